Background: an optimization exercise with open tools, aiming at small area. Do not read the settings as production practice. In this exercise RTL edits were held to simulation tests only and were not proved equivalent to the original. Runs are listed by start time; runs that overlapped did not see each other's results, and the first one shown may already differ from the original design. Not every run is shown, and edits may drop behaviour that the tests do not exercise. Power is estimated from default activity; no workload was simulated.

### design.v
module fz80wide(clk, reset, pc_out, insn_in, adr_out, data_in, data_out,
	mw_l, mw_u, iord, iowr, intreq, intack, nmireq, nmiack, busreq, busack);
input clk, reset, intreq, nmireq, busreq;
input [31:0] insn_in;
input [15:0] data_in;
output [15:0] pc_out, adr_out, data_out;
output mw_l, mw_u, iord, iowr, intack, nmiack, busack;
reg [15:0] pc, sp;
reg [7:0] rb[0:1], rc[0:1], rd[0:1], re[0:1], rh[0:1], rl[0:1];
reg [7:0] ra[0:1], rf[0:1];
reg [7:0] ixl, ixh, iyl, iyh, ri, rr;
reg [1:0] intmode;
reg iff1, iff2, intack, nmiack;
reg sel_bcdehl, sel_af;
wire [7:0] b = rb[sel_bcdehl];
wire [7:0] c = rc[sel_bcdehl];
wire [7:0] d = rd[sel_bcdehl];
wire [7:0] e = re[sel_bcdehl];
wire [7:0] h = rh[sel_bcdehl];
wire [7:0] l = rl[sel_bcdehl];
wire [7:0] a = ra[sel_af];
wire [7:0] f = rf[sel_af];
wire [15:0] ix = { ixh, ixl };
wire [15:0] iy = { iyh, iyl };
function [7:0] sel4x8;
	input [1:0] sel;
	input [31:0] a;
	begin
		case (sel)
			2'b00: sel4x8 = a[7:0];
			2'b01: sel4x8 = a[15:8];
			2'b10: sel4x8 = a[23:16];
			2'b11: sel4x8 = a[31:24];
		endcase
	end
endfunction
function [7:0] sel8x8;
	input [2:0] sel;
	input [63:0] a;
	begin
		case (sel)
			3'b000: sel8x8 = a[7:0];
			3'b001: sel8x8 = a[15:8];
			3'b010: sel8x8 = a[23:16];
			3'b011: sel8x8 = a[31:24];
			3'b100: sel8x8 = a[39:32];
			3'b101: sel8x8 = a[47:40];
			3'b110: sel8x8 = a[55:48];
			3'b111: sel8x8 = a[63:56];
		endcase
	end
endfunction
function [15:0] sel4x16;
	input [1:0] sel;
	input [63:0] a;
	begin
		case (sel)
			2'b00: sel4x16 = a[15:0];
			2'b01: sel4x16 = a[31:16];
			2'b10: sel4x16 = a[47:32];
			2'b11: sel4x16 = a[63:48];
		endcase
	end
endfunction
wire accept = ~(dbl_state & ~state) & ~exec_ret;
reg busack, busack1;
always @(posedge clk) begin
	if (reset | ~busreq) busack <= 1'b0;
	else if (busreq & accept) busack <= 1'b1;
	if (reset) busack1 <= 1'b0;
	else busack1 <= busack;
end
wire clken = ~busack;
reg [31:0] insn_in_l;
reg [15:0] data_in_l;
always @(posedge clk)
	if (~busack1) begin
		insn_in_l <= insn_in;
		data_in_l <= data_in;
	end
wire [31:0] insn_t = busack1 ? insn_in_l : insn_in;
wire [15:0] data = busack1 ? data_in_l : data_in;
wire force_nop;
wire [7:0] p0 = sel4x8(pc[1:0], insn_t);
wire [7:0] s = sel4x8(pc[1:0], { insn_t[7:0], insn_t[31:8] });
wire multi_pre = &p0[7:6] & p0[4:0] == 5'b11101 & &s[7:6] & s[4:0] == 5'b11101;
wire [7:0] pt = p0 & {8{ ~force_nop & ~multi_pre & ~nmiack }};
wire halt = pt == 8'h76;
wire [7:0] p = pt | {8{ intmode == 2'b10 & intack }};
wire [31:0] insn = {
	sel4x8(pc[1:0], { insn_t[23:0], insn_t[31:24] }),
	sel4x8(pc[1:0], { insn_t[15:0], insn_t[31:16] }),
	s,
	p
};
wire preIndex = &p[7:6] & p[4:0] == 5'b11101;
wire preIndexCB = preIndex & s == 8'hcb;
wire preCB = p == 8'hcb | preIndexCB;  
wire preED = p == 8'hed;
wire nopre = ~(preCB | preED | preIndex);
wire preNI = nopre | preIndex & s != 8'hcb;
wire indexSw = p[5];
wire [7:0] o = preIndexCB ? insn[31:24] : preIndex | preCB | preED ? s : p;
localparam LDSSNN = 0;  
localparam LDAIR = 1;
localparam LDIA = 2;
localparam LDRA = 3;
localparam PUSHPOP = 4;
localparam EXDEHL = 5;
localparam EXSPHL = 6;
localparam ARITH8CP = 7;  
localparam INCDEC8 = 8;
localparam ADD16 = 9;
localparam ADCSBC16 = 10; 
localparam DAA = 11;
localparam DJNZ = 12;
localparam BLOCK = 13;
localparam LDX = 14;
localparam CPX = 15;
localparam IOX = 16;
localparam SRALL = 17;
localparam RLDRRD = 18;
localparam BIT = 19;  
localparam CPL = 20;
localparam CCF = 21;
localparam SCF = 22;
localparam RETIN = 23;
localparam EIDI = 24;
localparam IM = 25;
localparam I1MAX = 25;
localparam LDRR = 26;  
localparam LDRN = 27;  
localparam LDRM = 28;  
localparam LDMR = 29;  
localparam LDMN = 30;  
localparam LDHL_NN = 31;  
localparam LDSS_NN = 32;  
localparam LDA_BC_A = 33;  
localparam LDA_DE_A = 34;  
localparam LDA_BCDENN = 35;  
localparam LD_BCDENNA = 36;  
localparam LDHL_NN_HL = 37;  
localparam LD_NNHL = 38;  
localparam LD_NNSS = 39;  
localparam LDSPHL = 40;  
localparam PUSH = 41;
localparam POP = 42;
localparam ADDADC8 = 43;  
localparam ARITH8 = 44;  
localparam NEG = 45;
localparam INCDEC16 = 46;
localparam LAL8 = 47;  
localparam AND = 48;
localparam XOR = 49;
localparam OR = 50;
localparam LOGIC = 51;  
localparam RA = 52;  
localparam SRCB = 53;  
localparam SETRES = 54;
localparam EXCBIT = 55;  
localparam INAN = 56;
localparam INRC = 57;
localparam OUTNA = 58;
localparam OUTCR = 59;
localparam IOCR = 60;  
localparam JP = 61;
localparam JR = 62;
localparam CALL = 63;
localparam RST = 64;
localparam RET = 65;
localparam JPHL = 66;
localparam IMAX = 66;
wire [IMAX:0] i;
assign i[LDRN] = ~|o[7:6] & o[2:0] == 3'b110 & preNI;
assign i[LDHL_NN] = o == 8'h2a & preNI;
assign i[LD_NNHL] = o == 8'h22 & preNI;
assign i[LD_NNSS] = o[7:6] == 2'b01 & o[3:0] == 4'b0011 & preED;
assign i[LDSS_NN] = o[7:6] == 2'b01 & o[3:0] == 4'b1011 & preED;
assign i[LDSPHL] = o == 8'hf9 & preNI;
assign i[PUSHPOP] = &o[7:6] & ~o[3] & o[1:0] == 2'b01 & preNI;
assign i[EXSPHL] = o == 8'he3 & preNI;
assign i[NEG] = preED & s == 8'h44;
assign i[ARITH8] = o[7:5] == 3'b100 & preNI |
	p[7:5] == 3'b110 & p[2:0] == 3'b110 |
	i[NEG];
assign i[ARITH8CP] = o[7:6] == 2'b10 & (~o[5] | &o[4:3]) & preNI |
	p[7:5] == 3'b110 & p[2:0] == 3'b110 |
	i[NEG] |
	p == 8'hfe;
assign i[ADD16] = ~|o[7:6] & o[3:0] == 4'b1001 & preNI;
assign i[ADCSBC16] = s[7:6] == 2'b01 & s[2:0] == 3'b010 & preED;
assign i[INCDEC8] = ~|o[7:6] & o[2:1] == 2'b10 & preNI;
assign i[INCDEC16] = ~|o[7:6] & o[2:0] == 3'b011 & preNI;
assign i[AND] = o[7:3] == 5'b10100 & preNI | p == 8'he6;
assign i[XOR] = o[7:3] == 5'b10101 & preNI | p == 8'hee;
assign i[OR] = o[7:3] == 5'b10110 & preNI | p == 8'hf6;
assign i[LOGIC] = o[7:5] == 3'b101 & ~&o[4:3] & preNI |
	&p[7:5] & ~&p[4:3] & p[2:0] == 3'b110;
assign i[CPL] = p == 8'h2f;
assign i[RLDRRD] = o[7:4] == 4'b0110 & &o[2:0] & preED;
assign i[DJNZ] = p == 8'h10;
assign i[INAN] = p == 8'hdb;
assign i[INRC] = s[7:6] == 2'b01 & ~|s[2:0] & preED;
assign i[OUTNA] = p == 8'hd3;
assign i[OUTCR] = s[7:6] == 2'b01 & s[2:0] == 3'b001 & preED;
assign i[CALL] = p == 8'hcd | &p[7:6] & p[2:0] == 3'b100;
assign i[RST] = &p[7:6] & &p[2:0];
assign i[RET] = p == 8'hc9 | &p[7:6] & ~|p[2:0];
assign i[RETIN] = s[7:4] == 4'b0100 & s[2:0] == 3'b101 & preED;
assign i[DAA] = p == 8'h27;
assign i[BLOCK] = s[7:5] == 3'b101 & ~s[2] & preED;
assign i[LDX] = i[BLOCK] & ~|s[1:0];
assign i[CPX] = i[BLOCK] & s[1:0] == 2'b01;
assign i[IOX] = i[BLOCK] & s[1];
assign i[LDIA] = s == 8'h47 & preED;
assign i[LDRA] = s == 8'h4f & preED;
assign i[RA] = ~|p[7:5] & &p[2:0];
assign i[SRCB] = ~|o[7:6] & preCB;
assign i[SETRES] = o[7] & preCB;
assign i[SRALL] = i[RA] | i[SRCB];
assign i[BIT] = o[7:6] == 2'b01 & preCB;
assign i[EXCBIT] = o[7:6] != 2'b01 & preCB;
assign i[SCF] = p == 8'h37;
assign i[CCF] = p == 8'h3f;
assign i[LDRR] = o[7:6] == 2'b01 & preNI;
assign i[LDSSNN] = ~|o[7:6] & o[3:0] == 4'b0001 & preNI;
assign i[EXDEHL] = p == 8'heb;
assign i[LDRM] = o[7:6] == 2'b01 & o[2:0] == 3'b110 & preNI;
assign i[PUSH] = i[PUSHPOP] & o[2];
assign i[POP] = i[PUSHPOP] & ~o[2];
assign i[LDAIR] = s[7:4] == 4'b0101 & &s[2:0] & preED;
assign i[LDA_BCDENN] = ~|p[7:6] & p[5:4] != 2'b10 & p[3:0] == 4'b1010;
assign i[LD_BCDENNA] = ~|p[7:6] & p[5:4] != 2'b10 & p[3:0] == 4'b0010;
assign i[ADDADC8] = o[7:4] == 4'b1000 & preNI |
	p[7:4] == 4'b1100 & p[2:0] == 3'b110;
assign i[LAL8] = ^o[7:6] & preNI;
assign i[LDMR] = o[7:3] == 5'b01110 & o[2:0] != 3'b110 & preNI;
assign i[LDMN] = o == 8'h36 & preNI;
assign i[LDA_BC_A] = ~|p[7:4] & p[2:0] == 3'b010;
assign i[LDA_DE_A] = p[7:4] == 4'b0001 & p[2:0] == 3'b010;
assign i[IOCR] = s[7:6] == 2'b01 & ~|s[2:1] & preED;
assign i[LDHL_NN_HL] = o[7:5] == 3'b001 & o[2:0] == 3'b010 & preNI;
assign i[JP] = p == 8'hc3 | &p[7:6] & ^p[2:1] & ~p[0];
assign i[JR] = p == 8'h18 | p[7:5] == 3'b001 & ~|p[2:0];
assign i[JPHL] = o == 8'he9 & preNI;
assign i[EIDI] = &p[7:4] & p[2:0] == 3'b011;
assign i[IM] = s[7:5] == 3'b010 & s[2:0] == 3'b110 & preED;
wire b_prim2 = ~^p[7:6] & p[2:0] == 3'b110 |
	~|p[7:6] & |p[5:4] & ~|p[2:0] |
	p[7:4] == 4'b1101 & p[2:0] == 3'b011;
wire b_prim3 = ~|p[7:6] & p[3:0] == 4'b0001 |
	p[7:5] == 3'b001 & p[2:0] == 3'b010 |
	&p[7:6] & ^p[2:1] & ~p[0] |
	p[7:4] == 4'b1100 & (p[3:1] == 3'b001 | p[3:1] == 3'b110) & p[0];
wire [1:0] b_prim = { b_prim2 | b_prim3, ~b_prim2 };
wire b_index3 = s[2:0] == 3'b110 & ~(~s[7] & s[5:3] == 3'b110) |
	s[7:3] == 5'b01110 & s[2:0] != 3'b110 |
	s[7:1] == 7'b0011010;
wire b_index4 = s == 8'h21 |
	s[7:4] == 4'b0010 & s[2:0] == 3'b010 |
	s == 8'h36;
wire [1:0] b_index = { ~b_index4, b_index3 };
wire [1:0] b_ed = { ~(s[7:6] == 2'b01 & s[2:0] == 3'b011), 1'b0 };
wire [1:0] t_bytes = preCB | preIndex ?
	preNI ? b_index : { ~preIndexCB, 1'b0 } :
	preED ? b_ed : b_prim;
wire [2:0] bytes = { ~|t_bytes[1:0], t_bytes };
wire dbl_state = i[EXSPHL] | i[RLDRRD] | i[LDX] | i[IOX] |
	i[INCDEC8] & o[5:3] == 3'b110 |
	(i[SRCB] | i[SETRES]) & o[2:0] == 3'b110;
reg state;
always @(posedge clk)
	if (reset) state <= 1'b0;
	else if (clken)
		if (state) state <= 1'b0;
		else if (dbl_state) state <= 1'b1;
wire exit8 = fwd_b == 8'h01;
wire exit16 = ~|fwd_b & fwd_c == 8'h01;
wire [3:0] cond = { fwd_f[7], fwd_f[2], fwd_f[0], fwd_f[6] };
wire cond_ok = cond[p[5:4]] ~^ p[3] | p[0];
wire cond_ok_jr = cond[{ 1'b0, p[4] }] ~^ p[3] | ~p[5];
wire exec_jp = i[JP] & cond_ok;
wire exec_jr = i[JR] & cond_ok_jr | i[DJNZ] & ~exit8;
wire exec_call = i[CALL] & cond_ok;
wire exec_ret = i[RET] & cond_ok | i[RETIN];
wire [15:0] nextpc_normal = pc + bytes;
reg exec_ret1;
always @(posedge clk)
	if (reset) exec_ret1 <= 0;
	else if (clken) exec_ret1 <= exec_ret;
wire [15:0] wd_hl;
wire [15:0] nextpc_imm = nmiack ?  16'h0066 :
	i[RST] ? { insn[5:3], 3'b000 } : insn[23:8];
wire [15:0] nextpc_s = exec_ret1 ? data : nextpc_imm;
wire [15:0] nextpc_rel = nextpc_normal + { {8{ insn[15] }}, insn[15:8] };
wire [15:0] nextpc = exec_jr ? nextpc_rel : i[JPHL] ? wd_hl :
	exec_jp | exec_call | i[RST] | exec_ret1 | nmiack ?
	nextpc_s : nextpc_normal;
wire alu_y_is0;
wire match = i1[CPX] & alu_y_is0;
reg match1;
always @(posedge clk)
	if (reset) match1 <= 1'b0;
	else if (clken) match1 <= match;
wire stay = halt & ~(intack | nmiack) |
	s[4] & ((i[LDX] | i[CPX] & ~match) & ~exit16 | i[IOX] & ~exit8);
reg active;
always @(posedge clk)
	if (reset) active <= 0;
	else if (clken) active <= 1;
assign pc_out = active & ~stay & ~(dbl_state & ~state) ? nextpc : pc;
always @(posedge clk)
	if (reset) pc <= 16'h0;
	else if (clken) pc <= pc_out;
assign force_nop = exec_ret1;
always @(posedge clk)
	if (reset) sel_af <= 0;
	else if (clken & p == 8'h08) sel_af <= ~sel_af;
always @(posedge clk)
	if (reset) sel_bcdehl <= 0;
	else if (clken & p == 8'hd9) sel_bcdehl <= ~sel_bcdehl;
wire sel_adr_bc = i[LDA_BC_A] | i[IOCR] | i[IOX] & ~s[2] & (s[0] ~^ state);
wire sel_adr_de = i[LDA_DE_A] | i[LDX] & state;
wire sel_adr_sp = i[EXSPHL] | i[PUSHPOP] |
	i[CALL] | i[RST] | i[RET] | i[RETIN] | nmiack;
wire [1:0] sel_adr = { sel_adr_bc | sel_adr_sp, sel_adr_de | sel_adr_sp };
wire sel_adr_imm = i[LDHL_NN_HL] | i[INAN] | i[OUTNA] | i[LDSS_NN] | i[LD_NNSS];
wire [7:0] fwd_b, fwd_c, fwd_d, fwd_e, fwd_h, fwd_l, fwd_f, fwd_a;
wire [7:0] fwd_ixh, fwd_ixl, fwd_iyh, fwd_iyl;
wire [15:0] fwd_ix = { fwd_ixh, fwd_ixl };
wire [15:0] fwd_iy = { fwd_iyh, fwd_iyl };
wire [15:0] fwd_sp;
wire [15:0] disp = { {8{ insn[23] }}, insn[23:16] };
wire [15:0] index_w_ofs = (indexSw ? fwd_iy : fwd_ix) + disp;
wire [15:0] hl_adr = preIndex ? index_w_ofs : { fwd_h, fwd_l };
wire [15:0] sp_adr = { fwd_sp[15:1] - (i[PUSH] | i[CALL] | i[RST] | nmiack), fwd_sp[0] };
wire [15:0] adr_r = sel4x16(sel_adr,
	{ sp_adr, fwd_b, fwd_c, fwd_d, fwd_e, hl_adr });
wire [15:0] imm16_s = nopre ? insn[23:8] : insn[31:16];
assign adr_out = sel_adr_imm ?
	{ i[INAN] | i[OUTNA] ? fwd_a : imm16_s[15:8], imm16_s[7:0] } : adr_r;
wire [2:0] sel_wd_r8 = (i[OUTCR] ? o[5:3] : o[2:0]) |
	{3{ ~(i[LDMR] | i[OUTCR]) }};
wire [7:0] wd_r8 = sel8x8(sel_wd_r8,
	{ fwd_a, 8'h00, fwd_l, fwd_h, fwd_e, fwd_d, fwd_c, fwd_b });
wire [7:0] wd_i = preIndex ? insn[31:24] : insn[15:8];
wire [7:0] wd8 = i[LDMN] ? wd_i : wd_r8;
assign wd_hl = preIndex ? indexSw ? fwd_iy : fwd_ix : { fwd_h, fwd_l };
wire [15:0] wd_spaf = i[PUSH] ? { fwd_a, fwd_f } : sp;
wire [15:0] wd_r16 = sel4x16(o[5:4],
	{ wd_spaf, wd_hl, fwd_d, fwd_e, fwd_b, fwd_c });
wire [15:0] wd16 = i[CALL] | i[RST] | nmiack ?
	(intack | nmiack) & ~halt ? pc : nextpc_normal : wd_r16;
wire mw_s0_u = ~state & (i[LD_NNHL] | i[LD_NNSS] | i[PUSH] | exec_call | i[RST] | nmiack);
wire mw_s0_l = ~state & (i[LDMR] | i[LDMN] | i[LD_BCDENNA]);
reg iord;
always @(posedge clk)
	if (reset) iord <= 1'b0;
	else if (clken) iord <= ~state & (i[INAN] | i[INRC] | i[IOX] & ~s[0]);
wire iowr_s0 = ~state & (i[OUTNA] | i[OUTCR]);
wire [15:0] wd_s0 = { wd16[15:8], mw_s0_u ? wd16[7:0] : wd8 };
reg [31:0] insn1;
reg [7:0] o1;
reg [I1MAX:0] i1;
reg preCB1, preIndex1, indexSw1, dbl_state1;
always @(posedge clk) if (clken) begin
	insn1 <= insn;
	i1 <= i[I1MAX:0];
	o1 <= o;
	preCB1 <= preCB;
	preIndex1 <= preIndex;
	indexSw1 <= indexSw;
	dbl_state1 <= dbl_state;
end
wire t_data = i[LDA_BCDENN] | i[LDHL_NN] | i[INAN] | i[INRC] | i[BLOCK];
wire [2:0] t_sel_alu_r = i[INCDEC8] | i[LAL8] | preCB ?
	i[INCDEC8] ? o[5:3] : o[2:0] :
	{ 2'b11, ~t_data };
reg [2:0] sel_alu_r;
always @(posedge clk)
	if (clken) sel_alu_r <= t_sel_alu_r & {3{ ~(i[DJNZ] | i[IOX]) }};
wire [15:0] hl_alu = preIndex1 ? indexSw1 ? iy : ix : { h, l };
wire [7:0] alu_r = sel8x8(sel_alu_r,
	{ a, data[7:0], hl_alu[7:0], hl_alu[15:8], e, d, c, b });
wire sel_by54 = i[LDSSNN] | i[LDSS_NN] | i[LD_NNSS] | i[PUSHPOP] |
	i[ADD16] | i[ADCSBC16] | i[INCDEC16];
reg [1:0] sel16;
always @(posedge clk)
	if (clken) sel16 <= { ~sel_by54 | o[5], sel_by54 & o[4] } & {2{ ~(i[LDX] | i[CPX]) }};
wire [15:0] spaf = i1[PUSHPOP] ? { a, f } : sp;
wire [15:0] alu16_b = sel4x16(sel16, { spaf, hl_alu, d, e, b, c });
wire imm34 = ~|s[7:6] & s[2:0] == 3'b110 & preIndex;
wire imm2 = ~^p[7:6] & p[2:0] == 3'b110;
wire imm4 = imm34 & s[5:3] == 3'b110;
reg [1:0] sel_i_sel;
always @(posedge clk)
	if (clken) sel_i_sel <= { imm34, imm4 | imm2 };
wire daa_l = f[4] | a[3:0] >= 4'b1010;
wire daa_u = f[0] | (a[7:4] >= 4'b1010 | a[7:4] == 4'b1001 & a[3:0] >= 4'b1010);
wire [7:0] daa_adj = { 1'b0, daa_u, daa_u, 2'b00, daa_l, daa_l, 1'b0 };
wire [7:0] sel_i = sel4x8(sel_i_sel, { insn1[31:8], daa_adj });
wire [7:0] alu_b = |sel_i_sel ? sel_i : alu_r;
reg t_isadd8, add_a_valid, add_a_ff, withCy8, cy8_1;
always @(posedge clk) if (clken) begin
	t_isadd8 <= i[INCDEC8] | i[DJNZ] | i[IOX] | i[ADDADC8];
	add_a_valid <= ~(i[CPL] | i[NEG] | i[INCDEC8] | i[DJNZ] | i[IOX]);
	add_a_ff <= i[INCDEC8] & o[0] | i[DJNZ] | i[IOX];
	withCy8 <= i[ARITH8] & o[3];
	cy8_1 <= i[NEG] | i[INCDEC8] & ~o[0];
end
wire isadd8 = t_isadd8 | i1[DAA] & ~f[1];
wire [7:0] add_a = a & {8{ add_a_valid }} | {8{ add_a_ff }};
wire [7:0] add_b = alu_b ~^ {8{ isadd8 }};
wire add_c = (withCy8 & f[0] ~^ isadd8) & ~i1[CPL] | cy8_1;
wire [8:0] add_y = add_a + add_b + add_c;
reg add16_a_valid, issub16, add16_a_ffff, cy16_1;
always @(posedge clk) if (clken) begin
	add16_a_valid <= i[ADD16] | i[ADCSBC16];
	issub16 <= i[ADCSBC16] & ~o[3];
	add16_a_ffff <= i[INCDEC16] & o[3] | i[LDX] | i[CPX];
	cy16_1 <= i[INCDEC16] & ~o[3];
end
wire [15:0] add16_a = hl_alu & {16{ add16_a_valid }} | {16{ add16_a_ffff }};
wire [15:0] add16_b = alu16_b ^ {16{ issub16 }};
wire add16_c = (i1[ADCSBC16] & f[0]) ^ issub16 | cy16_1;
wire [16:0] add16_y = add16_a + add16_b + add16_c;
wire l_and = i[AND] | ^o[7:6] & preCB;
wire l_or = i[OR] | &o[7:6] & preCB;
reg [1:0] sel_logic;
reg [7:0] logic_m;
always @(posedge clk) if (clken) begin
	sel_logic <= { i[XOR] | l_or , i[XOR] | l_and };
	logic_m <= 8'h01 << o[5:3] ^ {8{o[7:6] == 2'b10}};
end
wire [7:0] logic_a = preCB1 ? logic_m : a;
wire [7:0] logic_y = sel4x8(sel_logic,
	{ logic_a ^ alu_b, logic_a | alu_b, logic_a & alu_b, alu_b });
reg t_arith, t_left;
reg [1:0] sel_sftrot;
always @(posedge clk) if (clken) begin
	t_arith <= i[ARITH8CP] | i[INCDEC8] | i[DAA] | i[NEG] |
		i[CPL] | i[CPX] | i[DJNZ] | i[IOX];
	t_left <= i[SRALL] & ~o[3];
	sel_sftrot <= { preCB & o[5], o[4] };
end
wire [3:0] left0_a = { 2'b10, f[0], alu_r[7] };
wire [3:0] right7_a = { 1'b0, alu_r[7], f[0], alu_r[0] };
wire [7:0] alu_y = i1[SRALL] ?
	t_left ? { alu_r[6:0], left0_a[sel_sftrot] } :
		{ right7_a[sel_sftrot], alu_r[7:1] } :
	t_arith ? add_y[7:0] : logic_y;
assign alu_y_is0 = ~|alu_y;
reg sel_data16;
reg [15:0] imm16;
always @(posedge clk) if (clken) begin
	sel_data16 <= i[LDHL_NN] | i[LDSS_NN] | i[PUSHPOP] | i[EXSPHL];
	imm16 <= imm16_s;
end
wire [15:0] alu16_y = i1[LDSSNN] ? imm16 : sel_data16 ? data : add16_y[15:0];
wire alu16_y_is0 = ~|alu16_y;
wire [3:0] rldrrd_au = a[7:4];
wire [3:0] rldrrd_al = o1[3] ? data[7:4] : data[3:0];
wire [3:0] rldrrd_mu = o1[3] ? data[3:0] : a[3:0];
wire [3:0] rldrrd_ml = o1[3] ? a[3:0] : data[7:4];
wire [7:0] wd_a = i1[RLDRRD] ? { rldrrd_au, rldrrd_al } : alu_y;
reg sel_alu16, t_mw_s1_l;
always @(posedge clk) if (clken) begin
	sel_alu16 <= i[BLOCK] |
		i[LDHL_NN] | i[LD_NNHL] | i[LDSSNN] | i[LDSS_NN] | i[LDSPHL] |
		i[EXSPHL] | i[PUSHPOP] | i[ADD16] | i[ADCSBC16] | i[INCDEC16];
	t_mw_s1_l <= dbl_state & ~i[IOX];
end
wire mw_s1_l = state & t_mw_s1_l;
wire mw_s1_u = state & i1[EXSPHL];
wire iowr_s1 = state & i1[IOX] & o1[0];
wire [7:0] wd_s1_l = i1[RLDRRD] ? { rldrrd_mu, rldrrd_ml } :
	sel_alu16 ? alu16_y[7:0] : alu_y;
wire [15:0] wd_s1 = { alu16_y[15:8], wd_s1_l };
assign mw_u = ~busack & (mw_s0_u | mw_s1_u);
assign mw_l = ~busack & (mw_s0_l | mw_s1_l | mw_s0_u | mw_s1_u);
assign iowr = iowr_s0 | iowr_s1;
assign data_out = i1[LDX] & state ? data :
	i1[EXSPHL] & state ? hl_alu : mw_s1_l | mw_s1_u ? wd_s1 : wd_s0;
wire load8 = i[LDRR] | i[LDRN] | i[INCDEC8] | i[INRC] | i[EXCBIT];
wire [2:0] sel_load = preCB ? o[2:0] : o[5:3];
wire t_load16 = i[LDSSNN] | i[LDSS_NN] | i[INCDEC16];
wire load16 = t_load16 | i[POP];
wire loadaf = i[POP] & &o[5:4];
wire load_hl = i[LDHL_NN] | i[ADD16] | i[ADCSBC16] | i[EXSPHL] & ~state;
wire l_index = preIndex & ~(i[LDRM] & o[5:4] == 2'b10); 
wire match01 = match | match1;
reg load16_1, loadaf1, load16_hl1, l_index1, fsw_hl1, fsw_ix1, fsw_iy1, sp_sub1;
always @(posedge clk) if (clken) begin
	load16_1 <= load16;
	loadaf1 <= loadaf;
	load16_hl1 <= load16 | load_hl;
	l_index1 <= l_index;
	fsw_hl1 <= ~i[BLOCK] & ~l_index;
	fsw_ix1 <= l_index & ~indexSw;
	fsw_iy1 <= l_index &  indexSw;
	sp_sub1 <= o[2] & ~preED | nmiack;
end
wire [15:0] de_d = { d, e } + { {15{ o1[3] }}, 1'b1 };
wire [15:0] hl_d = { h, l } + { {15{ o1[3] }}, 1'b1 };
wire [15:0] sp_d = { sp[15:1] + { {14{ sp_sub1 }}, 1'b1 }, sp[0] };
wire ren = clken & (~dbl_state1 | state);
reg load_a1;
always @(posedge clk)
	if (clken) load_a1 <= i[LDA_BCDENN] | i[LDAIR] | i[ARITH8] | i[DAA] |
		i[LOGIC] | i[RA] | i[CPL] | i[INAN] |
		i[RLDRRD] & ~state |
		load8 & &sel_load |
		loadaf;
wire [7:0] r_or_i = o1[3] ? rr : ri;
assign fwd_a = load_a1 ?
	i1[LDAIR] ? r_or_i : load16_1 ? alu16_y[15:8] : wd_a : a;
always @(posedge clk)
	if (reset) begin
		ra[0] <= 8'hff;
		ra[1] <= 8'hff;
	end
	else if (ren & load_a1)
		ra[sel_af] <= fwd_a;
reg t_load_b1;
always @(posedge clk)
	if (clken) t_load_b1 <= i[DJNZ] | i[LDX] | i[CPX] & ~exit16 |
		load8 & sel_load == 3'b000 |
		load16 & o[5:4] == 2'b00;
wire load_b1 = t_load_b1 & ~match01;
assign fwd_b = load_b1 & ~i1[BLOCK] ? load16_1 ? alu16_y[15:8] : alu_y : b;
always @(posedge clk)
	if (reset) begin
		rb[0] <= 8'h00;
		rb[1] <= 8'h00;
	end
	else if (ren & load_b1)
		rb[sel_bcdehl] <= i1[BLOCK] ? alu16_y[15:8] : fwd_b;
reg t_load_c1;
always @(posedge clk)
	if (clken) t_load_c1 <= i[LDX] | i[CPX] & ~exit16 |
		load8 & sel_load == 3'b001 |
		load16 & o[5:4] == 2'b00;
wire load_c1 = t_load_c1 & ~match01;
assign fwd_c = load_c1 & ~i1[BLOCK] ? load16_1 ? alu16_y[7:0] : alu_y : c;
always @(posedge clk)
	if (reset) begin
		rc[0] <= 8'h00;
		rc[1] <= 8'h00;
	end
	else if (ren & load_c1)
		rc[sel_bcdehl] <= i1[BLOCK] ? alu16_y[7:0] : fwd_c;
reg load_d1;
always @(posedge clk)
	if (clken) load_d1 <= i[EXDEHL] | i[LDX] |
		load8 & sel_load == 3'b010 |
		load16 & o[5:4] == 2'b01;
assign fwd_d = load_d1 & ~i1[BLOCK] ?
	i1[EXDEHL] ? h : load16_1 ? alu16_y[15:8] : alu_y : d;
always @(posedge clk)
	if (reset) begin
		rd[0] <= 8'h00;
		rd[1] <= 8'h00;
	end
	else if (ren & load_d1)
		rd[sel_bcdehl] <= i1[BLOCK] ? de_d[15:8] : fwd_d;
reg load_e1;
always @(posedge clk)
	if (clken) load_e1 <= i[EXDEHL] | i[LDX] |
		load8 & sel_load == 3'b011 |
		load16 & o[5:4] == 2'b01;
assign fwd_e = load_e1 & ~i1[BLOCK] ?
	i1[EXDEHL] ? l : load16_1 ? alu16_y[7:0] : alu_y : e;
always @(posedge clk)
	if (reset) begin
		re[0] <= 8'h00;
		re[1] <= 8'h00;
	end
	else if (ren & load_e1)
		re[sel_bcdehl] <= i1[BLOCK] ? de_d[7:0] : fwd_e;
reg t_load_h1;
always @(posedge clk)
	if (clken) t_load_h1 <= i[EXDEHL] | i[LDX] | i[CPX] & ~exit16 |
		load_hl |
		load8 & sel_load == 3'b100 |
		load16 & o[5:4] == 2'b10;
wire [7:0] fwd_ht = i1[EXDEHL] ? d : load16_hl1 ? alu16_y[15:8] : alu_y;
assign fwd_h = t_load_h1 & ~match01 & fsw_hl1 ? fwd_ht : h;
assign fwd_ixh = t_load_h1 & fsw_ix1 ? fwd_ht : ixh;
assign fwd_iyh = t_load_h1 & fsw_iy1 ? fwd_ht : iyh;
always @(posedge clk)
	if (reset) begin
		rh[0] <= 8'h00;
		rh[1] <= 8'h00;
		ixh <= 8'h00;
		iyh <= 8'h00;
	end
	else if (ren)
		if (l_index1) begin
			if (t_load_h1)
				if (indexSw1) iyh <= fwd_iyh;
				else ixh <= fwd_ixh;
		end
		else if (t_load_h1 & ~match01)
			rh[sel_bcdehl] <= i1[BLOCK] ? hl_d[15:8] : fwd_h;
reg t_load_l1;
always @(posedge clk)
	if (clken) t_load_l1 <= i[EXDEHL] | i[LDX] | i[CPX] & ~exit16 |
		load_hl |
		load8 & sel_load == 3'b101 |
		load16 & o[5:4] == 2'b10;
wire [7:0] fwd_lt = i1[EXDEHL] ? e : load16_hl1 ? alu16_y[7:0] : alu_y;
assign fwd_l = t_load_l1 & ~match01 & fsw_hl1 ? fwd_lt : l;
assign fwd_ixl = t_load_l1 & fsw_ix1 ? fwd_lt : ixl;
assign fwd_iyl = t_load_l1 & fsw_iy1 ? fwd_lt : iyl;
always @(posedge clk)
	if (reset) begin
		rl[0] <= 8'h00;
		rl[1] <= 8'h00;
		ixl <= 8'h00;
		iyl <= 8'h00;
	end
	else if (ren)
		if (l_index1) begin
			if (t_load_l1)
				if (indexSw1) iyl <= fwd_iyl;
				else ixl <= fwd_ixl;
		end
		else if (t_load_l1 & ~match01)
			rl[sel_bcdehl] <= i1[BLOCK] ? hl_d[7:0] : fwd_l;
wire sp_addsub = exec_call | i[RST] | exec_ret | i[PUSHPOP] | nmiack;
reg load_sp1, sp_addsub1;
always @(posedge clk) if (clken) begin
	load_sp1 <= t_load16 & &o[5:4] | i[LDSPHL] | sp_addsub;
	sp_addsub1 <= sp_addsub;
end
assign fwd_sp = load_sp1 ? sp_addsub1 ? sp_d : alu16_y : sp;
always @(posedge clk)
	if (reset)
		sp <= 16'hffff;
	else if (ren & load_sp1)
		sp <= fwd_sp;
reg f_n1, f_h1, f_h16_1, f_ho1, f_p1, f_zs1;
always @(posedge clk) if (clken) begin
	f_n1 <= i[CPL] | i[NEG] | i[IOX];
	f_h1 <= i[ARITH8CP] | i[DAA];
	f_h16_1 <= i[ADD16] | i[ADCSBC16];
	f_ho1 <= i[AND] | i[CPL] | i[BIT];
	f_p1 <= i[LOGIC] | i[SRCB] | i[DAA] | i[INRC];
	f_zs1 <= i[ARITH8CP] | i[INCDEC8] | i[DAA] | i[LOGIC] | i[SRCB] | i[CPX] | i[INRC];
end
wire c3add = add_a[3] & alu_b[3] | alu_b[3] & ~add_y[3] | ~add_y[3] & add_a[3];
wire c3sub = ~add_a[3] & alu_b[3] | alu_b[3] & add_y[3] | add_y[3] & ~add_a[3];
wire v7 = add_a[7] & add_b[7] & ~add_y[7] | ~add_a[7] & ~add_b[7] & add_y[7];
wire c11add = add16_a[11] & alu16_b[11] | alu16_b[11] & ~add16_y[11] | ~add16_y[11] & add16_a[11];
wire c11sub = ~add16_a[11] & alu16_b[11] | alu16_b[11] & add16_y[11] | add16_y[11] & ~add16_a[11];
wire v15 = add16_a[15] & add16_b[15] & ~add16_y[15] | ~add16_a[15] & ~add16_b[15] & add16_y[15];
wire t_c = (i1[ARITH8CP] | i1[DAA]) & (isadd8 ~^ add_y[8]) |
	i1[ADCSBC16] & (issub16 ^ add16_y[16]) |
	i1[ADD16] & add16_y[16] |
	i1[SRALL] & (o1[3] ? alu_r[0] : alu_r[7]) |
	i1[CCF] & ~f[0] |
	i1[SCF];
wire t_n = i1[ARITH8CP] & ~isadd8 |
	i1[INCDEC8] & o1[0] |
	i1[ADCSBC16] & issub16 |
	f_n1;
wire t_p = (i1[ARITH8CP] | i1[INCDEC8]) & v7 |
	i1[ADCSBC16] & v15 |
	f_p1 & ~^alu_y |
	i1[BIT] & alu_y_is0 |
	(i1[LDX] | i1[CPX]) & ~exit16 | i1[LDAIR] & iff2;
wire t_h = f_h1 & (t_n ? c3sub : c3add) |
	f_h16_1 & (t_n ? c11sub : c11add) |
	i1[INCDEC8] & (t_n ? add_y[3] & ~alu_b[3] : ~add_y[3] & alu_b[3]) |
	f_ho1;
wire t_z = (f_zs1 | i1[BIT]) & alu_y_is0 |
	i1[ADCSBC16] & alu16_y_is0 |
	i1[IOX] & exit8 |
	i1[LDAIR] & ~|r_or_i;
wire t_s = f_zs1 & alu_y[7] |
	i1[ADCSBC16] & add16_y[15] |
	i1[LDAIR] & r_or_i[7];
wire f_all = i[ARITH8CP] | i[ADCSBC16] | i[LOGIC] | i[SRCB] & ~state;
wire f_szhpn = i[INCDEC8] & ~state | i[INRC] | i[CPX] | i[LDAIR];
reg update_c, update_n, update_p, update_h, update_z, update_s;
always @(posedge clk) if (clken) begin
	update_c <= f_all | i[ADD16] | i[RA] | i[DAA] | i[CCF] | i[SCF];
	update_n <= f_all | f_szhpn | i[ADD16] | i[RA] | i[CPL] | i[CCF] | i[SCF] | i[BIT] | (i[LDX] | i[IOX]) & ~state;
	update_p <= f_all | f_szhpn | i[DAA] | i[BIT] | i[LDX] & ~state;
	update_h <= f_all | f_szhpn | i[ADD16] | i[RA] | i[DAA] | i[CPL] | i[SCF] | i[LDX] & ~state;
	update_z <= f_all | f_szhpn | i[DAA] | i[BIT] | i[IOX] & ~state;
	update_s <= f_all | f_szhpn | i[DAA];
end
assign fwd_f = loadaf1 ? alu16_y[7:0] : {
	update_s ? t_s : f[7],
	update_z ? t_z : f[6],
	f[5],
	update_h ? t_h : f[4],
	f[3],
	update_p ? t_p : f[2],
	update_n ? t_n : f[1],
	update_c ? t_c : f[0]
};
always @(posedge clk)
	if (reset) begin
		rf[0] <= 8'hff;
		rf[1] <= 8'hff;
	end
	else if (ren & ~match1) rf[sel_af] <= fwd_f;
always @(posedge clk)
	if (ren & i1[LDIA]) ri <= a;
wire ren_r = clken & active & ~force_nop & (~dbl_state | state);
wire [6:0] t_r = rr[6:0] + { 5'b00000, ~nopre, nopre };
wire [7:0] fwd_r = { rr[7], t_r };
always @(posedge clk)
	if (reset) rr <= 0;
	else if (ren_r)
		if (i1[LDRA]) rr <= a;
		else if (~(i[CPX] & ~i1[CPX])) rr[6:0] <= t_r;
always @(posedge clk)
	if (reset) intmode <= 2'b00;
	else if (ren & i1[IM]) intmode <= o1[4:3];
reg nmireq1;
always @(posedge clk)
	if (reset) nmireq1 <= 1'b0;
	else nmireq1 <= nmireq;
reg nmiedge;
always @(posedge clk)
	if (reset) nmiedge <= 1'b0;
	else if (nmireq & ~nmireq1) nmiedge <= 1'b1;
	else if (nmiedge & nmiack) nmiedge <= 1'b0;
always @(posedge clk)
	if (reset) begin
		iff1 <= 1'b0;
		iff2 <= 1'b0;
	end
	else if (nmiedge & accept) begin
		iff1 <= 1'b0;
		if (i1[EIDI]) iff2 <= o1[3];
	end
	else if (intreq & iff1 & accept) begin
		iff1 <= 1'b0;
		iff2 <= 1'b0;
	end
	else if (i1[EIDI]) begin
		iff1 <= o1[3];
		iff2 <= o1[3];
	end
	else if (i1[RETIN]) iff1 <= iff2;
always @(posedge clk)
	if (reset) nmiack <= 1'b0;
	else if (nmiack) nmiack <= 1'b0;
	else if (nmiedge & accept) nmiack <= 1'b1;
always @(posedge clk)
	if (reset) intack <= 1'b0;
	else if (intack) intack <= 1'b0;
	else if (intreq & iff1 & accept) intack <= 1'b1;
wire [15:0] bc = { fwd_b, fwd_c }, de = { fwd_d, fwd_e }, hl = { fwd_h, fwd_l }, af = { fwd_a, fwd_f };
endmodule
### run.sh
#!/bin/bash
# synth_recipe.tcl (not shown) runs the flow's synth.tcl, then flattens the netlist and writes it again
# the make line also repeats each setting of config.mk as NAME=value (left out here)
make -C /OpenROAD-flow-scripts/flow DESIGN_CONFIG=/design/flow/config.mk WORK_HOME=/design/flow/orfs CLKGATE_MAP_FILE= SYNTH_SCRIPT=/design/flow/synth_recipe.tcl finish
### config.mk
export PLATFORM = sky130hd
export DESIGN_NAME = fz80wide
export DESIGN_NICKNAME = fz80wide
export VERILOG_FILES = /design/flow/design.v
export SDC_FILE = /design/flow/constraint.sdc
export NUM_CORES = 4
export LEC_CHECK = 0
export CAP_MARGIN = 20
export CORE_MARGIN = 2
export CORE_UTILIZATION = 40
export SETUP_SLACK_MARGIN = 0.3
export SLEW_MARGIN = 20
### constraint.sdc
create_clock -name core_clock -period 13.5 [get_ports {clk}]
set_input_delay 2.7000 -clock core_clock [delete_from_list [all_inputs] [get_ports {clk}]]
set_output_delay 2.7000 -clock core_clock [all_outputs]
set_load 0.01 [all_outputs]
==> impl_metrics.yaml, run 1 <==
status:
  status: "complete, no violations"
yosys:
  synth_edf_count: 268
  synth_area_leaders: "edfxtp_1, dfxtp_1, nor2_1"
  synth_top_area_share_pct: 22.4
  async_reset_ff_share_pct: 0
  synth_ff_type: "edfxtp_1"
  synth-seq-area-share_pct: 30.1
  syn-num-nets: 4624
  yosys.area.top_type: "edfxtp_1"
  ys_types: 130
  avgSynthCellArea_um2: 8.11
  ys_seq_elements: 407
  ys_warn_count: 1
  netlist_area_mm2: 0.0359
  netlist_instances: 4430
pwr:
  switching_share_pct: 53.3
  ir_worst_vdd_mv: 0.167
  p_sw_uw: 6310
  power_leakage_uw: 0.0178
  power_frac_comb_pct: 71.9
  internal_power_uw: 5520
  pwr-share-seq_pct: 15.9
  total_power_uw: 11800
  clockPowerShare_pct: 12.2
  powerDensity_mw_per_mm2: 269
floorplan:
  die_h_um: 304
  initial_utilization_pct: 40.5
  core_mm2: 0.0886
  num_rows: 109
  io_pins: 108
  die_area_mm2: 0.0922
  die_w_um: 304
route:
  viasPerCell: 6.54
  routed_wl_um: 208000
  vias: 39870
  drt_iter0_markers: 6254
  drc: 0
  wl_per_cell_um: 34.1
  dr.pass1.iters: 6
  drtAntennaViolNets: 0
worst_setup_path:
  cpMostUsedCell: "nand2_1"
  cp.required_ns: 10.80
  cp.buffers_inverters: 7
  r2r_cells: 39
  endpoint_kind: "output pin"
  cp-start-kind: "input pin"
  slowest_delay_ns: 0.63
  r2r-end: "pc[9]"
  reg2reg_from: "insn1[5]"
  cp_slowest_cell: "or4_4"
  rrSetupSlack_ns: 3.91
  cp-startpoint: "insn_in[25]"
  critical_path.top_delay_family: "simple AND/OR/NAND/NOR gates"
  worstPathArrival_ns: 10.51
  path_class: "in2out"
  crit_path_max_fanout: 8
layout:
  fin_nets: 5080
  n_fill_cell: 8756
  layout-drive-gt1-share_pct: 19.8
  area_delta_synth_final_pct: 22.3
  multiInputGateArea_mm2: 0.0238
  final_cells: 6097
  ff_latch_area_mm2: 0.0108
timing:
  finalWorstSetupSlack_ns: 0.294
  timing.final.crit_period_ns: 13.21
  rsz0062_at_grt: "yes"
  slew_viol_final: 0
  max_slew.worst_pin.slew_ns: 1.24
  timing.final.crit_share_pct: 97.8
  maxSlewHeadroom_pct: 15.2
  skew_ns: 0.0502
  final-setup-viol-count: 0
  fmax_ghz: 0.0757
  hold_viol: 0
  tns_ns: 0
clock_tree:
  cts-hold-fix-buffers: 0
  path_clk_slew_ns: 0.06
  ctsRootBufferMaster: "clkbuf_16"
  cts_buffers: 50
  clkSinkCount: 407
  cts_tree: "yes"
  htreeDepth: 2
  insertion_delay_ns: 0.70
  clockBufferDepth: 3
min_path:
  hold_depth: 2
  hold_start: "pc[15]"
  min_to: "pc[15]"
  hold_path_class: "reg2reg"
global_routing:
  grt_overflow_total: 0
  grt_pass1_vias: 36637
  grt_util_met1_pct: 58.7
  use_met2_pct: 61.6
  met3_usage_pct: 13.1
  grt_max_degree: 74
  grt_use_total_pct: 43.6
  antenna_found_initial: 13
  grt_pass1_wl_um: 287000
  busiest_layer: "met2"
job:
  maxCapViolCount: 0
placement:
  place_ws_ns: -0.510
  io_buffers: 107
  dp_hpwl_um: 168000
  numPlacedInstances: 5961
  gp_congestion: 1.09
-- kinds of logic (layout without fill, tap and decap cells) --
logic type	count (synthesis)	after routing	share of synthesized area, %
fa+ha+maj	141	141	5.14
other cells	0	4	0
mux	312	312	9.94
simple gates	1643	1643	21.0
xor+xnor	137	137	3.34
flops	407	407	30.1
buf+inv	463	961	5.34
compound gates	1327	1327	25.1
-- flip-flops by register name (all words and copies together), names as in the netlist, 16 cells and up, named ones only --
name	flops
re	16
sp	16
i1	25
rl	16
insn_in_l	32
ra	16
rf	16
imm16	16
rh	16
pc	16
data_in_l	16
rb	16
insn1	25
rc	16
rd	16
-- cells in the mapped netlist (53+ instances only) --
master    count
a211oi_1     76
a21o_1       69
a21oi_1     320
clkbuf_1    173
dfxtp_1     139
edfxtp_1    268
ha_1        130
inv_1       193
mux2_2       73
mux2i_1     195
nand2_1     512
nand3_1     112
nor2_1      586
nor2b_1      53
nor3_1       73
o211ai_1     90
o21ai_0     240
xnor2_1      87
-- worst min-delay path: cells and delay by family, from the launching register on --
kind | cells | cell delay (ns)
AND/OR/NAND/NOR | 1 | 0.05
AO/OA/AOI/OAI | 1 | 0.05
flip-flops | 1 | 0.31
-- repair_timing --
item	in CTS	in global routing
setup buffers	18	20
pin swaps	19	60
endpoints found under the setup margin	32	40
resized for setup	64	109
-- worst max path at each step --
stage | to | slack [ns] | cells after the start
after floorplan | pc_out[14] | 1.08 | 38
after global placement | pc_out[11] | -0.43 | 39
after detailed placement | pc_out[11] | -0.51 | 39
after CTS | pc_out[2] | 0.28 | 37
after global routing | adr_out[13] | 0.1 | 42
final | adr_out[13] | 0.29 | 36
-- layout make-up --
type / count / area share, %
Clock buffer: 69 / 3.30
Clock inverter: 25 / 0.638
Tap cell: 1165 / 3.32
Inverter: 212 / 1.83
Sequential cell: 407 / 24.7
Multi-Input combinational cell: 3560 / 54.2
Timing Repair Buffer: 655 / 12.0
Antenna cell: 4 / 0.0228
-- metal layers --
| layer | vias to the layer above | part of all wire, % |
|---|---|---|
| met2 | 2724 | 40 |
| li1 | 17230 | - |
| met3 | 628 | 12 |
| met5 | - | 0.037 |
| met4 | 12 | 7.1 |
| met1 | 19276 | 40 |
-- power groups by stage --
stage	clock network, uW	logic, uW	registers, uW
floorplan	0	4040	1690
global placement	0	7850	1880
detailed placement	0	7810	1880
CTS	1450	7970	1860
global route	1500	8740	1890
finish	1450	8510	1880
-- through the flow --
step,util [%],cell area [um2],hold slack (ns)
after floorplan,-,35900,0.436
after CTS,48.9,43300,0.455
after global routing,49.6,43900,0.489
after global placement,46.6,41300,0.442
final,49.6,43900,0.454
after detailed placement,46.6,41300,0.447
-- cell usage in the layout (no fill, tap or decap), types with 22 or more instances in the layout --
cell type          n
o22ai_1           42
a211o_1           32
o21ai_1           38
xor2_1            46
nor2b_1           51
a21oi_1          306
a211oi_1          74
o21a_1            37
a31oi_1           46
ha_1             124
a21o_1            69
or3_1             30
buf_4            538
nor3_1            66
o211ai_1          90
mux2_2            73
nand3_1          105
a221oi_1          23
nor2_1           581
o31ai_1           22
xnor2_1           85
or2_2             26
mux2i_1          186
nand2b_1          44
o21ai_0          222
nand4_1           23
clkdlybuf4s50_1   78
and2_1            40
and3_1            34
clkbuf_16         54
dfxtp_1          136
a22oi_1           31
nand2_1          508
edfxtp_1         268
inv_1            192
==> run 2, diff against run 1 <==
--- a/design.v
+++ b/design.v
@@ -8,4 +8,4 @@
 reg [15:0] pc, sp;
-reg [7:0] rb[0:1], rc[0:1], rd[0:1], re[0:1], rh[0:1], rl[0:1];
-reg [7:0] ra[0:1], rf[0:1];
+reg [7:0] rb0, rb1, rc0, rc1, rd0, rd1, re0, re1, rh0, rh1, rl0, rl1;
+reg [7:0] ra0, ra1, rf0, rf1;
 reg [7:0] ixl, ixh, iyl, iyh, ri, rr;
@@ -14,10 +14,10 @@
 reg sel_bcdehl, sel_af;
-wire [7:0] b = rb[sel_bcdehl];
-wire [7:0] c = rc[sel_bcdehl];
-wire [7:0] d = rd[sel_bcdehl];
-wire [7:0] e = re[sel_bcdehl];
-wire [7:0] h = rh[sel_bcdehl];
-wire [7:0] l = rl[sel_bcdehl];
-wire [7:0] a = ra[sel_af];
-wire [7:0] f = rf[sel_af];
+wire [7:0] b = sel_bcdehl ? rb1 : rb0;
+wire [7:0] c = sel_bcdehl ? rc1 : rc0;
+wire [7:0] d = sel_bcdehl ? rd1 : rd0;
+wire [7:0] e = sel_bcdehl ? re1 : re0;
+wire [7:0] h = sel_bcdehl ? rh1 : rh0;
+wire [7:0] l = sel_bcdehl ? rl1 : rl0;
+wire [7:0] a = sel_af ? ra1 : ra0;
+wire [7:0] f = sel_af ? rf1 : rf0;
 wire [15:0] ix = { ixh, ixl };
@@ -75,9 +75,8 @@
 reg [15:0] data_in_l;
-always @(posedge clk)
-	if (~busack1) begin
-		insn_in_l <= insn_in;
-		data_in_l <= data_in;
-	end
-wire [31:0] insn_t = busack1 ? insn_in_l : insn_in;
-wire [15:0] data = busack1 ? data_in_l : data_in;
+wire [31:0] insn_t = {32{busack1}} & insn_in_l | {32{~busack1}} & insn_in;
+wire [15:0] data = {16{busack1}} & data_in_l | {16{~busack1}} & data_in;
+always @(posedge clk) begin
+	insn_in_l <= insn_t;
+	data_in_l <= data;
+end
 wire force_nop;
@@ -295,5 +294,7 @@
 wire [15:0] nextpc_rel = nextpc_normal + { {8{ insn[15] }}, insn[15:8] };
-wire [15:0] nextpc = exec_jr ? nextpc_rel : i[JPHL] ? wd_hl :
-	exec_jp | exec_call | i[RST] | exec_ret1 | nmiack ?
-	nextpc_s : nextpc_normal;
+wire is_cc = i[JR] | i[DJNZ] | i[JP] | i[CALL];
+wire taken = exec_jr | exec_jp | exec_call;
+wire [15:0] tgt_cc = i[JR] | i[DJNZ] ? nextpc_rel : nextpc_s;
+wire [15:0] nextpc_other = i[JPHL] ? wd_hl :
+	i[RST] | exec_ret1 | nmiack ? nextpc_s : nextpc_normal;
 wire alu_y_is0;
@@ -310,3 +311,6 @@
 	else if (clken) active <= 1;
-assign pc_out = active & ~stay & ~(dbl_state & ~state) ? nextpc : pc;
+wire [15:0] pc_cc_t = active ? tgt_cc : pc;
+wire [15:0] pc_cc_n = active ? nextpc_normal : pc;
+wire [15:0] pc_oth = active & ~stay & ~(dbl_state & ~state) ? nextpc_other : pc;
+assign pc_out = is_cc ? taken ? pc_cc_t : pc_cc_n : pc_oth;
 always @(posedge clk)
@@ -360,15 +364,197 @@
 wire iowr_s0 = ~state & (i[OUTNA] | i[OUTCR]);
-wire [15:0] wd_s0 = { wd16[15:8], mw_s0_u ? wd16[7:0] : wd8 };
+wire sel_wd16 = ~state & (i[LD_NNHL] | i[LD_NNSS] | i[PUSH] | i[CALL] | i[RST] | nmiack);
+wire [15:0] wd_s0 = { wd16[15:8], sel_wd16 ? wd16[7:0] : wd8 };
 reg [31:0] insn1;
-reg [7:0] o1;
-reg [I1MAX:0] i1;
-reg preCB1, preIndex1, indexSw1, dbl_state1;
+reg state1, nexit16_1, load_sp1, sp_addsub1;
+always @(posedge clk) if (clken) begin
+	state1 <= state;
+	nexit16_1 <= ~exit16;
+end
+wire [7:0] s_e = insn1[15:8];
+reg preIndex_e, preIndexCB_e, preCB_e, preED_e;
+reg [7:0] o_e;
+always @(posedge clk) if (clken) begin
+	preIndex_e <= preIndex;
+	preIndexCB_e <= preIndexCB;
+	preCB_e <= preCB;
+	preED_e <= preED;
+	o_e <= o;
+end
+wire nopre_e = ~(preCB_e | preED_e | preIndex_e);
+wire preNI_e = nopre_e | preIndex_e & ~preIndexCB_e;
+wire [7:0] p_e = o_e & {8{ nopre_e }};
+reg indexSw_e;
+always @(posedge clk) if (clken) indexSw_e <= indexSw;
+wire [IMAX:0] ie;
+assign ie[LDRN] = ~|o_e[7:6] & o_e[2:0] == 3'b110 & preNI_e;
+assign ie[LDHL_NN] = o_e == 8'h2a & preNI_e;
+assign ie[LD_NNHL] = o_e == 8'h22 & preNI_e;
+assign ie[LD_NNSS] = o_e[7:6] == 2'b01 & o_e[3:0] == 4'b0011 & preED_e;
+assign ie[LDSS_NN] = o_e[7:6] == 2'b01 & o_e[3:0] == 4'b1011 & preED_e;
+assign ie[LDSPHL] = o_e == 8'hf9 & preNI_e;
+assign ie[PUSHPOP] = &o_e[7:6] & ~o_e[3] & o_e[1:0] == 2'b01 & preNI_e;
+assign ie[EXSPHL] = o_e == 8'he3 & preNI_e;
+assign ie[NEG] = preED_e & s_e == 8'h44;
+assign ie[ARITH8] = o_e[7:5] == 3'b100 & preNI_e |
+	p_e[7:5] == 3'b110 & p_e[2:0] == 3'b110 |
+	ie[NEG];
+assign ie[ARITH8CP] = o_e[7:6] == 2'b10 & (~o_e[5] | &o_e[4:3]) & preNI_e |
+	p_e[7:5] == 3'b110 & p_e[2:0] == 3'b110 |
+	ie[NEG] |
+	p_e == 8'hfe;
+assign ie[ADD16] = ~|o_e[7:6] & o_e[3:0] == 4'b1001 & preNI_e;
+assign ie[ADCSBC16] = s_e[7:6] == 2'b01 & s_e[2:0] == 3'b010 & preED_e;
+assign ie[INCDEC8] = ~|o_e[7:6] & o_e[2:1] == 2'b10 & preNI_e;
+assign ie[INCDEC16] = ~|o_e[7:6] & o_e[2:0] == 3'b011 & preNI_e;
+assign ie[AND] = o_e[7:3] == 5'b10100 & preNI_e | p_e == 8'he6;
+assign ie[XOR] = o_e[7:3] == 5'b10101 & preNI_e | p_e == 8'hee;
+assign ie[OR] = o_e[7:3] == 5'b10110 & preNI_e | p_e == 8'hf6;
+assign ie[LOGIC] = o_e[7:5] == 3'b101 & ~&o_e[4:3] & preNI_e |
+	&p_e[7:5] & ~&p_e[4:3] & p_e[2:0] == 3'b110;
+assign ie[CPL] = p_e == 8'h2f;
+assign ie[RLDRRD] = o_e[7:4] == 4'b0110 & &o_e[2:0] & preED_e;
+assign ie[DJNZ] = p_e == 8'h10;
+assign ie[INAN] = p_e == 8'hdb;
+assign ie[INRC] = s_e[7:6] == 2'b01 & ~|s_e[2:0] & preED_e;
+assign ie[OUTNA] = p_e == 8'hd3;
+assign ie[OUTCR] = s_e[7:6] == 2'b01 & s_e[2:0] == 3'b001 & preED_e;
+assign ie[CALL] = p_e == 8'hcd | &p_e[7:6] & p_e[2:0] == 3'b100;
+assign ie[RST] = &p_e[7:6] & &p_e[2:0];
+assign ie[RET] = p_e == 8'hc9 | &p_e[7:6] & ~|p_e[2:0];
+assign ie[RETIN] = s_e[7:4] == 4'b0100 & s_e[2:0] == 3'b101 & preED_e;
+assign ie[DAA] = p_e == 8'h27;
+assign ie[BLOCK] = s_e[7:5] == 3'b101 & ~s_e[2] & preED_e;
+assign ie[LDX] = ie[BLOCK] & ~|s_e[1:0];
+assign ie[CPX] = ie[BLOCK] & s_e[1:0] == 2'b01;
+assign ie[IOX] = ie[BLOCK] & s_e[1];
+assign ie[LDIA] = s_e == 8'h47 & preED_e;
+assign ie[LDRA] = s_e == 8'h4f & preED_e;
+assign ie[RA] = ~|p_e[7:5] & &p_e[2:0];
+assign ie[SRCB] = ~|o_e[7:6] & preCB_e;
+assign ie[SETRES] = o_e[7] & preCB_e;
+assign ie[SRALL] = ie[RA] | ie[SRCB];
+assign ie[BIT] = o_e[7:6] == 2'b01 & preCB_e;
+assign ie[EXCBIT] = o_e[7:6] != 2'b01 & preCB_e;
+assign ie[SCF] = p_e == 8'h37;
+assign ie[CCF] = p_e == 8'h3f;
+assign ie[LDRR] = o_e[7:6] == 2'b01 & preNI_e;
+assign ie[LDSSNN] = ~|o_e[7:6] & o_e[3:0] == 4'b0001 & preNI_e;
+assign ie[EXDEHL] = p_e == 8'heb;
+assign ie[LDRM] = o_e[7:6] == 2'b01 & o_e[2:0] == 3'b110 & preNI_e;
+assign ie[PUSH] = ie[PUSHPOP] & o_e[2];
+assign ie[POP] = ie[PUSHPOP] & ~o_e[2];
+assign ie[LDAIR] = s_e[7:4] == 4'b0101 & &s_e[2:0] & preED_e;
+assign ie[LDA_BCDENN] = ~|p_e[7:6] & p_e[5:4] != 2'b10 & p_e[3:0] == 4'b1010;
+assign ie[LD_BCDENNA] = ~|p_e[7:6] & p_e[5:4] != 2'b10 & p_e[3:0] == 4'b0010;
+assign ie[ADDADC8] = o_e[7:4] == 4'b1000 & preNI_e |
+	p_e[7:4] == 4'b1100 & p_e[2:0] == 3'b110;
+assign ie[LAL8] = ^o_e[7:6] & preNI_e;
+assign ie[LDMR] = o_e[7:3] == 5'b01110 & o_e[2:0] != 3'b110 & preNI_e;
+assign ie[LDMN] = o_e == 8'h36 & preNI_e;
+assign ie[LDA_BC_A] = ~|p_e[7:4] & p_e[2:0] == 3'b010;
+assign ie[LDA_DE_A] = p_e[7:4] == 4'b0001 & p_e[2:0] == 3'b010;
+assign ie[IOCR] = s_e[7:6] == 2'b01 & ~|s_e[2:1] & preED_e;
+assign ie[LDHL_NN_HL] = o_e[7:5] == 3'b001 & o_e[2:0] == 3'b010 & preNI_e;
+assign ie[JP] = p_e == 8'hc3 | &p_e[7:6] & ^p_e[2:1] & ~p_e[0];
+assign ie[JR] = p_e == 8'h18 | p_e[7:5] == 3'b001 & ~|p_e[2:0];
+assign ie[JPHL] = o_e == 8'he9 & preNI_e;
+assign ie[EIDI] = &p_e[7:4] & p_e[2:0] == 3'b011;
+assign ie[IM] = s_e[7:5] == 3'b010 & s_e[2:0] == 3'b110 & preED_e;
+wire dbl_state_e = ie[EXSPHL] | ie[RLDRRD] | ie[LDX] | ie[IOX] |
+	ie[INCDEC8] & o_e[5:3] == 3'b110 |
+	(ie[SRCB] | ie[SETRES]) & o_e[2:0] == 3'b110;
+wire t_data_e = ie[LDA_BCDENN] | ie[LDHL_NN] | ie[INAN] | ie[INRC] | ie[BLOCK];
+wire [2:0] t_sel_alu_r_e = ie[INCDEC8] | ie[LAL8] | preCB_e ?
+	ie[INCDEC8] ? o_e[5:3] : o_e[2:0] :
+	{ 2'b11, ~t_data_e };
+wire sel_by54_e = ie[LDSSNN] | ie[LDSS_NN] | ie[LD_NNSS] | ie[PUSHPOP] |
+	ie[ADD16] | ie[ADCSBC16] | ie[INCDEC16];
+wire imm34_e = ~|s_e[7:6] & s_e[2:0] == 3'b110 & preIndex_e;
+wire imm2_e = ~^p_e[7:6] & p_e[2:0] == 3'b110;
+wire imm4_e = imm34_e & s_e[5:3] == 3'b110;
+wire l_and_e = ie[AND] | ^o_e[7:6] & preCB_e;
+wire l_or_e = ie[OR] | &o_e[7:6] & preCB_e;
+wire load8_e = ie[LDRR] | ie[LDRN] | ie[INCDEC8] | ie[INRC] | ie[EXCBIT];
+wire [2:0] sel_load_e = preCB_e ? o_e[2:0] : o_e[5:3];
+wire t_load16_e = ie[LDSSNN] | ie[LDSS_NN] | ie[INCDEC16];
+wire load16_e = t_load16_e | ie[POP];
+wire loadaf_e = ie[POP] & &o_e[5:4];
+wire load_hl_e = ie[LDHL_NN] | ie[ADD16] | ie[ADCSBC16] | ie[EXSPHL] & ~state1;
+wire l_index_e = preIndex_e & ~(ie[LDRM] & o_e[5:4] == 2'b10);
+wire f_all_e = ie[ARITH8CP] | ie[ADCSBC16] | ie[LOGIC] | ie[SRCB] & ~state1;
+wire f_szhpn_e = ie[INCDEC8] & ~state1 | ie[INRC] | ie[CPX] | ie[LDAIR];
+wire [I1MAX:0] i1 = ie[I1MAX:0];
+wire [7:0] o1 = o_e;
+wire preCB1 = preCB_e;
+wire preIndex1 = preIndex_e;
+wire indexSw1 = indexSw_e;
+wire dbl_state1 = dbl_state_e;
+wire t_isadd8 = ie[INCDEC8] | ie[DJNZ] | ie[IOX] | ie[ADDADC8];
+wire add_a_valid = ~(ie[CPL] | ie[NEG] | ie[INCDEC8] | ie[DJNZ] | ie[IOX]);
+wire add_a_ff = ie[INCDEC8] & o_e[0] | ie[DJNZ] | ie[IOX];
+wire withCy8 = ie[ARITH8] & o_e[3];
+wire cy8_1 = ie[NEG] | ie[INCDEC8] & ~o_e[0];
+wire add16_a_valid = ie[ADD16] | ie[ADCSBC16];
+wire issub16 = ie[ADCSBC16] & ~o_e[3];
+wire add16_a_ffff = ie[INCDEC16] & o_e[3] | ie[LDX] | ie[CPX];
+wire cy16_1 = ie[INCDEC16] & ~o_e[3];
+wire [1:0] sel_logic = { ie[XOR] | l_or_e , ie[XOR] | l_and_e };
+wire t_arith = ie[ARITH8CP] | ie[INCDEC8] | ie[DAA] | ie[NEG] |
+		ie[CPL] | ie[CPX] | ie[DJNZ] | ie[IOX];
+wire t_left = ie[SRALL] & ~o_e[3];
+wire [1:0] sel_sftrot = { preCB_e & o_e[5], o_e[4] };
+wire sel_data16 = ie[LDHL_NN] | ie[LDSS_NN] | ie[PUSHPOP] | ie[EXSPHL];
+wire sel_alu16 = ie[BLOCK] |
+		ie[LDHL_NN] | ie[LD_NNHL] | ie[LDSSNN] | ie[LDSS_NN] | ie[LDSPHL] |
+		ie[EXSPHL] | ie[PUSHPOP] | ie[ADD16] | ie[ADCSBC16] | ie[INCDEC16];
+wire t_mw_s1_l = dbl_state_e & ~ie[IOX];
+wire load16_1 = load16_e;
+wire loadaf1 = loadaf_e;
+wire load16_hl1 = load16_e | load_hl_e;
+wire l_index1 = l_index_e;
+wire fsw_hl1 = ~ie[BLOCK] & ~l_index_e;
+wire fsw_ix1 = l_index_e & ~indexSw_e;
+wire fsw_iy1 = l_index_e &  indexSw_e;
+wire f_n1 = ie[CPL] | ie[NEG] | ie[IOX];
+wire f_h1 = ie[ARITH8CP] | ie[DAA];
+wire f_h16_1 = ie[ADD16] | ie[ADCSBC16];
+wire f_ho1 = ie[AND] | ie[CPL] | ie[BIT];
+wire f_p1 = ie[LOGIC] | ie[SRCB] | ie[DAA] | ie[INRC];
+wire f_zs1 = ie[ARITH8CP] | ie[INCDEC8] | ie[DAA] | ie[LOGIC] | ie[SRCB] | ie[CPX] | ie[INRC];
+wire update_c = f_all_e | ie[ADD16] | ie[RA] | ie[DAA] | ie[CCF] | ie[SCF];
+wire update_n = f_all_e | f_szhpn_e | ie[ADD16] | ie[RA] | ie[CPL] | ie[CCF] | ie[SCF] | ie[BIT] | (ie[LDX] | ie[IOX]) & ~state1;
+wire update_p = f_all_e | f_szhpn_e | ie[DAA] | ie[BIT] | ie[LDX] & ~state1;
+wire update_h = f_all_e | f_szhpn_e | ie[ADD16] | ie[RA] | ie[DAA] | ie[CPL] | ie[SCF] | ie[LDX] & ~state1;
+wire update_z = f_all_e | f_szhpn_e | ie[DAA] | ie[BIT] | ie[IOX] & ~state1;
+wire update_s = f_all_e | f_szhpn_e | ie[DAA];
+wire [2:0] sel_alu_r = t_sel_alu_r_e & {3{ ~(ie[DJNZ] | ie[IOX]) }};
+wire [1:0] sel16 = sp_addsub1 ? 2'b11 : { ~sel_by54_e | o_e[5], sel_by54_e & o_e[4] } & {2{ ~(ie[LDX] | ie[CPX]) }};
+wire [1:0] sel_i_sel = { imm34_e, imm4_e | imm2_e };
+wire load_a1 = ie[LDA_BCDENN] | ie[LDAIR] | ie[ARITH8] | ie[DAA] |
+		ie[LOGIC] | ie[RA] | ie[CPL] | ie[INAN] |
+		ie[RLDRRD] & ~state1 |
+		load8_e & &sel_load_e |
+		loadaf_e;
+wire t_load_b1 = ie[DJNZ] | ie[LDX] | ie[CPX] & nexit16_1 |
+		load8_e & sel_load_e == 3'b000 |
+		load16_e & o_e[5:4] == 2'b00;
+wire t_load_c1 = ie[LDX] | ie[CPX] & nexit16_1 |
+		load8_e & sel_load_e == 3'b001 |
+		load16_e & o_e[5:4] == 2'b00;
+wire load_d1 = ie[EXDEHL] | ie[LDX] |
+		load8_e & sel_load_e == 3'b010 |
+		load16_e & o_e[5:4] == 2'b01;
+wire load_e1 = ie[EXDEHL] | ie[LDX] |
+		load8_e & sel_load_e == 3'b011 |
+		load16_e & o_e[5:4] == 2'b01;
+wire t_load_h1 = ie[EXDEHL] | ie[LDX] | ie[CPX] & nexit16_1 |
+		load_hl_e |
+		load8_e & sel_load_e == 3'b100 |
+		load16_e & o_e[5:4] == 2'b10;
+wire t_load_l1 = ie[EXDEHL] | ie[LDX] | ie[CPX] & nexit16_1 |
+		load_hl_e |
+		load8_e & sel_load_e == 3'b101 |
+		load16_e & o_e[5:4] == 2'b10;
 always @(posedge clk) if (clken) begin
 	insn1 <= insn;
-	i1 <= i[I1MAX:0];
-	o1 <= o;
-	preCB1 <= preCB;
-	preIndex1 <= preIndex;
-	indexSw1 <= indexSw;
-	dbl_state1 <= dbl_state;
 end
@@ -378,5 +564,2 @@
 	{ 2'b11, ~t_data };
-reg [2:0] sel_alu_r;
-always @(posedge clk)
-	if (clken) sel_alu_r <= t_sel_alu_r & {3{ ~(i[DJNZ] | i[IOX]) }};
 wire [15:0] hl_alu = preIndex1 ? indexSw1 ? iy : ix : { h, l };
@@ -386,6 +569,3 @@
 	i[ADD16] | i[ADCSBC16] | i[INCDEC16];
-reg [1:0] sel16;
-always @(posedge clk)
-	if (clken) sel16 <= { ~sel_by54 | o[5], sel_by54 & o[4] } & {2{ ~(i[LDX] | i[CPX]) }};
-wire [15:0] spaf = i1[PUSHPOP] ? { a, f } : sp;
+wire [15:0] spaf = sp;
 wire [15:0] alu16_b = sel4x16(sel16, { spaf, hl_alu, d, e, b, c });
@@ -394,5 +574,2 @@
 wire imm4 = imm34 & s[5:3] == 3'b110;
-reg [1:0] sel_i_sel;
-always @(posedge clk)
-	if (clken) sel_i_sel <= { imm34, imm4 | imm2 };
 wire daa_l = f[4] | a[3:0] >= 4'b1010;
@@ -402,10 +579,2 @@
 wire [7:0] alu_b = |sel_i_sel ? sel_i : alu_r;
-reg t_isadd8, add_a_valid, add_a_ff, withCy8, cy8_1;
-always @(posedge clk) if (clken) begin
-	t_isadd8 <= i[INCDEC8] | i[DJNZ] | i[IOX] | i[ADDADC8];
-	add_a_valid <= ~(i[CPL] | i[NEG] | i[INCDEC8] | i[DJNZ] | i[IOX]);
-	add_a_ff <= i[INCDEC8] & o[0] | i[DJNZ] | i[IOX];
-	withCy8 <= i[ARITH8] & o[3];
-	cy8_1 <= i[NEG] | i[INCDEC8] & ~o[0];
-end
 wire isadd8 = t_isadd8 | i1[DAA] & ~f[1];
@@ -415,10 +584,4 @@
 wire [8:0] add_y = add_a + add_b + add_c;
-reg add16_a_valid, issub16, add16_a_ffff, cy16_1;
-always @(posedge clk) if (clken) begin
-	add16_a_valid <= i[ADD16] | i[ADCSBC16];
-	issub16 <= i[ADCSBC16] & ~o[3];
-	add16_a_ffff <= i[INCDEC16] & o[3] | i[LDX] | i[CPX];
-	cy16_1 <= i[INCDEC16] & ~o[3];
-end
-wire [15:0] add16_a = hl_alu & {16{ add16_a_valid }} | {16{ add16_a_ffff }};
+wire [15:0] add16_a = hl_alu & {16{ add16_a_valid }} | {16{ add16_a_ffff }} |
+	{ {14{ sp_addsub1 & sp_sub1 }}, sp_addsub1, 1'b0 };
 wire [15:0] add16_b = alu16_b ^ {16{ issub16 }};
@@ -428,8 +591,3 @@
 wire l_or = i[OR] | &o[7:6] & preCB;
-reg [1:0] sel_logic;
-reg [7:0] logic_m;
-always @(posedge clk) if (clken) begin
-	sel_logic <= { i[XOR] | l_or , i[XOR] | l_and };
-	logic_m <= 8'h01 << o[5:3] ^ {8{o[7:6] == 2'b10}};
-end
+wire [7:0] logic_m = 8'h01 << o1[5:3] ^ {8{o1[7:6] == 2'b10}};
 wire [7:0] logic_a = preCB1 ? logic_m : a;
@@ -437,10 +595,2 @@
 	{ logic_a ^ alu_b, logic_a | alu_b, logic_a & alu_b, alu_b });
-reg t_arith, t_left;
-reg [1:0] sel_sftrot;
-always @(posedge clk) if (clken) begin
-	t_arith <= i[ARITH8CP] | i[INCDEC8] | i[DAA] | i[NEG] |
-		i[CPL] | i[CPX] | i[DJNZ] | i[IOX];
-	t_left <= i[SRALL] & ~o[3];
-	sel_sftrot <= { preCB & o[5], o[4] };
-end
 wire [3:0] left0_a = { 2'b10, f[0], alu_r[7] };
@@ -452,8 +602,3 @@
 assign alu_y_is0 = ~|alu_y;
-reg sel_data16;
-reg [15:0] imm16;
-always @(posedge clk) if (clken) begin
-	sel_data16 <= i[LDHL_NN] | i[LDSS_NN] | i[PUSHPOP] | i[EXSPHL];
-	imm16 <= imm16_s;
-end
+wire [15:0] imm16 = preIndex1 ? insn1[31:16] : insn1[23:8];
 wire [15:0] alu16_y = i1[LDSSNN] ? imm16 : sel_data16 ? data : add16_y[15:0];
@@ -465,9 +610,2 @@
 wire [7:0] wd_a = i1[RLDRRD] ? { rldrrd_au, rldrrd_al } : alu_y;
-reg sel_alu16, t_mw_s1_l;
-always @(posedge clk) if (clken) begin
-	sel_alu16 <= i[BLOCK] |
-		i[LDHL_NN] | i[LD_NNHL] | i[LDSSNN] | i[LDSS_NN] | i[LDSPHL] |
-		i[EXSPHL] | i[PUSHPOP] | i[ADD16] | i[ADCSBC16] | i[INCDEC16];
-	t_mw_s1_l <= dbl_state & ~i[IOX];
-end
 wire mw_s1_l = state & t_mw_s1_l;
@@ -491,11 +629,4 @@
 wire match01 = match | match1;
-reg load16_1, loadaf1, load16_hl1, l_index1, fsw_hl1, fsw_ix1, fsw_iy1, sp_sub1;
+reg sp_sub1;
 always @(posedge clk) if (clken) begin
-	load16_1 <= load16;
-	loadaf1 <= loadaf;
-	load16_hl1 <= load16 | load_hl;
-	l_index1 <= l_index;
-	fsw_hl1 <= ~i[BLOCK] & ~l_index;
-	fsw_ix1 <= l_index & ~indexSw;
-	fsw_iy1 <= l_index &  indexSw;
 	sp_sub1 <= o[2] & ~preED | nmiack;
@@ -504,11 +635,3 @@
 wire [15:0] hl_d = { h, l } + { {15{ o1[3] }}, 1'b1 };
-wire [15:0] sp_d = { sp[15:1] + { {14{ sp_sub1 }}, 1'b1 }, sp[0] };
 wire ren = clken & (~dbl_state1 | state);
-reg load_a1;
-always @(posedge clk)
-	if (clken) load_a1 <= i[LDA_BCDENN] | i[LDAIR] | i[ARITH8] | i[DAA] |
-		i[LOGIC] | i[RA] | i[CPL] | i[INAN] |
-		i[RLDRRD] & ~state |
-		load8 & &sel_load |
-		loadaf;
 wire [7:0] r_or_i = o1[3] ? rr : ri;
@@ -518,12 +641,7 @@
 	if (reset) begin
-		ra[0] <= 8'hff;
-		ra[1] <= 8'hff;
+		ra0 <= 8'hff;
+		ra1 <= 8'hff;
 	end
 	else if (ren & load_a1)
-		ra[sel_af] <= fwd_a;
-reg t_load_b1;
-always @(posedge clk)
-	if (clken) t_load_b1 <= i[DJNZ] | i[LDX] | i[CPX] & ~exit16 |
-		load8 & sel_load == 3'b000 |
-		load16 & o[5:4] == 2'b00;
+		begin if (sel_af) ra1 <= fwd_a; else ra0 <= fwd_a; end
 wire load_b1 = t_load_b1 & ~match01;
@@ -532,12 +650,7 @@
 	if (reset) begin
-		rb[0] <= 8'h00;
-		rb[1] <= 8'h00;
+		rb0 <= 8'h00;
+		rb1 <= 8'h00;
 	end
 	else if (ren & load_b1)
-		rb[sel_bcdehl] <= i1[BLOCK] ? alu16_y[15:8] : fwd_b;
-reg t_load_c1;
-always @(posedge clk)
-	if (clken) t_load_c1 <= i[LDX] | i[CPX] & ~exit16 |
-		load8 & sel_load == 3'b001 |
-		load16 & o[5:4] == 2'b00;
+		begin if (sel_bcdehl) rb1 <= i1[BLOCK] ? alu16_y[15:8] : fwd_b; else rb0 <= i1[BLOCK] ? alu16_y[15:8] : fwd_b; end
 wire load_c1 = t_load_c1 & ~match01;
@@ -546,12 +659,7 @@
 	if (reset) begin
-		rc[0] <= 8'h00;
-		rc[1] <= 8'h00;
+		rc0 <= 8'h00;
+		rc1 <= 8'h00;
 	end
 	else if (ren & load_c1)
-		rc[sel_bcdehl] <= i1[BLOCK] ? alu16_y[7:0] : fwd_c;
-reg load_d1;
-always @(posedge clk)
-	if (clken) load_d1 <= i[EXDEHL] | i[LDX] |
-		load8 & sel_load == 3'b010 |
-		load16 & o[5:4] == 2'b01;
+		begin if (sel_bcdehl) rc1 <= i1[BLOCK] ? alu16_y[7:0] : fwd_c; else rc0 <= i1[BLOCK] ? alu16_y[7:0] : fwd_c; end
 assign fwd_d = load_d1 & ~i1[BLOCK] ?
@@ -560,12 +668,7 @@
 	if (reset) begin
-		rd[0] <= 8'h00;
-		rd[1] <= 8'h00;
+		rd0 <= 8'h00;
+		rd1 <= 8'h00;
 	end
 	else if (ren & load_d1)
-		rd[sel_bcdehl] <= i1[BLOCK] ? de_d[15:8] : fwd_d;
-reg load_e1;
-always @(posedge clk)
-	if (clken) load_e1 <= i[EXDEHL] | i[LDX] |
-		load8 & sel_load == 3'b011 |
-		load16 & o[5:4] == 2'b01;
+		begin if (sel_bcdehl) rd1 <= i1[BLOCK] ? de_d[15:8] : fwd_d; else rd0 <= i1[BLOCK] ? de_d[15:8] : fwd_d; end
 assign fwd_e = load_e1 & ~i1[BLOCK] ?
@@ -574,13 +677,7 @@
 	if (reset) begin
-		re[0] <= 8'h00;
-		re[1] <= 8'h00;
+		re0 <= 8'h00;
+		re1 <= 8'h00;
 	end
 	else if (ren & load_e1)
-		re[sel_bcdehl] <= i1[BLOCK] ? de_d[7:0] : fwd_e;
-reg t_load_h1;
-always @(posedge clk)
-	if (clken) t_load_h1 <= i[EXDEHL] | i[LDX] | i[CPX] & ~exit16 |
-		load_hl |
-		load8 & sel_load == 3'b100 |
-		load16 & o[5:4] == 2'b10;
+		begin if (sel_bcdehl) re1 <= i1[BLOCK] ? de_d[7:0] : fwd_e; else re0 <= i1[BLOCK] ? de_d[7:0] : fwd_e; end
 wire [7:0] fwd_ht = i1[EXDEHL] ? d : load16_hl1 ? alu16_y[15:8] : alu_y;
@@ -591,4 +688,4 @@
 	if (reset) begin
-		rh[0] <= 8'h00;
-		rh[1] <= 8'h00;
+		rh0 <= 8'h00;
+		rh1 <= 8'h00;
 		ixh <= 8'h00;
@@ -603,9 +700,3 @@
 		else if (t_load_h1 & ~match01)
-			rh[sel_bcdehl] <= i1[BLOCK] ? hl_d[15:8] : fwd_h;
-reg t_load_l1;
-always @(posedge clk)
-	if (clken) t_load_l1 <= i[EXDEHL] | i[LDX] | i[CPX] & ~exit16 |
-		load_hl |
-		load8 & sel_load == 3'b101 |
-		load16 & o[5:4] == 2'b10;
+			begin if (sel_bcdehl) rh1 <= i1[BLOCK] ? hl_d[15:8] : fwd_h; else rh0 <= i1[BLOCK] ? hl_d[15:8] : fwd_h; end
 wire [7:0] fwd_lt = i1[EXDEHL] ? e : load16_hl1 ? alu16_y[7:0] : alu_y;
@@ -616,4 +707,4 @@
 	if (reset) begin
-		rl[0] <= 8'h00;
-		rl[1] <= 8'h00;
+		rl0 <= 8'h00;
+		rl1 <= 8'h00;
 		ixl <= 8'h00;
@@ -628,5 +719,4 @@
 		else if (t_load_l1 & ~match01)
-			rl[sel_bcdehl] <= i1[BLOCK] ? hl_d[7:0] : fwd_l;
+			begin if (sel_bcdehl) rl1 <= i1[BLOCK] ? hl_d[7:0] : fwd_l; else rl0 <= i1[BLOCK] ? hl_d[7:0] : fwd_l; end
 wire sp_addsub = exec_call | i[RST] | exec_ret | i[PUSHPOP] | nmiack;
-reg load_sp1, sp_addsub1;
 always @(posedge clk) if (clken) begin
@@ -635,3 +725,3 @@
 end
-assign fwd_sp = load_sp1 ? sp_addsub1 ? sp_d : alu16_y : sp;
+assign fwd_sp = load_sp1 ? sp_addsub1 ? add16_y[15:0] : alu16_y : sp;
 always @(posedge clk)
@@ -641,11 +731,2 @@
 		sp <= fwd_sp;
-reg f_n1, f_h1, f_h16_1, f_ho1, f_p1, f_zs1;
-always @(posedge clk) if (clken) begin
-	f_n1 <= i[CPL] | i[NEG] | i[IOX];
-	f_h1 <= i[ARITH8CP] | i[DAA];
-	f_h16_1 <= i[ADD16] | i[ADCSBC16];
-	f_ho1 <= i[AND] | i[CPL] | i[BIT];
-	f_p1 <= i[LOGIC] | i[SRCB] | i[DAA] | i[INRC];
-	f_zs1 <= i[ARITH8CP] | i[INCDEC8] | i[DAA] | i[LOGIC] | i[SRCB] | i[CPX] | i[INRC];
-end
 wire c3add = add_a[3] & alu_b[3] | alu_b[3] & ~add_y[3] | ~add_y[3] & add_a[3];
@@ -684,11 +765,2 @@
 wire f_szhpn = i[INCDEC8] & ~state | i[INRC] | i[CPX] | i[LDAIR];
-reg update_c, update_n, update_p, update_h, update_z, update_s;
-always @(posedge clk) if (clken) begin
-	update_c <= f_all | i[ADD16] | i[RA] | i[DAA] | i[CCF] | i[SCF];
-	update_n <= f_all | f_szhpn | i[ADD16] | i[RA] | i[CPL] | i[CCF] | i[SCF] | i[BIT] | (i[LDX] | i[IOX]) & ~state;
-	update_p <= f_all | f_szhpn | i[DAA] | i[BIT] | i[LDX] & ~state;
-	update_h <= f_all | f_szhpn | i[ADD16] | i[RA] | i[DAA] | i[CPL] | i[SCF] | i[LDX] & ~state;
-	update_z <= f_all | f_szhpn | i[DAA] | i[BIT] | i[IOX] & ~state;
-	update_s <= f_all | f_szhpn | i[DAA];
-end
 assign fwd_f = loadaf1 ? alu16_y[7:0] : {
@@ -705,6 +777,6 @@
 	if (reset) begin
-		rf[0] <= 8'hff;
-		rf[1] <= 8'hff;
+		rf0 <= 8'hff;
+		rf1 <= 8'hff;
 	end
-	else if (ren & ~match1) rf[sel_af] <= fwd_f;
+	else if (ren & ~match1) begin if (sel_af) rf1 <= fwd_f; else rf0 <= fwd_f; end
 always @(posedge clk)
--- a/config.mk
+++ b/config.mk
@@ -7,5 +7,6 @@
 export LEC_CHECK = 0
+export ABC_AREA = 1
 export CAP_MARGIN = 20
 export CORE_MARGIN = 2
-export CORE_UTILIZATION = 40
+export CORE_UTILIZATION = 55
 export SETUP_SLACK_MARGIN = 0.3
==> impl_metrics.yaml, run 2 <==
job:
  maxCapViolCount: 0
global_routing:
  antenna_found_initial: 12
  grt_overflow_total: 0
  grt_use_total_pct: 55.2
  grt_max_degree: 82
  grt_pass1_wl_um: 243000
  grt_pass1_vias: 36560
yosys:
  synth_top_area_share_pct: 16.7
  yosysMostFrequentCell: "nand2_1"
  netlist_area_mm2: 0.0318
  synth-seq-area-share_pct: 21.4
  ys_types: 75
  synth_edf_count: 50
  yosys.area.top_type: "dfxtp_1"
  avgSynthCellArea_um2: 6.03
  async_reset_ff_share_pct: 0
  ys_warn_count: 1
  synth_ff_type: "dfxtp_1"
  synth_commonest_cells: "nand2_1, o21ai_0, inv_1, nor2_1, a21oi_1"
  netlist_instances: 5277
  ys_seq_elements: 315
  syn-num-nets: 5458
  synth_area_leaders: "dfxtp_1, nand2_1, o21ai_0"
layout:
  final_cells: 6193
  area_delta_synth_final_pct: 13.1
  layout-drive-gt1-share_pct: 10.1
  postLayoutCoreUtil_pct: 62.6
  largest_reg_flops: 32
  reg.largest.list: "insn_in_l (32), insn1 (25)"
  layout_commonest_cell: "nand2_1"
  n_fill_cell: 5481
  regMostFlops: "insn_in_l"
  fin_nets: 5575
  ff_latch_area_mm2: 0.00681
  multiInputGateArea_mm2: 0.0216
  final_cell_mix: "nand2_1, o21ai_0, inv_1, nor2_1, a21oi_1"
clock_tree:
  clockBufferDepth: 3
  htreeDepth: 2
  cts_buffers: 37
  clkSinkCount: 315
  cts_tree: "yes"
  ctsRootBufferMaster: "clkbuf_16"
  insertion_delay_ns: 0.60
  cts-hold-fix-buffers: 0
  path_clk_slew_ns: 0.06
timing:
  timing.final.crit_period_ns: 13.16
  tns_ns: 0
  hold_viol: 0
  rsz0062_at_grt: "yes"
  max_slew.worst_pin.slew_ns: 1.30
  skew_ns: 0.0385
  timing.final.crit_share_pct: 97.4
  slew_viol_final: 0
  hold_slack_ns: 0.448
  maxSlewHeadroom_pct: 12.4
  final-setup-viol-count: 0
  fmax_ghz: 0.0760
floorplan:
  initial_utilization_pct: 55.3
  die_h_um: 244
  num_rows: 88
  io_pins: 108
  die_area_mm2: 0.0598
  core_mm2: 0.0575
  die_w_um: 244
placement:
  numPlacedInstances: 6103
  gp_congestion: 1.14
  io_buffers: 107
  dp_hpwl_um: 134000
route:
  vias: 41157
  drc: 0
  wirelength_met1_um: 59700
  highest_layer: "met5"
  viasPerCell: 6.65
  wl_per_cell_um: 27.8
  drt_iter0_markers: 6904
  dr.pass1.iters: 14
  routed_wl_um: 172000
  drtAntennaViolNets: 0
  dr_wl_met3_um: 27600
  dr_wl_met2_um: 67600
worst_setup_path:
  reg2reg_from: "o_e[0]"
  cp_slowest_cell: "xor2_1"
  endpoint_kind: "output pin"
  path_class: "reg2out"
  cp.required_ns: 10.80
  worstPathArrival_ns: 10.46
  crit_path_max_fanout: 29
  cp-start-kind: "register"
  r2r-end: "load_sp1"
  rrSetupSlack_ns: 3.90
  slowest_delay_ns: 0.60
  r2r_cells: 53
min_path:
  min_to: "nmiedge"
  hold_depth: 1
  hold_path_class: "reg2reg"
  hold_start: "nmireq1"
status:
  status: "complete, no violations"
run 2: cell count changes after synthesis, moves of 126 or more:
cell | previous run | this run
nand3_1 | 112 | 297
dfxtp_1 | 139 | 265
nand2_1 | 512 | 1140
a21oi_1 | 320 | 454
edfxtp_1 | 268 | 50
inv_1 | 193 | 654
o21ai_0 | 240 | 693
mux2i_1 | 195 | 15
run 2: cell families (layout without fill, tap and decap cells):
family,Yosys count,count (layout),synth area share (%)
AOI/OAI and AO/OA,1511,1511,26.6
xor gates and xnor gates,130,130,3.58
adders and majority gates,128,128,5.27
buffers and inverters,936,1078,11.6
DFF,315,315,21.4
muxes,15,15,0.472
other,0,9,0
and+or+nand+nor,2242,2242,31.0
run 2: worst max path at each step:
stage	startpoint	endpoint	slack [ns]	cells past startpoint
after CTS	insn_in[3]	pc_out[15]	0.29	51
after detailed placement	insn_in[22]	pc_out[15]	0.28	55
after global placement	insn_in[24]	pc_out[15]	0.44	54
final	o_e[3]	adr_out[15]	0.34	46
after global routing	data_in[0]	adr_out[15]	-0.02	50
after floorplan	insn_in[16]	pc_out[15]	1.75	54
run 2: layout make-up:
cell class                 instances  area share [%]
inverter                         704            7.38
clock inverter                    17           0.644
timing repair buffer             310            7.25
sequential                       315            18.9
antenna                            9          0.0626
tap                              765            2.66
clock buffer                      47            2.94
multi-input combinational       4026            60.1
run 2: stage by stage:
| step | setup slack [ns] | area [um2] |
|---|---|---|
| 2_1_floorplan | 1.75 | 31800 |
| 3_3_place_gp | 0.442 | 34200 |
| 3_5_place_dp | 0.275 | 34200 |
| 4_1_cts | 0.292 | 35500 |
| 5_1_grt | -0.0247 | 35900 |
| 6_report | 0.345 | 36000 |
run 2: worst max-delay path, delay by kind of cell, from the launching register on:
kind	cells	cell delay, ns
DFF	1	0.36
AOI/OAI and AO/OA	11	2.32
and+or+nand+nor	19	2.85
buffers and inverters	9	1.85
adders and majority gates	3	1.31
xor gates and xnor gates	4	1.11
run 2: routing by layer:
layer	up-vias	GRT usage, %
li1	17909	-
met5	-	0
met2	3604	78.8
met3	1011	22.1
met4	10	41.6
met1	18623	66.3
run 2: what timing repair did:
item / 4_1_cts / 5_1_grt
pin swaps: 0 / 23
setup buffers: 0 / 15
setup endpoints to repair: 2 / 34
resized for setup: 6 / 94
Power of run 2 is not shown: the default activity estimate is doubtful for this run.
==> run 3, diff against run 2 <==
==> flow/run.sh (new file) <==
#!/bin/bash
# The standard layout (standard.sh, ORFS steps unchanged) with two changes:
#  - synthesis is synth_recipe.tcl with only its ABC mapping script replaced
#    (flow/abc_synth.tcl, flow/map.abc);
#  - the port buffers that ORFS inserts at global placement are sky130_fd_sc_hd__buf_2
#    instead of the default delay-cell buffer.
# The full make output goes to flow_make.log here; each ORFS step also keeps its own log
# under orfs/logs/.
set -euo pipefail
WORK=$(pwd)
export FLOW_SYNTH_TCL=$WORK/synth_recipe.tcl
export ABC_SCRIPT_FILE=$WORK/flow/map.abc
bash standard.sh "SYNTH_SCRIPT=$WORK/flow/abc_synth.tcl" \
  "BUFFER_PORTS_ARGS=-buffer_cell sky130_fd_sc_hd__buf_2" finish > flow_make.log 2>&1
==> flow/abc_synth.tcl (new file) <==
# The standard synthesis script (synth_recipe.tcl, sourced unchanged), except for the
# technology-mapping ABC call: it runs the ABC script flow/map.abc (yosys's built-in
# liberty-mapping script without ABC's own buffering and gate sizing, which the layout
# flow's repair steps do instead). Flip-flops are mapped by dfflibmap before this call,
# so the registers (names, count, cell types) are those of the standard synthesis.
proc abc {args} {
  set i [lsearch -exact $args -script]
  if {$i >= 0} { set args [lreplace $args $i [expr {$i + 1}]] }
  set j [lsearch -exact $args -D]
  if {$j >= 0} { set args [lreplace $args $j [expr {$j + 1}]] }
  set args [linsert $args 0 -script $::env(ABC_SCRIPT_FILE)]
  lappend args -D 5000
  puts "abc $args"
  yosys abc {*}$args
}
source $::env(FLOW_SYNTH_TCL)
==> flow/map.abc (new file) <==
strash
&get -n
&fraig -x
&put
scorr
dc2
dretime
strash
&get -n
&dch -f
&nf -D 5000
&put
stime -p
==> standard.sh (new file) <==
#!/bin/bash
# synth_recipe.tcl (not shown) runs the flow's synth.tcl, then flattens the netlist and writes it again
# the make line also repeats each setting of config.mk as NAME=value (left out here)
make -C /OpenROAD-flow-scripts/flow DESIGN_CONFIG=/design/flow/config.mk WORK_HOME=/design/flow/orfs CLKGATE_MAP_FILE= SYNTH_SCRIPT=/design/flow/synth_recipe.tcl "${@:-finish}"
--- a/config.mk
+++ b/config.mk
@@ -7,6 +7,5 @@
 export LEC_CHECK = 0
-export ABC_AREA = 1
 export CAP_MARGIN = 20
 export CORE_MARGIN = 2
-export CORE_UTILIZATION = 55
+export CORE_UTILIZATION = 60
 export SETUP_SLACK_MARGIN = 0.3
removed: run.sh
==> impl_metrics.yaml, run 3 <==
layout:
  area_delta_synth_final_pct: 19.3
  ff_latch_area_mm2: 0.00681
  layout-drive-gt1-share_pct: 13.7
  fin_nets: 4553
  n_fill_cell: 3879
  largest_reg_flops: 32
  reg.largest.list: "insn_in_l (32), insn1 (25)"
  regMostFlops: "insn_in_l"
  multiInputGateArea_mm2: 0.0213
  final_cell_mix: "nor2_1, a21oi_1, nand2_1, o21ai_0, buf_4"
  layout_commonest_cell: "nor2_1"
timing:
  hold_viol: 0
  timing.final.crit_share_pct: 97.6
  final-setup-viol-count: 0
  tns_ns: 0
  fmax_ghz: 0.0759
  timing.final.crit_period_ns: 13.18
  slew_viol_final: 0
  maxSlewHeadroom_pct: 3.11
  max_slew.worst_pin.slew_ns: 1.45
  skew_ns: 0.0353
  rsz0062_at_grt: "yes"
job:
  maxCapViolCount: 0
worst_setup_path:
  endpoint_kind: "output pin"
  cp.required_ns: 10.80
  worstPathArrival_ns: 10.48
  r2r_cells: 51
  path_class: "reg2out"
  cp_slowest_cell: "edfxtp_1"
  slowest_delay_ns: 0.51
  cp.buffers_inverters: 9
  critical_path_depth: 51
  cpMostUsedCell: "buf_4"
  crit_path_max_fanout: 9
  critical_path.top_delay_family: "compound AO/OA/AOI/OAI gates"
  cp-start-kind: "register"
clock_tree:
  htreeDepth: 2
  cts-hold-fix-buffers: 0
  cts_buffers: 38
  clkSinkCount: 315
  ctsRootBufferMaster: "clkbuf_16"
  insertion_delay_ns: 0.62
  cts_tree: "yes"
  path_clk_slew_ns: 0.06
  clockBufferDepth: 3
floorplan:
  io_pins: 108
  die_w_um: 220
  num_rows: 79
  core_mm2: 0.0463
  die_h_um: 220
  initial_utilization_pct: 60.5
  die_area_mm2: 0.0484
yosys:
  avgSynthCellArea_um2: 7.08
  synth_commonest_cells: "nor2_1, a21oi_1, nand2_1, o21ai_0, dfxtp_1"
  synth_edf_count: 50
  ys_types: 70
  ys_warn_count: 1
  yosysMostFrequentCell: "nor2_1"
  yosys.area.top_type: "dfxtp_1"
  synth_top_area_share_pct: 18.9
  ys_seq_elements: 315
  synth_ff_type: "dfxtp_1"
  synth_area_leaders: "dfxtp_1, a21oi_1, nor2_1"
  async_reset_ff_share_pct: 0
  netlist_instances: 3956
  syn-num-nets: 4137
  synth-seq-area-share_pct: 24.3
  netlist_area_mm2: 0.0280
min_path:
  hold_depth: 1
  hold_path_class: "reg2reg"
placement:
  dp_hpwl_um: 111000
  gp_congestion: 1.27
  io_buffers: 107
status:
  status: "complete, no violations"
route:
  drtAntennaViolNets: 0
  drt_iter0_markers: 8203
  drc: 0
  routed_wl_um: 149000
  wl_per_cell_um: 29.7
  dr.pass1.iters: 15
  viasPerCell: 7.43
  vias: 37226
global_routing:
  grt_max_degree: 123
  grt_overflow_total: 0
  antenna_found_initial: 6
  grt_use_total_pct: 58.8
  grt_pass1_wl_um: 210000
  grt_pass1_vias: 32541
## run 3: cell types whose count changed after synthesis, moves of 58 or more
cell,previous run,this run
inv_1,654,0
nand3_1,297,94
mux2_1,0,58
nor3_1,59,151
clkinv_1,14,190
xor2_1,103,37
nor2_1,465,594
o21ai_0,693,396
nand2_1,1140,455
mux2i_1,15,108
clkbuf_1,156,0
a211oi_1,15,111
## run 3: worst paths after layout
kind / start / endpoint / slack (ns)
max: preIndex_e / pc_out[10] / 0.32
max reg2reg: preIndex_e / pc[2] / 3.47
min reg2reg: nmireq1 / nmiedge / 0.42
min: nmireq1 / nmiedge / 0.42
## run 3: area by class of cell
cell class | instances | share of cell area (%)
antenna | 4 | 0.0300
clock buffer | 54 | 3.31
clock inverter | 15 | 0.412
inverter | 190 | 2.15
multi-input combinational | 3451 | 63.7
sequential | 315 | 20.4
tap | 607 | 2.27
timing repair buffer | 376 | 7.74
## run 3: cell families after synthesis
family                     after synthesis  share of synthesized area, %
and+or+nand+nor                       1559                          24.6
AOI/OAI and AO/OA                     1493                          33.1
DFF                                    315                          24.3
buffers and inverters                  190                          2.55
muxes                                  166                          6.19
adders and majority gates              128                          5.99
xor gates and xnor gates               105                          3.28
## run 3: per-layer routing
layer,global-route usage [%],routed length [um],share of wire (%)
met1,70.2,49900,33
met2,77.7,54400,36
met3,30.5,28100,19
met4,47.3,16700,11
met5,0,11,0.0074
## run 3: through the flow
stage	area (um2)	hold slack (ns)	std cells	worst slack, ns	util (%)
final	33400	0.424	5012	0.322	72.2
after global routing	33400	0.438	5008	0.120	72.2
after CTS	32600	0.427	4986	0.300	70.4
after detailed placement	31200	0.415	4912	0.0673	67.5
after global placement	31200	0.396	4912	0.279	67.5
after floorplan	28000	0.391	3956	0.349	-
## run 3: repair_timing
action,CTS,global route
cloned,0,0
resized for setup,26,177
pin swaps,2,51
setup buffers,5,20
endpoints found under the setup margin,19,32
Power of run 3 is not shown: the default activity estimate is doubtful for this run.

port drivers added, routing unchanged:
Ports are ideal in the flow. The routed layouts listed here were re-timed in OpenROAD.
Step 1 (the two cells are an assumption about what drives the block):
set clk [get_ports {clk}]
set_driving_cell -lib_cell sky130_fd_sc_hd__clkbuf_16 $clk
set_driving_cell -lib_cell sky130_fd_sc_hd__buf_2 [delete_from_list [all_inputs] $clk]
Step 2, shift: input delay + t, output delay - t, t = (earliest + latest rising clock arrival at the registers) / 2. This alone moves slack from input paths to output paths.
Slacks: ideal / step 1 / step 2; pairs: ideal / step 1.
| run | shift t [ns] | setup WS [ns] | latest minus earliest clock arrival (ns) | cell pins on the clock port's net |
|---|---|---|---|---|
| run 1 | 0.745 | 0.294 / 0.269 / 0.269 | 0.052 / 0.052 | 1 |
| run 2 | 0.651 | 0.345 / 0.276 / 0.495 | 0.038 / 0.038 | 1 |
| run 3 | 0.663 | 0.322 / 0.258 / 0.319 | 0.035 / 0.035 | 1 |
After both steps every run listed still meets setup and hold. For run 1, which loses most, drivers alone change the setup slack by -0.025 ns; drivers and shift together by -0.025 ns.
